Background: an optimization exercise with open tools, aiming at small area. Do not read the settings as production practice.
RTL that was checked went through simulation tests only; none was proved equivalent to the original.
Order is by start time. A run may have started before the one above it ended, and the first run may already hold edits.
Some runs may be left out. An edit can pass the tests and still lose a function that they never use.
Only the layout flow was run in run 1; the RTL was not checked for function there.
Power and IR drop assume default switching activity.

$ cat flow/constraint.sdc
create_clock -name core_clock -period 10.0 [get_ports {clk}]
set_input_delay 2.0000 -clock core_clock [delete_from_list [all_inputs] [get_ports {clk}]]
set_output_delay 2.0000 -clock core_clock [all_outputs]
set_load 0.01 [all_outputs]
$ cat flow/design.v
module vga_synchronization( clk, reset, h_scan, v_scan, p_count, pixel_x, pixel_y );
	input            clk, reset;
	output           h_scan, v_scan;
	output [1:0]     p_count;
	output [9:0]     pixel_x, pixel_y;
	reg    [1:0]     p_count;
	reg    [9:0]     h_count, v_count;
	reg              h_scan_reg, v_scan_reg;
	wire p_tick = p_count[1] & p_count[0];
	wire h_end  = h_count[9] & h_count[8] & h_count[4] & h_count[3] &
	              h_count[2] & h_count[1] & h_count[0];
	wire v_end  = v_count[9] & v_count[3] & v_count[2];
	wire [9:0] h_t, v_t;
	assign h_t[0] = p_tick;
	assign v_t[0] = p_tick & h_end;
	genvar i;
	generate for ( i = 1; i < 10; i = i + 1 ) begin : g
		assign h_t[i] = h_t[i-1] & h_count[i-1];
		assign v_t[i] = v_t[i-1] & v_count[i-1];
	end endgenerate
	wire [9:0] h_clr = { h_end, h_end, 2'b0, h_end, 5'b0 };
	wire [9:0] v_clr = { v_end, 5'b0, v_end, v_end, 1'b0, v_end };
	wire h_sync = h_count[9] & ~h_count[8] & h_count[7] &
	              ( h_count[6] | h_count[5] | h_count[4] ) &
	              ~( h_count[6] & h_count[5] & h_count[4] );
	wire v_sync = ( v_count[8:1] == 8'b11110101 );
	always @ ( posedge clk, posedge reset )
		if ( reset )
			begin
				p_count    <= 2'b0;
				h_count    <= 10'b0;
				v_count    <= 10'b0;
				h_scan_reg <= 1'b0;
				v_scan_reg <= 1'b0;
			end
		else
			begin
				p_count    <= { p_count[1] ^ p_count[0], ~p_count[0] };
				h_count    <= ( h_count ^ h_t ) & ~( h_clr & {10{p_tick}} );
				v_count    <= ( v_count ^ v_t ) & ~( v_clr & {10{v_t[0]}} );
				h_scan_reg <= ~h_sync;
				v_scan_reg <= ~v_sync;
			end
	assign h_scan  = h_scan_reg;
	assign v_scan  = v_scan_reg;
	assign pixel_x = h_count;
	assign pixel_y = v_count;
endmodule
module pixel_generation( clk, reset, rgb, pixel_x, pixel_y, button );
	input         clk, reset;
	input  [1:0]  button;
	input  [9:0]  pixel_x, pixel_y;
	output [11:0] rgb;
	reg    [6:0]  bar_q;      
	reg    [8:0]  ball_xq;    
	reg    [7:0]  ball_yq;    
	reg           x_neg;      
	reg           x_four;     
	reg           y_neg;      
	reg           y_four;     
	wire [9:0] h = pixel_x;
	wire [9:0] v = pixel_y;
	function automatic ge9;
		input [8:0] a, b;
		integer k;
		reg c;
		begin
			c = 1'b1;
			for ( k = 0; k < 9; k = k + 1 )
				c = ( a[k] & ~b[k] ) | ( ( a[k] | ~b[k] ) & c );
			ge9 = c;
		end
	endfunction
	wire ref_tick = ( v[8:0] == 9'b111100001 ) & ( h == 10'b0 );
	wire top    = ~|ball_yq;
	wire bottom = ball_yq[7] & ball_yq[6] & ball_yq[5] & ball_yq[3] & ball_yq[2] &
	              ( ball_yq[1] | ball_yq[0] );
	wire wall_hit = ~|ball_xq[8:5] & ~( ball_xq[4] & |ball_xq[3:1] );
	wire pad_x    = ( ball_xq[8:2] == 7'b1001010 ) & ( ball_xq[1] ^ ball_xq[0] );
	wire pad_y    = ge9( {1'b0, ball_yq} + 9'd3, {1'b0, bar_q, 1'b0} ) &
	                ge9( {1'b0, bar_q, 1'b0} + 9'd35, {1'b0, ball_yq} );
	wire bar_at_bottom = bar_q[6] & bar_q[5] & bar_q[2] & bar_q[0];  
	wire bar_at_top    = ~|bar_q[6:1];                                
	wire bar_up   = ref_tick & button[1] & ~bar_at_bottom;
	wire bar_down = ref_tick & ~( button[1] & ~bar_at_bottom ) & button[0] & ~bar_at_top;
	wire [6:0] bar_t;
	wire [8:0] bx_t;
	wire [7:0] by_t;
	assign bar_t[0] = bar_up | bar_down;
	assign bx_t[0]  = ref_tick & ~x_four;
	assign bx_t[1]  = ref_tick & ( x_four | ( bx_t[0] & ( ball_xq[0] ^ x_neg ) ) );
	assign by_t[0]  = ref_tick;
	genvar i;
	generate
		for ( i = 1; i < 7; i = i + 1 ) begin : gb
			assign bar_t[i] = bar_t[i-1] & ( bar_q[i-1] ^ bar_down );
		end
		for ( i = 2; i < 9; i = i + 1 ) begin : gx
			assign bx_t[i] = bx_t[i-1] & ( ball_xq[i-1] ^ x_neg );
		end
		for ( i = 1; i < 8; i = i + 1 ) begin : gy
			assign by_t[i] = by_t[i-1] & ( ball_yq[i-1] ^ y_neg );
		end
	endgenerate
	always @ ( posedge clk, posedge reset )
		if ( reset )
			begin
				bar_q   <= 7'd0;
				ball_xq <= 9'd0;
				ball_yq <= 8'd0;
				x_neg   <= 1'b0;
				x_four  <= 1'b1;
				y_neg   <= 1'b0;
				y_four  <= 1'b1;
			end
		else
			begin
				y_four <= 1'b0;
				x_four <= x_four & ~ball_yq[0];
				if ( top )
					y_neg <= 1'b0;
				else if ( bottom )
					y_neg <= 1'b1;
				else if ( wall_hit )
					x_neg <= 1'b0;
				else if ( pad_x & pad_y )
					x_neg <= 1'b1;
				bar_q   <= bar_q ^ bar_t;
				ball_xq <= ball_xq ^ bx_t;
				ball_yq <= ball_yq ^ by_t;
			end
	wire [8:0] hq = h[9:1];
	wire wall   = ( h[9:2] == 8'd8 );
	wire bar_c  = ( h[9:2] == 8'd150 );
	wire bar_r  = ge9( {1'b0, v[9:2]}, {2'b0, bar_q} ) &
	              ~ge9( {1'b0, v[9:2]}, {2'b0, bar_q} + 9'd18 );
	wire bar    = bar_c & bar_r;
	wire ball_c = ge9( hq, ball_xq ) & ~ge9( hq, ball_xq + 9'd4 ) & ~( ball_xq[8] & ball_xq[7] & ball_xq[6] & ball_xq[5] & ball_xq[4] & ball_xq[3] & ball_xq[2] & ~hq[8] );
	wire ball_r = ge9( v[9:1], {1'b0, ball_yq} ) & ~ge9( v[9:1], {1'b0, ball_yq} + 9'd4 );
	wire [2:0] col = { hq[1:0] - ball_xq[1:0], h[0] };
	wire [2:0] row = { v[2:1] - ball_yq[1:0], v[0] };
	wire edge2 = ( row == 3'd0 ) | ( row == 3'd7 );
	wire edge1 = ( row == 3'd1 ) | ( row == 3'd6 );
	wire rom_bit = edge2 ? ( col >= 3'd2 && col <= 3'd5 ) :
	               edge1 ? ( col >= 3'd1 && col <= 3'd6 ) : 1'b1;
	wire ball   = ball_c & ball_r & rom_bit;
	wire video_on = ( ~h[9] | ~( h[8] | h[7] ) ) & ~v[9] & ~( v[8] & v[7] & v[6] & v[5] );
	wire white   = video_on & ~wall & ~bar & ~ball;
	wire is_wall = video_on & wall;
	wire is_bar  = video_on & ~wall & bar;
	wire is_ball = video_on & ~wall & ~bar & ball;
	assign rgb = { white, white | is_bar, white, white | is_bar,
	               white | is_ball, white | is_ball, white, white,
	               white | is_wall, white | is_wall, white, white | is_wall };
endmodule
module VGA_controller( clk, reset, rgb, h_scan, v_scan, button );
	input         clk, reset;
	input  [1:0]  button;
	output [11:0] rgb;
	output        h_scan, v_scan;
	wire   [1:0]  p_count;
	wire   [9:0]  pixel_x, pixel_y;
	vga_synchronization u1 ( .clk(clk), .reset(reset), .h_scan(h_scan), .v_scan(v_scan),
	                         .p_count(p_count), .pixel_x(pixel_x), .pixel_y(pixel_y) );
	pixel_generation    u0 ( .clk(clk), .reset(reset), .rgb(rgb), .pixel_x(pixel_x),
	                         .pixel_y(pixel_y), .button(button) );
endmodule
$ cat flow/config.mk
export PLATFORM = sky130hd
export DESIGN_NAME = VGA_controller
export DESIGN_NICKNAME = VGA_controller
export VERILOG_FILES = /design/flow/design.v
export SDC_FILE = /design/flow/constraint.sdc
export NUM_CORES = 4
export LEC_CHECK = 0
export CAP_MARGIN = 20
export CORE_MARGIN = 2
export CORE_UTILIZATION = 40
export SLEW_MARGIN = 20
$ cat flow/run.sh
#!/bin/bash
# synth_recipe.tcl (not shown) runs the flow's synth.tcl, then flattens the netlist and writes it again
# the make line also repeats each setting of config.mk as NAME=value (left out here)
make -C /OpenROAD-flow-scripts/flow DESIGN_CONFIG=/design/flow/config.mk WORK_HOME=/design/flow/orfs CLKGATE_MAP_FILE= SYNTH_SCRIPT=/design/flow/synth_recipe.tcl finish
==> results.cfg, run 1 <==
[run]
max_cap_viol_count = 0

[cts]
ctsResizeCount = 0
root_buffer_cell = sky130_fd_sc_hd__clkbuf_8
cts_max_level = 2
ctsLongestPathBuffers = 2
clock-sinks = 51
path_clk_slew_ps = 100
tritoncts_clock_tree = yes
post_cts.repair.setup_buffers = 0
numCtsBuffers = 5
cts_hold_buffers = 0
clock_latency_late_sink_ps = 310

[sta]
report.final.slew_viol_count = 0
unrepaired_setup_endpoints_after_global_routing = no
setup_total_negative_slack_ps = 0
finClkSkew_ps = 3.520
fin_crit_ps = 5860
final_hold_viol_count = 0
worst_pin_slew_ps = 884.7
final_setup_vio_count = 0
post-route-period-util_pct = 58.60
maxClockFrequency_mhz = 170.7
slew_headroom_pct = 40.48

[cells_and_area]
ratio_of_cells_with_drive_above_1_in_the_final_layout_pct = 4.812
largestRegisters = u1.h_count: 10 flops, u1.v_count: 10 flops, u0.ball_xq: 9 flops
num-fill-cells = 1001
final_nets = 513
antennaDiodeCount = 0
synthToLayoutAreaGrowth_pct = 6.005

[critical_path]
timing.critical_path.from_type = register
cp_max_fo = 4
arrival_ps = 3860
worst_setup_path_end_kind = primary output
ws_path_type = reg -> out
critical_path_required_ps = 8000

[placement]
gp_weighted_congestion = 0.9231
port_buffers = 17
place.detailed.hpwl_um = 7169

[synth]
synth.cell_area_um2 = 4188
avg_synthesized_cell_area_um2 = 8.581
yosys_most_used_dff = sky130_fd_sc_hd__dfrtp_1
yosysWarnings = 2
number_of_flops_mapped_to_enable_cells_by_yosys = 0
synth.ff_latch_count = 51
syn-num-nets = 524
async_reset_ff_share_pct = 100.0
synth.yosys.seq_area_share_pct = 30.50
syn_inst = 488
synth.lib_cells_used.distinct = 69

[drt]
drc = 0
wl_um = 9598
initial_drc_count = 235
number_of_iterations_in_the_first_detailed_routing_pass = 5
vias_per_cell = 5.637
num_vias = 3461
detail_route.wl_per_cell_um = 15.63
residual_antenna_violating_net_count_after_detailed_routing = 0

[global_route]
antenna_found_initial = 0
first_global_vias = 3303
global_route.overflow_total = 0
grt_start_max_net_pins = 52
grt_pass1_wl_um = 16190
grt_usage_pct = 17.70

[min_path]
hp-class = reg -> reg

[floorplan]
design.portCount = 18
fp.dieW_um = 106.3
core-area_um2 = 10230
placement_rows = 37
die_area_um2 = 11300
chip_height_um = 106.3
floorplan.initialDensity_pct = 40.93

[outcome]
outcome = no timing/DRC/antenna violations
[synth_stat cells, drive strengths merged (2+ instances only)]
cell | n | area, um2
xnor2 | 46 | 402.9
a41oi | 3 | 26.28
nor2 | 44 | 183.9
a211oi | 6 | 57.56
nand4b | 2 | 17.52
and3 | 5 | 31.28
nand2 | 36 | 135.1
nand2b | 6 | 37.54
nand3b | 2 | 15.01
clkbuf | 10 | 37.54
buf | 26 | 173.9
o22ai | 2 | 12.51
nor2b | 11 | 68.82
or4 | 5 | 41.29
nor4 | 6 | 37.54
or3 | 6 | 37.54
nor3 | 14 | 70.07
a211o | 3 | 26.28
o21a | 3 | 22.52
o21ai | 27 | 138.9
dfrtp | 50 | 1251
ha | 30 | 375.4
xor2 | 14 | 122.6
a31oi | 9 | 56.30
a2111oi | 3 | 26.28
a221oi | 3 | 26.28
o2111ai | 2 | 17.52
maj3 | 12 | 121.4
fa | 2 | 40.04
inv | 32 | 120.1
a21oi | 21 | 105.1
nand3 | 13 | 65.06
o211ai | 3 | 22.52
and2 | 5 | 31.28
nand4 | 4 | 25.02
[critical path, cell delays in order (launching register included)]
cell	delay [ps]
sky130_fd_sc_hd__dfrtp_1	400
sky130_fd_sc_hd__inv_1	60
sky130_fd_sc_hd__ha_1	200
sky130_fd_sc_hd__fa_1	400
sky130_fd_sc_hd__nor2b_1	150
sky130_fd_sc_hd__o41ai_1	410
sky130_fd_sc_hd__maj3_1	250
sky130_fd_sc_hd__maj3_1	160
sky130_fd_sc_hd__a221oi_1	40
sky130_fd_sc_hd__or4_1	540
sky130_fd_sc_hd__a21oi_1	190
sky130_fd_sc_hd__o21a_1	190
sky130_fd_sc_hd__clkdlybuf4s50_1	550
[cells in the final DEF, fill, tap and decap left out, types with 17 or more instances in the layout]
master	count
sky130_fd_sc_hd__dfrtp_1	50
sky130_fd_sc_hd__nor2_1	42
sky130_fd_sc_hd__xnor2_1	46
sky130_fd_sc_hd__inv_1	30
sky130_fd_sc_hd__nand2_1	36
sky130_fd_sc_hd__ha_1	30
sky130_fd_sc_hd__clkdlybuf4s50_1	17
sky130_fd_sc_hd__a21oi_1	21
sky130_fd_sc_hd__o21ai_0	25
[path summary, 6_finish.rpt]
check,cells after the start,end,slack [ps],from
min reg2reg,1,u1.p_count[0],430,u1.p_count[0]
min in group asynchronous,3,u0.bar_q[4],2180,reset
min,1,u1.p_count[0],430,u1.p_count[0]
max in group asynchronous,3,u0.ball_xq[3],7360,reset
max reg2reg,15,u1.v_count[9],6960,u1.p_count[0]
max,12,rgb[0],4140,u1.h_count[1]
[routing by layer]
| layer | vias to the layer above | track usage [%] | wire, um |
|---|---|---|---|
| met4 | 0 | 4.699 | 188 |
| met1 | 1676 | 25.14 | 4583 |
| li1 | 1678 | - | - |
| met3 | 18 | 2.391 | 373 |
| met2 | 89 | 28.30 | 4453 |
| met5 | - | 0 | 0 |
[logic make-up after synthesis]
| logic type | share of synthesized area (%) |
|---|---|
| AND/OR/NAND/NOR | 19.60 |
| buffers and inverters | 8.007 |
| flip-flops | 30.51 |
| XOR/XNOR | 12.55 |
| AO/OA/AOI/OAI | 16.52 |
| adder cells (fa/ha/maj) | 12.82 |
[through the flow]
stage                     cell area, um2  worst slack [ps]  util (%)  instances  hold slack, ps
after floorplan                     4188              5129         -        488           400.6
after global placement              4324              4564     42.26        606           413.2
after detailed placement            4324              4524     42.26        606           417.3
after CTS                           4439              4142     43.39        614           433.8
after global routing                4439              3895     43.39        614           446.6
final                               4439              4140     43.39        614           427.5
[final cells by class]
type | count | area [um2] | area share, %
Clock inverter | 3 | 46.29 | 1.043
Tap cell | 136 | 170.2 | 3.833
Timing Repair Buffer | 18 | 177.7 | 4.002
Multi-Input combinational cell | 368 | 2575 | 58.00
Sequential cell | 51 | 1277 | 28.78
Clock buffer | 5 | 68.82 | 1.550
Inverter | 33 | 123.9 | 2.790
Power of run 1 is not shown: the default activity estimate is doubtful for this run.
==> inputs of run 2 (changes only) <==
--- a/flow/design.v
+++ b/flow/design.v
@@ -47,18 +47,19 @@
 	assign pixel_y = v_count;
 endmodule
-module pixel_generation( clk, reset, rgb, pixel_x, pixel_y, button );
+module pixel_generation( clk, reset, rgb, p_count, pixel_x, pixel_y, button );
 	input         clk, reset;
 	input  [1:0]  button;
+	input  [1:0]  p_count;
 	input  [9:0]  pixel_x, pixel_y;
 	output [11:0] rgb;
 	reg    [6:0]  bar_q;      
 	reg    [8:0]  ball_xq;    
-	reg    [7:0]  ball_yq;    
+	reg    [5:0]  ball_yb;    
 	reg           x_neg;      
 	reg           x_four;     
 	reg           y_neg;      
-	reg           y_four;     
 	wire [9:0] h = pixel_x;
 	wire [9:0] v = pixel_y;
+	wire [1:0] p = p_count;
 	function automatic ge9;
 		input [8:0] a, b;
@@ -73,11 +74,34 @@
 	endfunction
 	wire ref_tick = ( v[8:0] == 9'b111100001 ) & ( h == 10'b0 );
-	wire top    = ~|ball_yq;
-	wire bottom = ball_yq[7] & ball_yq[6] & ball_yq[5] & ball_yq[3] & ball_yq[2] &
-	              ( ball_yq[1] | ball_yq[0] );
+	wire tick_mid = ref_tick & ( p[1] | p[0] );    
+	wire tick_end = ref_tick & p[1] & p[0];        
+	wire y_turn = ( ball_yb == 6'd59 ) & ~y_neg;   
+	wire [2:0] y_off = ~tick_mid ? 3'd0 :
+	                   y_turn    ? ( p[1] & ~p[0] ? 3'd2 : 3'd1 ) :
+	                   y_neg     ? -{1'b0, p} : {1'b0, p};
+	wire top    = ( ball_yb == 6'd0 ) & ~tick_mid;
+	wire bottom = y_turn & tick_mid;
 	wire wall_hit = ~|ball_xq[8:5] & ~( ball_xq[4] & |ball_xq[3:1] );
 	wire pad_x    = ( ball_xq[8:2] == 7'b1001010 ) & ( ball_xq[1] ^ ball_xq[0] );
-	wire pad_y    = ge9( {1'b0, ball_yq} + 9'd3, {1'b0, bar_q, 1'b0} ) &
-	                ge9( {1'b0, bar_q, 1'b0} + 9'd35, {1'b0, ball_yq} );
+	wire [7:0] e, e_b;
+	assign e[0]   = bar_q[0];
+	assign e_b[0] = bar_q[0];
+	genvar j;
+	generate for ( j = 1; j < 7; j = j + 1 ) begin : ge
+		assign e[j]   = ball_yb[j-1] ^ bar_q[j] ^ e_b[j-1];
+		assign e_b[j] = ( ~ball_yb[j-1] & ( bar_q[j] | e_b[j-1] ) ) | ( bar_q[j] & e_b[j-1] );
+	end endgenerate
+	assign e[7] = e_b[6];
+	wire e_m1 = e[7] & ( &e[6:0] );                       
+	wire e_m2 = e[7] & ( &e[6:1] ) & ~e[0];               
+	wire e_m3 = e[7] & ( &e[6:2] ) & ~e[1] & e[0];        
+	wire e_le15 = e[7] | ~|e[6:4];
+	wire e_16   = ~e[7] & ( e[6:2] == 5'b00100 );          
+	wire pad_lo = ~e[7] | ( e_m1 & ~( y_off == 3'd6 || y_off == 3'd5 ) ) |
+	              ( e_m2 & ( y_off == 3'd1 || y_off == 3'd2 || y_off == 3'd3 ) ) |
+	              ( e_m3 & ( y_off == 3'd3 ) );
+	wire [1:0] hi_l = y_off[2] ? ( y_off == 3'd5 ? 2'd3 : 2'd2 ) : ( y_off[1] ? 2'd0 : 2'd1 );
+	wire pad_hi = e_le15 | ( e_16 & ( e[1:0] <= hi_l ) );
+	wire pad_y  = pad_lo & pad_hi;
 	wire bar_at_bottom = bar_q[6] & bar_q[5] & bar_q[2] & bar_q[0];  
 	wire bar_at_top    = ~|bar_q[6:1];                                
@@ -86,9 +110,9 @@
 	wire [6:0] bar_t;
 	wire [8:0] bx_t;
-	wire [7:0] by_t;
+	wire [5:0] by_t;
 	assign bar_t[0] = bar_up | bar_down;
 	assign bx_t[0]  = ref_tick & ~x_four;
-	assign bx_t[1]  = ref_tick & ( x_four | ( bx_t[0] & ( ball_xq[0] ^ x_neg ) ) );
-	assign by_t[0]  = ref_tick;
+	assign bx_t[1]  = ref_tick & ( x_four | ( ball_xq[0] ^ x_neg ) );
+	assign by_t[0]  = tick_end & ~y_turn;
 	genvar i;
 	generate
@@ -99,6 +123,6 @@
 			assign bx_t[i] = bx_t[i-1] & ( ball_xq[i-1] ^ x_neg );
 		end
-		for ( i = 1; i < 8; i = i + 1 ) begin : gy
-			assign by_t[i] = by_t[i-1] & ( ball_yq[i-1] ^ y_neg );
+		for ( i = 1; i < 6; i = i + 1 ) begin : gy
+			assign by_t[i] = by_t[i-1] & ( ball_yb[i-1] ^ y_neg );
 		end
 	endgenerate
@@ -108,36 +132,43 @@
 				bar_q   <= 7'd0;
 				ball_xq <= 9'd0;
-				ball_yq <= 8'd0;
+				ball_yb <= 6'd0;
 				x_neg   <= 1'b0;
 				x_four  <= 1'b1;
 				y_neg   <= 1'b0;
-				y_four  <= 1'b1;
 			end
 		else
 			begin
-				y_four <= 1'b0;
-				x_four <= x_four & ~ball_yq[0];
+				x_four <= x_four & top;
 				if ( top )
 					y_neg <= 1'b0;
-				else if ( bottom )
+				else if ( tick_end & y_turn )
 					y_neg <= 1'b1;
-				else if ( wall_hit )
-					x_neg <= 1'b0;
-				else if ( pad_x & pad_y )
-					x_neg <= 1'b1;
+				if ( ~top & ~bottom )
+					if ( wall_hit )
+						x_neg <= 1'b0;
+					else if ( pad_x & pad_y )
+						x_neg <= 1'b1;
 				bar_q   <= bar_q ^ bar_t;
 				ball_xq <= ball_xq ^ bx_t;
-				ball_yq <= ball_yq ^ by_t;
+				ball_yb <= ball_yb ^ by_t;
 			end
 	wire [8:0] hq = h[9:1];
 	wire wall   = ( h[9:2] == 8'd8 );
 	wire bar_c  = ( h[9:2] == 8'd150 );
-	wire bar_r  = ge9( {1'b0, v[9:2]}, {2'b0, bar_q} ) &
-	              ~ge9( {1'b0, v[9:2]}, {2'b0, bar_q} + 9'd18 );
+	wire [7:0] v8 = v[9:2];
+	wire [8:0] v8m = {1'b0, v8} - 9'd18;     
+	wire bar_r  = ge9( {1'b0, v8}, {2'b0, bar_q} ) &
+	              ( v8m[8] | ~ge9( {1'b0, v8m[7:0]}, {2'b0, bar_q} ) );
 	wire bar    = bar_c & bar_r;
-	wire ball_c = ge9( hq, ball_xq ) & ~ge9( hq, ball_xq + 9'd4 ) & ~( ball_xq[8] & ball_xq[7] & ball_xq[6] & ball_xq[5] & ball_xq[4] & ball_xq[3] & ball_xq[2] & ~hq[8] );
-	wire ball_r = ge9( v[9:1], {1'b0, ball_yq} ) & ~ge9( v[9:1], {1'b0, ball_yq} + 9'd4 );
+	wire x_bl = ( ~hq[1] & ball_xq[1] ) | ( ~( hq[1] ^ ball_xq[1] ) & ~hq[0] & ball_xq[0] );
+	wire [7:0] x_c;
+	assign x_c[0] = x_bl;
+	generate for ( j = 1; j < 8; j = j + 1 ) begin : gxc
+		assign x_c[j] = ball_xq[j+1] & ~hq[j+1];
+	end endgenerate
+	wire ball_c = ~|( hq[8:2] ^ ball_xq[8:2] ^ x_c[6:0] ) & ~x_c[7];
+	wire ball_r = ( v[9:3] == {1'b0, ball_yb} );
 	wire [2:0] col = { hq[1:0] - ball_xq[1:0], h[0] };
-	wire [2:0] row = { v[2:1] - ball_yq[1:0], v[0] };
+	wire [2:0] row = v[2:0];
 	wire edge2 = ( row == 3'd0 ) | ( row == 3'd7 );
 	wire edge1 = ( row == 3'd1 ) | ( row == 3'd6 );
@@ -163,5 +194,5 @@
 	vga_synchronization u1 ( .clk(clk), .reset(reset), .h_scan(h_scan), .v_scan(v_scan),
 	                         .p_count(p_count), .pixel_x(pixel_x), .pixel_y(pixel_y) );
-	pixel_generation    u0 ( .clk(clk), .reset(reset), .rgb(rgb), .pixel_x(pixel_x),
+	pixel_generation    u0 ( .clk(clk), .reset(reset), .rgb(rgb), .p_count(p_count), .pixel_x(pixel_x),
 	                         .pixel_y(pixel_y), .button(button) );
 endmodule
==> results.cfg, run 2 <==
[outcome]
outcome = no timing/DRC/antenna violations

[global_route]
antenna_found_initial = 0
grt_pass1_wl_um = 14040
first_global_vias = 2824
global_route.overflow_total = 0
grt_usage_pct = 17.42
grt_start_max_net_pins = 50

[synth]
syn-num-nets = 434
yosysWarnings = 2
avg_synthesized_cell_area_um2 = 9.467
yosys_most_used_dff = sky130_fd_sc_hd__dfrtp_1
netlist.area_leader.share_pct = 32.53
number_of_flops_mapped_to_enable_cells_by_yosys = 0
synth.lib_cells_used.distinct = 69
synth_commonest_cells = 48 x sky130_fd_sc_hd__dfrtp_1, 34 x sky130_fd_sc_hd__ha_1, 30 x sky130_fd_sc_hd__xnor2_1
synth.cell_area_um2 = 3692
synth_top_area_cell = sky130_fd_sc_hd__dfrtp_1
synth.yosys.seq_area_share_pct = 33.24
synth.ff_latch_count = 49
syn_inst = 390
async_reset_ff_share_pct = 100.0
synth.area.top_cells = sky130_fd_sc_hd__dfrtp_1 33%, sky130_fd_sc_hd__ha_1 12%, sky130_fd_sc_hd__xnor2_1 7.1%
synth_most_common_cell = sky130_fd_sc_hd__dfrtp_1

[cells_and_area]
area.sequential_um2 = 1227
post_layout_nonfiller_instances = 503
final_common_cell = sky130_fd_sc_hd__dfrtp_1
num-fill-cells = 897
ratio_of_cells_with_drive_above_1_in_the_final_layout_pct = 5.867
most-common-layout-cells = 48 x sky130_fd_sc_hd__dfrtp_1, 34 x sky130_fd_sc_hd__ha_1, 30 x sky130_fd_sc_hd__xnor2_1
final_nets = 435
largestRegisters = u1.h_count: 10 flops, u1.v_count: 10 flops, u0.ball_xq: 9 flops
antennaDiodeCount = 0
multi_input_gate_area_um2 = 2222
fin_util_pct = 43.27
synthToLayoutAreaGrowth_pct = 6.743

[sta]
unrepaired_setup_endpoints_after_global_routing = no
worst_pin_slew_ps = 865.3
slew_headroom_pct = 42.25
report.final.slew_viol_count = 0
fin_crit_ps = 5314
final_setup_vio_count = 0
final_hold_viol_count = 0
setup_slack_ps = 4686
maxClockFrequency_mhz = 188.2
finClkSkew_ps = 7.194
setup_total_negative_slack_ps = 0
post-route-period-util_pct = 53.14

[drt]
met1_length_um = 3895
residual_antenna_violating_net_count_after_detailed_routing = 0
drc = 0
route.top_layer_used = met4
initial_drc_count = 105
routed_length_on_met2_um = 3834
number_of_iterations_in_the_first_detailed_routing_pass = 4
vias_per_cell = 5.533
num_vias = 2783
detail_route.wl_per_cell_um = 16.00
wl_um = 8050
detailroute.wirelength.met3_um = 232

[cts]
clock-sinks = 49
path_clk_slew_ps = 90
cts_hold_buffers = 0
numCtsBuffers = 5
post_cts.repair.setup_buffers = 0
ctsLongestPathBuffers = 2
root_buffer_cell = sky130_fd_sc_hd__clkbuf_8
clock_latency_late_sink_ps = 300
ctsResizeCount = 0
cts_max_level = 2
tritoncts_clock_tree = yes

[critical_path]
cp_cell_sequence = inv_1 > ha_1 > or2_2 > a41oi_1 > a221oi_1 > a21oi_1 > nor2_1 > nor3_1 > clkdlybuf4s50_1
crit_cells = 9
timing.critical_path.from_type = register
critPathMaxStageDelay_ps = 640
arrival_ps = 3310
critical_path_required_ps = 8000
critical-path-slowest-cell = sky130_fd_sc_hd__clkdlybuf4s50_1
worst_setup_path_end_kind = primary output
cp_max_fo = 12
timing.critical_path.max_delay_family = simple AND/OR/NAND/NOR gates
ff2ff_path_depth = 13
cp_num_buf_inv = 2
ws_path_type = reg -> out

[run]
max_cap_viol_count = 0

[floorplan]
core-area_um2 = 9109
placement_rows = 35
design.portCount = 18
floorplan.initialDensity_pct = 40.54
chip_height_um = 100.1
fp.dieW_um = 100.1
die_area_um2 = 10020

[placement]
port_buffers = 17
placed_cells = 495
gp_weighted_congestion = 0.8832
place.detailed.hpwl_um = 6084
placement.setup.worst_slack_ps = 5025

[min_path]
hold_path_depth = 1
hp-class = reg -> reg
==> run 2: cell count changes in the layout (fill, tap and decap cells not counted), moves of 10 or more <==
cell                      before  now
sky130_fd_sc_hd__maj3_1       11    1
sky130_fd_sc_hd__nor2_1       42   27
sky130_fd_sc_hd__o21ai_0      25   13
sky130_fd_sc_hd__xnor2_1      46   30
sky130_fd_sc_hd__nand2_1      36   25
==> run 2: kinds of logic after synthesis <==
kind of cell    Yosys count  synth area share (%)
mux                       3                0.8810
compound gates           66                 12.03
xor+xnor                 47                 11.15
fa+ha+maj                41                 15.05
simple gates            135                 21.08
flops                    49                 33.24
buf+inv                  49                 6.573
==> run 2: area by class of cell <==
cell class              count  area share [%]
clock inverters             1          0.1905
flip-flops and latches     49           31.14
clock buffers               7           1.937
inverters                  26           2.508
multi-input cells         292           56.38
repair buffers             17           4.317
well taps                 111           3.524
==> run 2: layer usage <==
layer,GRT usage [%],vias up
li1,-,1359
met1,24.12,1367
met2,28.74,49
met3,2.507,8
met4,4.636,0
met5,0,-
==> run 2: path summary, 6_finish.rpt <==
path	start	end	slack [ps]
min in group asynchronous	reset	u0.ball_xq[2]	2170
hold / removal	u0.x_four	u0.x_four	510
setup / recovery	u1.v_count[3]	rgb[9]	4690
max in group asynchronous	reset	u1.v_count[2]	7320
setup reg to reg	u0.bar_q[0]	u0.x_neg	5450
hold reg to reg	u0.x_four	u0.x_four	510
==> run 2: per-stage QoR <==
step                cell area (um2)  hold WS (ps)
floorplan                      3692         477.5
global placement               3856         491.9
detailed placement             3856         495.5
CTS                            3940         508.9
global route                   3941         517.2
finish                         3941         507.0
Power of run 2 is not shown: the default activity estimate is doubtful for this run.
==> inputs of run 3 (changes only) <==
==> flow/flow/run.sh (new file) <==
#!/bin/bash
# Layout flow: the standard ORFS flow (standard.sh), with three changes
# that only affect how the cells are chosen:
#  - Yosys maps adders as plain logic and ABC maps the logic with an
#    area-oriented script (flow/abc_area.script) instead of the delay one;
#  - ports are buffered with buf_1 instead of clkdlybuf4s50_1;
#  - clock tree synthesis uses small clock buffers and no dummy loads.
# Registers, floorplan, power grid and the rest of the flow are unchanged.
set -euo pipefail
rm -rf myscripts
cp -r "$FLOW_HOME/scripts" myscripts
cp flow/abc_area.script myscripts/abc_speed.script
bash standard.sh \
  SCRIPTS_DIR="$PWD/myscripts" \
  ADDER_MAP_FILE= \
  BUFFER_PORTS_ARGS="-buffer_cell sky130_fd_sc_hd__buf_1" \
  CTS_ARGS="-sink_clustering_enable -repair_clock_nets -dont_use_dummy_load -buf_list {sky130_fd_sc_hd__clkbuf_4 sky130_fd_sc_hd__clkbuf_8}" \
  finish > flow.log 2>&1
==> flow/flow/abc_area.script (new file) <==
strash
&get -n
&st
&dch -f
&nf -R 1000 -p
&st
&syn2
&dch -f
&nf -R 1000 -p
&st
&syn2
&dch -f
&nf -R 1000 -p
&put
topo
==> flow/standard.sh (new file) <==
#!/bin/bash
# synth_recipe.tcl (not shown) runs the flow's synth.tcl, then flattens the netlist and writes it again
# the make line also repeats each setting of config.mk as NAME=value (left out here)
make -C /OpenROAD-flow-scripts/flow DESIGN_CONFIG=/design/flow/config.mk WORK_HOME=/design/flow/orfs CLKGATE_MAP_FILE= SYNTH_SCRIPT=/design/flow/synth_recipe.tcl "${@:-finish}"
removed: flow/run.sh
==> results.cfg, run 3 <==
[outcome]
outcome = no timing/DRC/antenna violations

[critical_path]
critical_path_required_ps = 8000
timing.critical_path.from_type = register
cp_max_fo = 6
ff2ff_path_depth = 12
worst_setup_path_end_kind = primary output
arrival_ps = 3340
ws_path_type = reg -> out

[placement]
placedInstanceArea_um2 = 3433
placement.setup.worst_slack_ps = 5016
place.detailed.hpwl_um = 5670
port_buffers = 17
gp_weighted_congestion = 0.8524

[global_route]
grt_usage_pct = 18.71
grt_start_max_net_pins = 50
global_route.overflow_total = 0
grt_pass1_wl_um = 13280
first_global_vias = 2746
antenna_found_initial = 0

[min_path]
hold_path_depth = 1
hp-class = reg -> reg

[synth]
synth_commonest_cells = 48 x sky130_fd_sc_hd__dfrtp_1, 45 x sky130_fd_sc_hd__nor2_1, 40 x sky130_fd_sc_hd__nand2_1, 40 x sky130_fd_sc_hd__xnor2_1, 30 x sky130_fd_sc_hd__a21oi_1
synth.yosys.seq_area_share_pct = 37.22
synth.lib_cells_used.distinct = 47
synth.cell_area_um2 = 3298
avg_synthesized_cell_area_um2 = 8.392
synth.area.top_cells = sky130_fd_sc_hd__dfrtp_1 36%, sky130_fd_sc_hd__xnor2_1 11%, sky130_fd_sc_hd__xor2_1 5.3%
netlist.area_leader.share_pct = 36.42
yosysWarnings = 2
syn-num-nets = 397
synth.ff_latch_count = 49
yosys_most_used_dff = sky130_fd_sc_hd__dfrtp_1
synth_top_area_cell = sky130_fd_sc_hd__dfrtp_1
synth_most_common_cell = sky130_fd_sc_hd__dfrtp_1
syn_inst = 393
number_of_flops_mapped_to_enable_cells_by_yosys = 0
async_reset_ff_share_pct = 100.0

[cells_and_area]
multi_input_gate_area_um2 = 1943
largestRegisters = u1.h_count: 10 flops, u1.v_count: 10 flops, u0.ball_xq: 9 flops
ratio_of_cells_with_drive_above_1_in_the_final_layout_pct = 1.966
final_nets = 413
num-fill-cells = 841
synthToLayoutAreaGrowth_pct = 6.184
antennaDiodeCount = 0
fin_util_pct = 43.27
final_area_um2 = 3502
most-common-layout-cells = 48 x sky130_fd_sc_hd__dfrtp_1, 45 x sky130_fd_sc_hd__nor2_1, 40 x sky130_fd_sc_hd__nand2_1, 40 x sky130_fd_sc_hd__xnor2_1, 30 x sky130_fd_sc_hd__a21oi_1
final_common_cell = sky130_fd_sc_hd__dfrtp_1
area.sequential_um2 = 1227

[floorplan]
design.portCount = 18
placement_rows = 33
core-area_um2 = 8093
fp.dieW_um = 94.81
floorplan.initialDensity_pct = 40.75
die_area_um2 = 8988
chip_height_um = 94.81

[cts]
cts_max_level = 2
tritoncts_clock_tree = yes
cts_hold_buffers = 0
clock-sinks = 49
root_buffer_cell = sky130_fd_sc_hd__clkbuf_8
post_cts.repair.setup_buffers = 0
path_clk_slew_ps = 90
ctsLongestPathBuffers = 2
clock_latency_late_sink_ps = 300
ctsResizeCount = 0
numCtsBuffers = 5

[drt]
num_vias = 2865
initial_drc_count = 144
drc = 0
vias_per_cell = 5.596
number_of_iterations_in_the_first_detailed_routing_pass = 4
wl_um = 7747
residual_antenna_violating_net_count_after_detailed_routing = 0
detail_route.wl_per_cell_um = 15.13

[run]
max_cap_viol_count = 0

[sta]
post-route-period-util_pct = 53.37
maxClockFrequency_mhz = 187.4
final_setup_vio_count = 0
fin_crit_ps = 5337
worst_pin_slew_ps = 749.3
setup_slack_ps = 4663
unrepaired_setup_endpoints_after_global_routing = no
slew_headroom_pct = 49.58
setup_total_negative_slack_ps = 0
finClkSkew_ps = 18.74
final_hold_viol_count = 0
report.final.slew_viol_count = 0
==> run 3: changes by cell type after synthesis, moves of 5 or more <==
cell / previous run / this run
sky130_fd_sc_hd__a21oi_1: 16 / 30
sky130_fd_sc_hd__a31oi_1: 4 / 9
sky130_fd_sc_hd__and2_1: 6 / 0
sky130_fd_sc_hd__clkbuf_1: 9 / 0
sky130_fd_sc_hd__clkinv_1: 0 / 16
sky130_fd_sc_hd__fa_1: 6 / 0
sky130_fd_sc_hd__ha_1: 34 / 0
sky130_fd_sc_hd__inv_1: 26 / 0
sky130_fd_sc_hd__nand2_1: 25 / 40
sky130_fd_sc_hd__nor2_1: 27 / 45
sky130_fd_sc_hd__nor2b_1: 9 / 14
sky130_fd_sc_hd__o22ai_1: 2 / 9
sky130_fd_sc_hd__or3_1: 1 / 6
sky130_fd_sc_hd__xnor2_1: 30 / 40
==> run 3: kinds of logic (layout without fill, tap and decap cells) <==
family	Yosys count	in the layout	share of synthesized area (%)
multiplexers	1	1	0.3035
AND/OR/NAND/NOR	163	163	24.24
flip-flops	49	49	37.22
adder cells (fa/ha/maj)	3	3	0.9105
buffers and inverters	25	39	3.869
AO/OA/AOI/OAI	92	92	17.53
XOR/XNOR	60	60	15.93
==> run 3: critical path: stages (launching register included) <==
cell and delay, ps:
sky130_fd_sc_hd__dfrtp_1 490, sky130_fd_sc_hd__clkinv_1 180, sky130_fd_sc_hd__o22ai_1 180, sky130_fd_sc_hd__a21oi_1 70, sky130_fd_sc_hd__a21o_1 170, sky130_fd_sc_hd__maj3_1 350
sky130_fd_sc_hd__o21ai_0 80, sky130_fd_sc_hd__o221ai_1 140, sky130_fd_sc_hd__o221ai_1 100, sky130_fd_sc_hd__a21oi_1 90, sky130_fd_sc_hd__or3_1 390, sky130_fd_sc_hd__and2_0 200
sky130_fd_sc_hd__nor2b_1 200, sky130_fd_sc_hd__o21bai_1 230, sky130_fd_sc_hd__buf_1 160
==> run 3: area by class of cell <==
| class | instances | share of cell area (%) |
|---|---|---|
| multi-input combinational | 319 | 55.48 |
| sequential | 49 | 35.05 |
| tap | 105 | 3.751 |
| timing repair buffer | 18 | 2.036 |
| clock buffer | 5 | 1.965 |
| inverter | 16 | 1.715 |
==> run 3: final timing paths <==
kind	start	to	slack, ps
min	u0.x_four	u0.x_four	500
min in group asynchronous	reset	u1.h_count[6]	1840
max reg2reg	u1.h_count[3]	u0.x_neg	6120
max in group asynchronous	reset	u1.p_count[0]	7720
max	u1.v_count[4]	rgb[0]	4660
min reg2reg	u0.x_four	u0.x_four	500
==> run 3: metal layers <==
layer / wire length (um) / up-vias / share of wire [%] / track usage [%]
met5: 0 / - / 0 / 0
met1: 3663 / 1386 / 47 / 25.70
li1: - / 1416 / - / -
met2: 3740 / 55 / 48 / 30.85
met4: 82 / 0 / 1.1 / 4.952
met3: 260 / 8 / 3.4 / 2.793
==> run 3: per-stage QoR <==
step | hold WS, ps | std cells
final | 500.8 | 512
after global routing | 512.9 | 512
after CTS | 501.9 | 512
after detailed placement | 489.1 | 507
after global placement | 488.6 | 507
after floorplan | 473.4 | 393
Power of run 3 is not shown: the default activity estimate is doubtful for this run.
==> inputs of run 4 (changes only) <==
==> flow/flow/abc_area.script (replaced) <==
strash
&get -n
&st
&deepsyn -T 240
&dch -f
&nf -R 1000 -p
&st
&dc2
&dch -f
&nf -R 1000 -p
&put
topo
==> results.cfg, run 4 <==
[synth]
number_of_flops_mapped_to_enable_cells_by_yosys = 0
synth_most_common_cell = sky130_fd_sc_hd__dfrtp_1
syn_inst = 354
yosys_most_used_dff = sky130_fd_sc_hd__dfrtp_1
synth_simple_gate_area_share_pct = 26.02
avg_synthesized_cell_area_um2 = 8.748
synth.area.top_cells = sky130_fd_sc_hd__dfrtp_1 39%, sky130_fd_sc_hd__xnor2_1 7.9%, sky130_fd_sc_hd__xor2_1 7.1%
netlist.area_leader.share_pct = 38.79
synthesized_area_fraction_occupied_by_ao_oa_aoi_and_oai_cells_pct = 13.70
synth_top_family_by_area = simple AND/OR/NAND/NOR gates
synth.cell_area_um2 = 3097
synthAdderAreaFrac_pct = 0.6465
yosysWarnings = 2
synth.lib_cells_used.distinct = 46
synth_top_area_cell = sky130_fd_sc_hd__dfrtp_1
async_reset_ff_share_pct = 100.0
synth.ff_latch_count = 49
synth_mux_area_share_pct = 1.010
synth_xor_area_share_pct = 14.99
synth_commonest_cells = 48 x sky130_fd_sc_hd__dfrtp_1, 32 x sky130_fd_sc_hd__nor2_1, 31 x sky130_fd_sc_hd__nand2_1
syn-num-nets = 358
synth.yosys.seq_area_share_pct = 39.64

[critical_path]
ws_path_type = reg -> out
arrival_ps = 2960
timing.critical_path.from_type = register
critical_path_required_ps = 8000
cp_max_fo = 9
worst_setup_path_end_kind = primary output

[pwr]
leakagePower_nw = 1.407
irDropWorstVdd_mv = 0.04565
power_density_nw_per_um2 = 98.41

[sta]
worst_pin_slew_ps = 835.7
unrepaired_setup_endpoints_after_global_routing = no
finClkSkew_ps = 30.05
fin_crit_ps = 4962
slew_headroom_pct = 44.22
final_hold_viol_count = 0
report.final.slew_viol_count = 0
final_setup_vio_count = 0
maxClockFrequency_mhz = 201.5
setup_total_negative_slack_ps = 0
post-route-period-util_pct = 49.62

[cells_and_area]
largestRegisters = u1.h_count: 10 flops, u1.v_count: 10 flops, u0.ball_xq: 9 flops
num-fill-cells = 787
antennaDiodeCount = 0
final_common_cell = sky130_fd_sc_hd__dfrtp_1
ratio_of_cells_with_drive_above_1_in_the_final_layout_pct = 1.907
synthToLayoutAreaGrowth_pct = 6.263
fin_util_pct = 43.26
final_nets = 373
post_layout_nonfiller_instances = 469
most-common-layout-cells = 48 x sky130_fd_sc_hd__dfrtp_1, 32 x sky130_fd_sc_hd__nor2_1, 31 x sky130_fd_sc_hd__nand2_1

[global_route]
grt_usage_pct = 17.14
global_route.overflow_total = 0
antenna_found_initial = 0
grt_pass1_wl_um = 11720
first_global_vias = 2443
grt_start_max_net_pins = 50

[min_path]
hp-class = reg -> reg

[floorplan]
die_area_um2 = 8461
fp.dieW_um = 91.99
design.portCount = 18
chip_height_um = 91.99
core-area_um2 = 7607
floorplan.initialDensity_pct = 40.71
placement_rows = 32

[run]
max_cap_viol_count = 0

[cts]
ctsLongestPathBuffers = 2
clock-sinks = 49
cts_hold_buffers = 0
cts_max_level = 2
clock_latency_late_sink_ps = 310
ctsResizeCount = 0
tritoncts_clock_tree = yes
post_cts.repair.setup_buffers = 0
numCtsBuffers = 5
path_clk_slew_ps = 100
root_buffer_cell = sky130_fd_sc_hd__clkbuf_8

[drt]
vias_per_cell = 5.350
number_of_iterations_in_the_first_detailed_routing_pass = 5
route.top_layer_used = met4
detail_route.wl_per_cell_um = 14.23
met1_length_um = 3229
drc = 0
detailroute.wirelength.met3_um = 192
residual_antenna_violating_net_count_after_detailed_routing = 0
routed_length_on_met2_um = 3188
wl_um = 6676
initial_drc_count = 138
num_vias = 2509

[outcome]
outcome = no timing/DRC/antenna violations

[placement]
placed_cells = 464
port_buffers = 17
gp_weighted_congestion = 0.8493
place.detailed.hpwl_um = 5000
==> run 4: cell type report <==
cell class	count	area, um2	share of cell area [%]
repair buffers	17	63.81	1.939
flip-flops and latches	49	1227	37.30
clock buffers	5	68.82	2.091
multi-input cells	281	1745	53.04
well taps	102	127.6	3.878
inverters	15	57.56	1.749
==> run 4: report_power, final <==
group          switching, mW  internal (mW)  leakage, nW  total (mW)
clock                 0.0617         0.0453       0.0359       0.107
sequential           0.00238          0.199        0.654       0.201
combinational         0.0101        0.00561        0.717      0.0157
==> run 4: routing by layer <==
metal	track usage [%]	up-vias
met4	3.731	0
met2	28.13	36
met1	23.97	1207
met5	0	-
met3	2.712	7
li1	-	1259
==> run 4: worst paths after layout <==
| kind | startpoint | end | slack, ps | cells after the start |
|---|---|---|---|---|
| worst min-delay path | u0.x_four | u0.x_four | 500 | 1 |
| worst min register to register | u0.x_four | u0.x_four | 500 | 1 |
| worst max-delay path | u1.v_count[4] | rgb[3] | 5040 | 11 |
| max in group asynchronous | reset | u0.ball_yb[5] | 7660 | 2 |
| worst max register to register | u1.h_count[6] | u0.ball_xq[8] | 6890 | 9 |
| min in group asynchronous | reset | u1.v_count[1] | 1810 | 2 |
==> run 4: cells by family after synthesis <==
| kind of cell | after synthesis |
|---|---|
| muxes | 3 |
| AOI/OAI and AO/OA | 70 |
| adders and majority gates | 2 |
| and+or+nand+nor | 153 |
| buffers and inverters | 24 |
| xor gates and xnor gates | 53 |
| DFF | 49 |
==> run 4: metrics by stage <==
stage / power, mW / setup slack (ps) / cell area, um2 / hold WS [ps]
floorplan: 0.2165 / 5482 / 3097 / 471.5
global placement: 0.2206 / 5473 / 3221 / 482.8
detailed placement: 0.2212 / 5378 / 3221 / 487.6
CTS: 0.3279 / 5041 / 3289 / 502.2
global route: 0.3379 / 4763 / 3291 / 523.3
finish: 0.3238 / 5038 / 3291 / 501.6
==> run 4: critical path: stages (launching register included) <==
cell and delay, ps:
sky130_fd_sc_hd__dfrtp_1 540, sky130_fd_sc_hd__clkinv_1 190, sky130_fd_sc_hd__nand2_1 120, sky130_fd_sc_hd__a21oi_1 80, sky130_fd_sc_hd__nand2_1 70, sky130_fd_sc_hd__a21oi_1 60
sky130_fd_sc_hd__or4b_1 520, sky130_fd_sc_hd__nand4b_1 150, sky130_fd_sc_hd__nor2b_1 210, sky130_fd_sc_hd__nor2b_1 320, sky130_fd_sc_hd__o21bai_1 200, sky130_fd_sc_hd__buf_1 180
==> inputs of run 5 (changes only) <==
--- a/flow/design.v
+++ b/flow/design.v
@@ -73,35 +73,30 @@
 		end
 	endfunction
-	wire ref_tick = ( v[8:0] == 9'b111100001 ) & ( h == 10'b0 );
+	wire line_481 = ( v[8:0] == 9'b111100001 );
+	wire ref_tick = line_481 & ( h == 10'b0 );
 	wire tick_mid = ref_tick & ( p[1] | p[0] );    
 	wire tick_end = ref_tick & p[1] & p[0];        
 	wire y_turn = ( ball_yb == 6'd59 ) & ~y_neg;   
-	wire [2:0] y_off = ~tick_mid ? 3'd0 :
-	                   y_turn    ? ( p[1] & ~p[0] ? 3'd2 : 3'd1 ) :
-	                   y_neg     ? -{1'b0, p} : {1'b0, p};
+	wire [5:0] yb_t;
+	assign yb_t[0] = 1'b1;
+	genvar i;
+	generate for ( i = 1; i < 6; i = i + 1 ) begin : gy
+		assign yb_t[i] = yb_t[i-1] & ( ball_yb[i-1] ^ y_neg );
+	end endgenerate
+	wire [5:0] yb_step = ball_yb ^ yb_t;
 	wire top    = ( ball_yb == 6'd0 ) & ~tick_mid;
 	wire bottom = y_turn & tick_mid;
 	wire wall_hit = ~|ball_xq[8:5] & ~( ball_xq[4] & |ball_xq[3:1] );
 	wire pad_x    = ( ball_xq[8:2] == 7'b1001010 ) & ( ball_xq[1] ^ ball_xq[0] );
-	wire [7:0] e, e_b;
-	assign e[0]   = bar_q[0];
-	assign e_b[0] = bar_q[0];
-	genvar j;
-	generate for ( j = 1; j < 7; j = j + 1 ) begin : ge
-		assign e[j]   = ball_yb[j-1] ^ bar_q[j] ^ e_b[j-1];
-		assign e_b[j] = ( ~ball_yb[j-1] & ( bar_q[j] | e_b[j-1] ) ) | ( bar_q[j] & e_b[j-1] );
-	end endgenerate
-	assign e[7] = e_b[6];
-	wire e_m1 = e[7] & ( &e[6:0] );                       
-	wire e_m2 = e[7] & ( &e[6:1] ) & ~e[0];               
-	wire e_m3 = e[7] & ( &e[6:2] ) & ~e[1] & e[0];        
-	wire e_le15 = e[7] | ~|e[6:4];
-	wire e_16   = ~e[7] & ( e[6:2] == 5'b00100 );          
-	wire pad_lo = ~e[7] | ( e_m1 & ~( y_off == 3'd6 || y_off == 3'd5 ) ) |
-	              ( e_m2 & ( y_off == 3'd1 || y_off == 3'd2 || y_off == 3'd3 ) ) |
-	              ( e_m3 & ( y_off == 3'd3 ) );
-	wire [1:0] hi_l = y_off[2] ? ( y_off == 3'd5 ? 2'd3 : 2'd2 ) : ( y_off[1] ? 2'd0 : 2'd1 );
-	wire pad_hi = e_le15 | ( e_16 & ( e[1:0] <= hi_l ) );
-	wire pad_y  = pad_lo & pad_hi;
+	wire a_hi = tick_mid & ~y_neg;                             
+	wire a_lo = ~tick_mid | ( y_neg & ~p[1] & p[0] ) |
+	            ( ~y_neg & ~y_turn & p[1] & p[0] );            
+	wire k_odd = tick_mid & p[0];
+	wire [7:0] cmp_w = line_481 ? { 1'b0, a_hi ? yb_step : ball_yb, a_lo } : v[9:2];
+	wire [8:0] cmp_k = line_481 ? ( k_odd ? 9'd20 : 9'd19 ) : 9'd18;
+	wire [8:0] cmp_m = {1'b0, cmp_w} - cmp_k;                  
+	wire bar_cmp = ge9( {1'b0, cmp_w}, {2'b0, bar_q} ) &
+	               ( cmp_m[8] | ~ge9( {1'b0, cmp_m[7:0]}, {2'b0, bar_q} ) );
+	wire pad_y   = bar_cmp;
 	wire bar_at_bottom = bar_q[6] & bar_q[5] & bar_q[2] & bar_q[0];  
 	wire bar_at_top    = ~|bar_q[6:1];                                
@@ -110,10 +105,7 @@
 	wire [6:0] bar_t;
 	wire [8:0] bx_t;
-	wire [5:0] by_t;
 	assign bar_t[0] = bar_up | bar_down;
 	assign bx_t[0]  = ref_tick & ~x_four;
 	assign bx_t[1]  = ref_tick & ( x_four | ( ball_xq[0] ^ x_neg ) );
-	assign by_t[0]  = tick_end & ~y_turn;
-	genvar i;
 	generate
 		for ( i = 1; i < 7; i = i + 1 ) begin : gb
@@ -122,7 +114,4 @@
 		for ( i = 2; i < 9; i = i + 1 ) begin : gx
 			assign bx_t[i] = bx_t[i-1] & ( ball_xq[i-1] ^ x_neg );
-		end
-		for ( i = 1; i < 6; i = i + 1 ) begin : gy
-			assign by_t[i] = by_t[i-1] & ( ball_yb[i-1] ^ y_neg );
 		end
 	endgenerate
@@ -139,33 +128,36 @@
 		else
 			begin
-				x_four <= x_four & top;
-				if ( top )
-					y_neg <= 1'b0;
-				else if ( tick_end & y_turn )
-					y_neg <= 1'b1;
-				if ( ~top & ~bottom )
-					if ( wall_hit )
-						x_neg <= 1'b0;
-					else if ( pad_x & pad_y )
-						x_neg <= 1'b1;
+				if ( line_481 )
+					begin
+						x_four <= x_four & top;
+						if ( top )
+							y_neg <= 1'b0;
+						else if ( tick_end & y_turn )
+							y_neg <= 1'b1;
+						if ( ~top & ~bottom )
+							if ( wall_hit )
+								x_neg <= 1'b0;
+							else if ( pad_x & pad_y )
+								x_neg <= 1'b1;
+					end
+				if ( tick_end & ~y_turn )
+					ball_yb <= yb_step;
 				bar_q   <= bar_q ^ bar_t;
 				ball_xq <= ball_xq ^ bx_t;
-				ball_yb <= ball_yb ^ by_t;
 			end
 	wire [8:0] hq = h[9:1];
+	wire h_on = ~h[9] | ~( h[8] | h[7] );    
 	wire wall   = ( h[9:2] == 8'd8 );
 	wire bar_c  = ( h[9:2] == 8'd150 );
-	wire [7:0] v8 = v[9:2];
-	wire [8:0] v8m = {1'b0, v8} - 9'd18;     
-	wire bar_r  = ge9( {1'b0, v8}, {2'b0, bar_q} ) &
-	              ( v8m[8] | ~ge9( {1'b0, v8m[7:0]}, {2'b0, bar_q} ) );
-	wire bar    = bar_c & bar_r;
-	wire x_bl = ( ~hq[1] & ball_xq[1] ) | ( ~( hq[1] ^ ball_xq[1] ) & ~hq[0] & ball_xq[0] );
-	wire [7:0] x_c;
-	assign x_c[0] = x_bl;
-	generate for ( j = 1; j < 8; j = j + 1 ) begin : gxc
-		assign x_c[j] = ball_xq[j+1] & ~hq[j+1];
-	end endgenerate
-	wire ball_c = ~|( hq[8:2] ^ ball_xq[8:2] ^ x_c[6:0] ) & ~x_c[7];
+	wire bar    = bar_c & bar_cmp;
+	wire x_lo_eq = ( hq[1:0] == ball_xq[1:0] );
+	wire x_hi_eq = ( hq[8:2] == ball_xq[8:2] );
+	reg  ball_c_q;
+	wire ball_c = x_lo_eq ? x_hi_eq : ball_c_q;
+	always @ ( posedge clk, posedge reset )
+		if ( reset )
+			ball_c_q <= 1'b0;
+		else
+			ball_c_q <= ball_c & h_on;
 	wire ball_r = ( v[9:3] == {1'b0, ball_yb} );
 	wire [2:0] col = { hq[1:0] - ball_xq[1:0], h[0] };
@@ -176,5 +168,5 @@
 	               edge1 ? ( col >= 3'd1 && col <= 3'd6 ) : 1'b1;
 	wire ball   = ball_c & ball_r & rom_bit;
-	wire video_on = ( ~h[9] | ~( h[8] | h[7] ) ) & ~v[9] & ~( v[8] & v[7] & v[6] & v[5] );
+	wire video_on = h_on & ~v[9] & ~( v[8] & v[7] & v[6] & v[5] );
 	wire white   = video_on & ~wall & ~bar & ~ball;
 	wire is_wall = video_on & wall;
==> flow/flow/abc_area.script (replaced) <==
strash
&get -n
&st
&deepsyn -T 300
&dch -f
&nf -R 1000 -p
&st
&dc2
&dch -f
&nf -R 1000 -p
&put
topo
==> results.cfg, run 5 <==
[sta]
finClkSkew_ps = 14.31
final_hold_viol_count = 0
post-route-period-util_pct = 69.49
worst_pin_slew_ps = 870.4
unrepaired_setup_endpoints_after_global_routing = no
slew_headroom_pct = 41.98
maxClockFrequency_mhz = 143.9
report.final.slew_viol_count = 0
setup_total_negative_slack_ps = 0
final_setup_vio_count = 0
fin_crit_ps = 6949

[floorplan]
floorplan.initialDensity_pct = 41.01
design.portCount = 18
core-area_um2 = 7176
placement_rows = 31
die_area_um2 = 8060
fp.dieW_um = 89.78
chip_height_um = 89.78

[placement]
place.detailed.hpwl_um = 4395
gp_weighted_congestion = 0.8593
port_buffers = 17
placed_cells = 429

[outcome]
outcome = no timing/DRC/antenna violations

[critical_path]
critPathMostFrequentCell = sky130_fd_sc_hd__nor2_1
cp_max_fo = 6
timing.critical_path.max_delay_family = simple AND/OR/NAND/NOR gates
critPathMaxStageDelay_ps = 710
worst_setup_path_end_kind = primary output
timing.critical_path.from_type = register
cp_cell_sequence = nor4_1 > nand2_1 > or4_1 > or2_0 > nor2_1 > xor2_1 > nor2_1 > o32ai_1 > clkinv_1 > a221oi_1 > or3_1 > a22oi_1 > nor4bb_1 > a31oi_1 > nor2b_1 > a21o_1 > buf_1
critical_path_required_ps = 8000
r2r-end = u0.x_neg
crit_cells = 17
critical-path-slowest-cell = sky130_fd_sc_hd__nor4bb_1
reg2reg_setup_slack_ps = 5620
ws_path_type = reg -> out
cp_num_buf_inv = 2
r2r-start = u1.h_count[3]
crit_end = rgb[2]
critPathLaunch = u1.h_count[3]
arrival_ps = 4950
ff2ff_path_depth = 15

[synth]
yosysWarnings = 2
async_reset_ff_share_pct = 100.0
syn_inst = 322
synth.area.top_cells = sky130_fd_sc_hd__dfrtp_1 42%, sky130_fd_sc_hd__xnor2_1 10%, sky130_fd_sc_hd__xor2_1 5.4%
synth.yosys.seq_area_share_pct = 42.56
yosys_most_used_dff = sky130_fd_sc_hd__dfrtp_1
synth.lib_cells_used.distinct = 46
avg_synthesized_cell_area_um2 = 9.139
synth.ff_latch_count = 50
netlist.area_leader.share_pct = 41.67
synth_top_area_cell = sky130_fd_sc_hd__dfrtp_1
synth_simple_gate_area_share_pct = 24.19
synth_top_family_by_area = simple AND/OR/NAND/NOR gates
synthesized_area_fraction_occupied_by_ao_oa_aoi_and_oai_cells_pct = 13.27
synth_mux_area_share_pct = 0.6803
syn-num-nets = 326
number_of_flops_mapped_to_enable_cells_by_yosys = 0
synth.cell_area_um2 = 2943
synthAdderAreaFrac_pct = 0
synth_xor_area_share_pct = 15.48
synth_most_common_cell = sky130_fd_sc_hd__dfrtp_1
synth_commonest_cells = 49 x sky130_fd_sc_hd__dfrtp_1, 39 x sky130_fd_sc_hd__nor2_1, 34 x sky130_fd_sc_hd__xnor2_1

[cts]
ctsResizeCount = 0
ctsLongestPathBuffers = 2
post_cts.repair.setup_buffers = 0
root_buffer_cell = sky130_fd_sc_hd__clkbuf_8
numCtsBuffers = 5
clock-sinks = 50
tritoncts_clock_tree = yes
cts_hold_buffers = 0
cts_max_level = 2
path_clk_slew_ps = 90
clock_latency_late_sink_ps = 300

[global_route]
grt_pass1_wl_um = 10360
grt_use_met1_pct = 22.52
antenna_found_initial = 0
grt_usage_pct = 15.48
global_route.peak_usage_layer = met2
global_route.overflow_total = 0
grtUsageMet3_pct = 2.850
first_global_vias = 2166
grt_use_met2_pct = 24.24
grt_start_max_net_pins = 51

[cells_and_area]
final_common_cell = sky130_fd_sc_hd__dfrtp_1
final_nets = 341
most-common-layout-cells = 49 x sky130_fd_sc_hd__dfrtp_1, 39 x sky130_fd_sc_hd__nor2_1, 34 x sky130_fd_sc_hd__xnor2_1
antennaDiodeCount = 0
synthToLayoutAreaGrowth_pct = 6.462
post_layout_nonfiller_instances = 434
ratio_of_cells_with_drive_above_1_in_the_final_layout_pct = 2.090
largestRegisters = u1.h_count: 10 flops, u1.v_count: 10 flops, u0.ball_xq: 9 flops

[drt]
number_of_iterations_in_the_first_detailed_routing_pass = 4
drc = 0
residual_antenna_violating_net_count_after_detailed_routing = 0
vias_per_cell = 5.359
num_vias = 2326
wl_um = 6024
initial_drc_count = 126
detail_route.wl_per_cell_um = 13.88

[run]
max_cap_viol_count = 0

[min_path]
hp-class = reg -> reg
hold_path_startpoint = u1.p_count[0]
run 5: cell count changes after synthesis, sizes merged, moves of 5 or more:
cell / delta
nand4: -5
nor2b: -5
xor2: -7
a21oi: -8
nor2: +7
xnor2: +6
o21ai: -9
and2: +6
nand2: -8
nand2b: -11
run 5: kinds of logic after synthesis:
group | Yosys count
AND/OR/NAND/NOR | 138
AO/OA/AOI/OAI | 59
XOR/XNOR | 52
flip-flops | 50
buffers and inverters | 21
multiplexers | 2
run 5: worst min path at each step:
| stage | to | slack, ps | cells past startpoint |
|---|---|---|---|
| 2_1_floorplan | u1.p_count[0] | 450 | 1 |
| 3_3_place_gp | u1.p_count[0] | 470 | 1 |
| 3_5_place_dp | u1.p_count[0] | 480 | 1 |
| 4_1_cts | u1.p_count[0] | 510 | 1 |
| 5_1_grt | u1.p_count[0] | 510 | 1 |
| 6_report | u1.p_count[0] | 500 | 1 |
run 5: worst register-to-register path: cells and delay by family, from the launching register on:
family | cells | cell delay, ps
AND/OR/NAND/NOR | 8 | 2330
AO/OA/AOI/OAI | 5 | 1160
flip-flops | 1 | 460
XOR/XNOR | 1 | 210
buffers and inverters | 1 | 130
run 5: cell type report:
| cell class | instances | area, um2 |
|---|---|---|
| clock buffer | 5 | 68.82 |
| fill | 727 | 4043 |
| inverter | 12 | 46.29 |
| multi-input combinational | 251 | 1578 |
| sequential | 50 | 1252 |
| tap | 99 | 123.9 |
| timing repair buffer | 17 | 63.81 |
run 5: through the flow:
step	hold slack, ps	area [um2]	utilization [%]	setup WS, ps
2_1_floorplan	451.4	2943	-	4047
3_3_place_gp	472.0	3063	42.69	3705
3_5_place_dp	480.9	3063	42.69	3525
4_1_cts	505.1	3132	43.64	3165
5_1_grt	509.5	3133	43.66	2744
6_report	500.2	3133	43.66	3051
run 5: metal layers:
layer | part of all wire, % | wire [um]
met5 | 0 | 0
met2 | 44 | 2678
met1 | 52 | 3118
met3 | 3.3 | 199
met4 | 0.45 | 27
Power of run 5 is not shown: the default activity estimate is doubtful for this run.
==> inputs of run 6 (changes only) <==
--- a/flow/design.v
+++ b/flow/design.v
@@ -57,5 +57,4 @@
 	reg    [5:0]  ball_yb;    
 	reg           x_neg;      
-	reg           x_four;     
 	reg           y_neg;      
 	wire [9:0] h = pixel_x;
@@ -99,4 +98,6 @@
 	               ( cmp_m[8] | ~ge9( {1'b0, cmp_m[7:0]}, {2'b0, bar_q} ) );
 	wire pad_y   = bar_cmp;
+	wire x_four = x_neg & ~|ball_xq[8:3];
+	wire x_down = x_neg & ~x_four;
 	wire bar_at_bottom = bar_q[6] & bar_q[5] & bar_q[2] & bar_q[0];  
 	wire bar_at_top    = ~|bar_q[6:1];                                
@@ -107,5 +108,5 @@
 	assign bar_t[0] = bar_up | bar_down;
 	assign bx_t[0]  = ref_tick & ~x_four;
-	assign bx_t[1]  = ref_tick & ( x_four | ( ball_xq[0] ^ x_neg ) );
+	assign bx_t[1]  = ref_tick & ( x_four | ( ball_xq[0] ^ x_down ) );
 	generate
 		for ( i = 1; i < 7; i = i + 1 ) begin : gb
@@ -113,5 +114,5 @@
 		end
 		for ( i = 2; i < 9; i = i + 1 ) begin : gx
-			assign bx_t[i] = bx_t[i-1] & ( ball_xq[i-1] ^ x_neg );
+			assign bx_t[i] = bx_t[i-1] & ( ball_xq[i-1] ^ x_down );
 		end
 	endgenerate
@@ -122,6 +123,5 @@
 				ball_xq <= 9'd0;
 				ball_yb <= 6'd0;
-				x_neg   <= 1'b0;
-				x_four  <= 1'b1;
+				x_neg   <= 1'b1;
 				y_neg   <= 1'b0;
 			end
@@ -130,5 +130,4 @@
 				if ( line_481 )
 					begin
-						x_four <= x_four & top;
 						if ( top )
 							y_neg <= 1'b0;
==> flow/flow/abc_area.script (replaced) <==
strash
&get -n
&st
&deepsyn -T 400
&dch -f
&nf -R 1000 -p
&st
&dc2
&dch -f
&nf -R 1000 -p
&put
topo
==> results.cfg, run 6 <==
[critical_path]
critPathMostFrequentCell = sky130_fd_sc_hd__nor2b_1
critical_path_required_ps = 8000
ws_path_type = reg -> out
arrival_ps = 5560
cp_cell_sequence = nand4_1 > or3_1 > or3_1 > nor2_1 > nor2b_1 > and2_0 > nor2b_1 > nor2_1 > a21oi_1 > o21ai_0 > xnor2_1 > a21oi_1 > a211oi_1 > a21oi_1 > a211oi_1 > nand4_1 > nor2b_1 > nor2b_1 > o21bai_1 > buf_1
cp_max_fo = 8
critPathMaxStageDelay_ps = 480
crit_end = rgb[0]
timing.critical_path.from_type = register
reg2reg_setup_slack_ps = 5300
r2r-end = u0.x_neg
r2r-start = u1.v_count[5]
critPathLaunch = u1.v_count[5]
worst_setup_path_end_kind = primary output
ff2ff_path_depth = 17
critical-path-slowest-cell = sky130_fd_sc_hd__dfrtp_1

[cts]
ctsResizeCount = 0
cts_max_level = 2
path_clk_slew_ps = 100
root_buffer_cell = sky130_fd_sc_hd__clkbuf_8
numCtsBuffers = 5
tritoncts_clock_tree = yes
ctsLongestPathBuffers = 2
post_cts.repair.setup_buffers = 0
clock-sinks = 49
cts_hold_buffers = 0
clock_latency_late_sink_ps = 310

[synth]
synth_most_common_cell = sky130_fd_sc_hd__dfrtp_1
synth.lib_cells_used.distinct = 43
synth.cell_area_um2 = 2923
synth_xor_area_share_pct = 15.58
netlist.area_leader.share_pct = 41.10
synth_simple_gate_area_share_pct = 25.77
synth_top_area_cell = sky130_fd_sc_hd__dfrtp_1
async_reset_ff_share_pct = 100.0
synth_commonest_cells = 48 x sky130_fd_sc_hd__dfrtp_1, 39 x sky130_fd_sc_hd__nor2_1, 36 x sky130_fd_sc_hd__xnor2_1
syn_inst = 323
synth_top_family_by_area = simple AND/OR/NAND/NOR gates
yosysWarnings = 2
number_of_flops_mapped_to_enable_cells_by_yosys = 0
synthAdderAreaFrac_pct = 0
syn-num-nets = 327
synth_mux_area_share_pct = 0
synth.ff_latch_count = 49
avg_synthesized_cell_area_um2 = 9.049
synth.area.top_cells = sky130_fd_sc_hd__dfrtp_1 41%, sky130_fd_sc_hd__xnor2_1 11%, sky130_fd_sc_hd__nor2_1 5.0%
yosys_most_used_dff = sky130_fd_sc_hd__dfrtp_1
synth.yosys.seq_area_share_pct = 41.99
synthesized_area_fraction_occupied_by_ao_oa_aoi_and_oai_cells_pct = 13.31

[sta]
maxClockFrequency_mhz = 132.3
worst_pin_slew_ps = 837.5
final_hold_viol_count = 0
setup_total_negative_slack_ps = 0
post-route-period-util_pct = 75.59
report.final.slew_viol_count = 0
finClkSkew_ps = 22.25
unrepaired_setup_endpoints_after_global_routing = no
slew_headroom_pct = 44.10
final_setup_vio_count = 0
fin_crit_ps = 7559

[global_route]
grt_usage_pct = 16.20
grt_start_max_net_pins = 50
global_route.overflow_total = 0
antenna_found_initial = 0
grt_pass1_wl_um = 10150
first_global_vias = 2120

[floorplan]
floorplan.initialDensity_pct = 40.73
design.portCount = 18
chip_height_um = 89.48
fp.dieW_um = 89.48
core-area_um2 = 7176
die_area_um2 = 8007
placement_rows = 31

[drt]
met1_length_um = 2872
vias_per_cell = 5.280
drc = 0
num_vias = 2297
initial_drc_count = 102
routed_length_on_met2_um = 2783
residual_antenna_violating_net_count_after_detailed_routing = 0
number_of_iterations_in_the_first_detailed_routing_pass = 4
detail_route.wl_per_cell_um = 13.57
detailroute.wirelength.met3_um = 215
wl_um = 5904
route.top_layer_used = met4

[cells_and_area]
ratio_of_cells_with_drive_above_1_in_the_final_layout_pct = 2.083
antennaDiodeCount = 0
synthToLayoutAreaGrowth_pct = 6.507
largestRegisters = u1.h_count: 10 flops, u1.v_count: 10 flops, u0.ball_xq: 9 flops
final_common_cell = sky130_fd_sc_hd__dfrtp_1
most-common-layout-cells = 48 x sky130_fd_sc_hd__dfrtp_1, 39 x sky130_fd_sc_hd__nor2_1, 36 x sky130_fd_sc_hd__xnor2_1
final_nets = 342

[min_path]
hp-class = reg -> reg

[outcome]
outcome = no timing/DRC/antenna violations

[placement]
place.detailed.hpwl_um = 4327
port_buffers = 17
gp_weighted_congestion = 0.8547

[run]
max_cap_viol_count = 0
==> run 6: cell types whose count changed after synthesis, sizes merged, moves of 4 or more <==
cell and change:
a21oi +6, a221oi -4, a31oi -4, clkinv -4
nand3b +5, nor2b -5
==> run 6: final cells by class <==
type                            instances  area, um2
Inverter                                8      31.28
Sequential cell                        49       1227
Clock buffer                            5      68.82
Multi-Input combinational cell        257       1598
Timing Repair Buffer                   17      63.81
Fill cell                             723       4063
Tap cell                               99      123.9
==> run 6: cell families (layout without fill, tap and decap cells) <==
| logic type | Yosys count | in the layout |
|---|---|---|
| xor gates and xnor gates | 52 | 52 |
| and+or+nand+nor | 145 | 145 |
| AOI/OAI and AO/OA | 60 | 60 |
| DFF | 49 | 49 |
| buffers and inverters | 17 | 30 |
==> run 6: per-layer routing <==
metal / global-route usage, % / vias to the layer above
met3: 3.047 / 5
li1: - / 1164
met5: 0 / -
met4: 4.885 / 0
met1: 23.19 / 1093
met2: 24.92 / 35
==> run 6: stage by stage <==
| step | cells | utilization, % | worst slack (ps) | hold WS [ps] | instance area [um2] |
|---|---|---|---|---|---|
| 2_1_floorplan | 323 | - | 3681 | 463.7 | 2923 |
| 4_1_cts | 435 | 43.37 | 2491 | 515.2 | 3112 |
| 3_5_place_dp | 430 | 42.41 | 2829 | 488.8 | 3043 |
| 5_1_grt | 435 | 43.38 | 1827 | 532.8 | 3113 |
| 6_report | 435 | 43.38 | 2441 | 513.4 | 3113 |
| 3_3_place_gp | 430 | 42.41 | 3039 | 492.1 | 3043 |
==> run 6: how the worst min path moves through the flow <==
stage / start / to / slack, ps / cells after the start
2_1_floorplan: u1.p_count[0] / u1.p_count[0] / 460 / 1
3_3_place_gp: u1.p_count[0] / u1.p_count[0] / 490 / 1
3_5_place_dp: u1.p_count[0] / u1.p_count[0] / 490 / 1
4_1_cts: u1.p_count[0] / u1.p_count[0] / 520 / 1
5_1_grt: u1.p_count[0] / u1.p_count[0] / 530 / 1
6_report: u1.p_count[0] / u1.p_count[0] / 510 / 1
==> run 6: critical path: cells and delay by family (launching register included) <==
kind                      cells  cell delay, ps
AOI/OAI and AO/OA             7            1250
and+or+nand+nor              11            3130
buffers and inverters         1             140
xor gates and xnor gates      1             250
DFF                           1             480
Power of run 6 is not shown: the default activity estimate is doubtful for this run.

afterwards: timing with drivers on the ports:
No port has a modelled driver above. Below, the same layouts with a new extraction and two added sets of constraints. Step 1 assumes that a clkbuf_16 drives the clock port and a buf_2 every other input. Step 2, shift: input delay + t, output delay - t, t = (earliest + latest rising clock arrival at the registers) / 2. This alone moves slack from input paths to output paths. Three values: no drivers, after step 1, after step 2; two values: the first two.
run	shift t [ns]	setup slack, ns	slew at the worst register clock pin (ns)
run 1	0.340	4.140 / 4.108 / 4.448	0.10 / 0.10
run 2	0.329	4.686 / 4.654 / 4.982	0.09 / 0.09
run 3	0.323	4.663 / 4.632 / 4.955	0.09 / 0.09
run 4	0.324	5.038 / 5.007 / 5.331	0.10 / 0.10
run 5	0.323	3.051 / 3.022 / 3.345	0.09 / 0.09
run 6	0.325	2.441 / 2.413 / 2.738	0.10 / 0.10
After both steps setup and hold are still met in every run listed.
